From an optimization exercise on the open Yosys and OpenROAD flow, aimed at small area and a short achievable clock period; shortcuts taken in it are not production practice.
Function was checked by simulation only, so behaviour that the tests miss may differ from the original.
Runs are listed by start time; runs that overlapped did not see each other's results, and the first one shown may already differ from the original design.
The series may have gaps, and a smaller design here may also do less where the tests do not look.
Power and IR drop assume default switching activity.

[run.sh]
#!/bin/bash
# synth_recipe.tcl (not shown) runs the flow's synth.tcl, then flattens the netlist and writes it again
# the make line also repeats each setting of config.mk as NAME=value (left out here)
make -C /OpenROAD-flow-scripts/flow DESIGN_CONFIG=/design/flow/config.mk WORK_HOME=/design/flow/orfs CLKGATE_MAP_FILE= SYNTH_SCRIPT=/design/flow/synth_recipe.tcl finish
[config.mk]
export PLATFORM = sky130hd
export DESIGN_NAME = rf_alu
export DESIGN_NICKNAME = rf_alu
export VERILOG_FILES = /design/flow/design.v
export SDC_FILE = /design/flow/constraint.sdc
export NUM_CORES = 4
export LEC_CHECK = 0
export CAP_MARGIN = 20
export CORE_MARGIN = 2
export CORE_UTILIZATION = 35
export SETUP_SLACK_MARGIN = 0.5
export SLEW_MARGIN = 20
[constraint.sdc]
create_clock -name core_clock -period 11.0 [get_ports {clk}]
set_input_delay 2.2000 -clock core_clock [delete_from_list [all_inputs] [get_ports {clk}]]
set_output_delay 2.2000 -clock core_clock [all_outputs]
set_load 0.01 [all_outputs]
[design.v]
`timescale 1ns / 1ps
module registerfile(
    input clk,
    input rst,
    input WriteEnable,
    input [4:0] rs1,
    input [4:0] rs2,
    input [4:0] rd,
    input [31:0] WriteData,
    output [31:0] readdata1,
    output [31:0] readdata2
);
reg [31:0] regs [31:0];
integer i;
always @(posedge clk or posedge rst)
begin
    if (rst)
    begin
        for (i = 0; i < 32; i = i + 1)
            regs[i] <= i;
        regs[0] <= 32'b0;
    end
    else
    begin
        if (WriteEnable && rd != 5'b00000)
            regs[rd] <= WriteData;
        regs[0] <= 32'b0;
    end
end
assign readdata1 = (rs1 == 5'b00000) ? 32'b0 : regs[rs1];
assign readdata2 = (rs2 == 5'b00000) ? 32'b0 : regs[rs2];
endmodule
module alu(
    input  [31:0] A,
    input  [31:0] B,
    input  [3:0]  ALUControl,
    output reg [31:0] ALUResult,
    output Zero
);
always @(*) begin
    case (ALUControl)
        4'b0000: ALUResult = A & B;               
        4'b0001: ALUResult = A | B;               
        4'b0010: ALUResult = A + B;               
        4'b0110: ALUResult = A - B;               
        4'b0011: ALUResult = A ^ B;               
        4'b0100: ALUResult = A << B[4:0];         
        4'b0101: ALUResult = A >> B[4:0];         
        4'b0111: ALUResult = (A == B) ? 32'd1 : 32'd0;  
        default: ALUResult = 32'd0;
    endcase
end
assign Zero = (ALUResult == 32'd0);
endmodule
`timescale 1ns / 1ps
module rf_alu(
    input         clk,
    input         rst,
    input         WriteEnable,
    input  [4:0]  rs1,
    input  [4:0]  rs2,
    input  [4:0]  rd,
    input  [31:0] WriteData,
    input  [3:0]  ALUControl,
    output [31:0] ReadData1,
    output [31:0] ReadData2,
    output [31:0] ALUResult,
    output        Zero
);
registerfile rfmod(
    .clk(clk),
    .rst(rst),
    .WriteEnable(WriteEnable),
    .rs1(rs1),
    .rs2(rs2),
    .rd(rd),
    .WriteData(WriteData),
    .readdata1(ReadData1),
    .readdata2(ReadData2)
);
alu alumod(
    .A(ReadData1),
    .B(ReadData2),
    .ALUControl(ALUControl),
    .ALUResult(ALUResult),
    .Zero(Zero)
);
endmodule
==> impl.org, run 1 <==
** Yosys
- Avg Synthesized Cell Area :: 10.37 µm²
- The cell area that synthesis handed to floorplanning was slightly above 60,000 µm².
- The synthesized design contains 0 enable-type register cells.
- Count of cell types in the netlist :: 106
- The largest total area in the synthesized netlist belongs to dfrtp_1.
- By area the synthesized netlist is led by dfrtp_1, mux2_2, a22oi_1.
- Sequential cells were found to cover around two fifths of the synthesized design area.
- Counting flops and latches in the post-synthesis netlist gives just under 1,000.
- The Yosys step of the flow raised 3 warnings.
- Counting every net in the synthesized netlist gives just over 6,000.
- The top cell type by area accounts for between 30 and 40% of the synthesized area.
- Counting flops with an async set or reset pin after synthesis yields a share of between 90% and 100%.
- In the synthesized netlist the dominant register cell turns out to be dfrtp_1.
- After technology mapping, the gate count stands at 5,883.

** Cells and area
- Most common cell after layout, fill and taps aside :: mux2_2
- Highest-count cells in the layout ignoring fill and taps :: mux2_2, buf_4, dfrtp_1, a22oi_1, nand3_1
- Design Area, Final :: between 70,000 and 80,000 µm²
- Fraction of layout cells with a size suffix above 1 :: roughly two fifths
- Filler cell count in the final layout :: 16,370
- Area growth, synth to finish :: 27.67%
- The register with the most flip-flops in the layout has roughly 1,000 of them.
- Registers with the most flip-flops :: rfmod.regs: 992 flops
- At the end of the flow, the number of nets in the layout was between 6,000 and 7,000.
- Register bank with the most flops :: rfmod.regs

** Floorplanning
- Die W :: between 400 and 500 µm
- The floorplan step defined a die boundary enclosing 177,600 µm².
- Initial cell density of the core :: roughly a third
- The initialized floorplan defines 153 standard-cell rows.
- Core footprint :: ~170,000 µm²
- During I/O placement, the number of pins put on the boundary was between 150 and 200.
- Chip height :: around 420 µm

** Global route
- GR Overflow Total :: 0
- Entering global routing, the biggest net connects ~170 pins.
- The number of antenna violations at the first check in global routing is 32.
- The first global-routing pass estimated around 500,000 µm of wire.
- The number of global-route vias before repair was between 50,000 and 60,000.
- GRT Resource Usage Total :: about two fifths

** Power
- VDD IR max :: approximately 0.13 mV
- Leakage power of the design :: ~35 nW
- Pwr per Cell Area :: 175.8 nW/µm²

** Min path
- The worst hold path begins at rfmod.regs[25][7].
- Counting instances, the worst hold path has a depth of 1.
- Hold-critical path endpoint :: rfmod.regs[25][7]
- The path class of the tightest hold or removal check is flop to flop.

** STA
- The worst pin sits at a relative slew slack of around 18%.
- Max-slew violation total from the final report :: 0
- Setup repair after global routing left no endpoint under its margin.
- After layout, the worst setup slack is between 0.4 and 0.5 ns.
- The worst path needs roughly 11 ns of the cycle, external delays included.
- Period Utilization, post-route :: 95.81%
- At the pin with the least slew margin, the transition time is about 1.2 ns.
- Clock Skews :: 0 ns
- Hold Worst Slack :: approximately 0.53 ns
- Endpoints failing setup :: 0
- Max Fclk :: ~0.095 GHz
- Number of endpoints with negative hold slack in the final report :: 0

** Clock network
- Number of clock sinks :: between 900 and 1,000
- CTS tree :: yes
- Clock Root Buffer :: clkbuf_16
- Clock-pin slew was measured on the worst setup and hold paths at about 0.070 ns.
- Number of clock buffers inserted by TritonCTS :: 107
- Clock latency on the worst-skew pair, taken at its later pin, is roughly 0.77 ns.
- CTS built an H-tree with a depth of 3.
- In this run, post-CTS hold repair placed 0 buffers.
- The longest clock path from root to sink contains 3 buffers.

** Worst setup path
- Arrival time at the worst endpoint :: approximately 8.3 ns
- Number of cells traversed by the worst register-to-register path :: 1
- STA classifies the critical path endpoint as a primary output.
- Required time of the critical path :: 8.80 ns
- Worst Setup Start Kind :: input pin
- The endpoint identified for the worst register-to-register timing path is rfmod.regs[17][7].
- Setup slack on the worst reg-to-reg path comes out at 9.99 ns.
- Crit Reg-Reg Startpoint :: rfmod.regs[17][7]
- Critical path start-end classification :: input pin to primary output
- Worst Path Max Fanout :: 10

** Status
- The flow ran to the end and the layout has no timing, DRC or antenna violations.

** Placement
- Number of buffers inserted by port buffering :: 150
- Post-place instance area :: 72,260 µm²
- At the placement stage, the worst setup path has a slack of -0.7587 ns.
- Final weighted congestion in routability-driven placement :: around 1.1
- Dpl hpwl :: 252,900 µm

** Drt
- Dividing the detail-routed via count by the number of cells gives 6.966.
- Number of DRC violations after detailed-routing iteration 0 :: 10,390
- Average wire per standard cell :: about 41 µm
- Drc violations :: 0
- Wires add up to 370,700 µm.
- In this run the remaining antenna-violating nets after routing total 0.
- Summing over every cut layer, the via total after detailed routing is 63,210.
- The first TritonRoute pass finished after 8 iterations.

** Run
- MaxCap Viol Count :: 0
==> cell type report <==
cell class	count	area, µm²	area share, %
tap	2325	2909	3.736
antenna	20	50.05	0.06428
sequential	992	24920	32.01
clock buffer	146	2974	3.820
clock inverter	51	665.6	0.8549
inverter	104	394.1	0.5062
timing repair buffer	1227	11000	14.13
multi-input combinational	4209	34940	44.88
==> cell usage after synthesis, drive strengths merged, types with 12 or more instances <==
| cell type | count |
|---|---|
| mux2 | 1013 |
| dfrtp | 912 |
| clkbuf | 408 |
| a22oi | 397 |
| nor2 | 292 |
| nand3 | 289 |
| and3 | 265 |
| nand2 | 232 |
| mux2i | 186 |
| a21oi | 172 |
| buf | 170 |
| nand4 | 128 |
| a2111oi | 107 |
| inv | 103 |
| a22o | 102 |
| o21ai | 99 |
| ha | 96 |
| nor3 | 81 |
| dfstp | 80 |
| a221oi | 67 |
| a211oi | 45 |
| o211ai | 41 |
| nand3b | 36 |
| nor4 | 33 |
| o22ai | 29 |
| a222oi | 27 |
| nand2b | 27 |
| nor2b | 26 |
| a32oi | 21 |
| o32ai | 21 |
| a31oi | 19 |
| and4 | 19 |
| a21o | 17 |
| nor3b | 17 |
| xnor2 | 16 |
| and3b | 15 |
| o21bai | 15 |
| o221ai | 14 |
| or3 | 14 |
| or4 | 14 |
| o2111ai | 13 |
| or3b | 13 |
| or2 | 12 |
==> repair_timing <==
| item | in CTS | in global routing |
|---|---|---|
| gates resized for setup | 122 | 219 |
| pin swaps | 37 | 78 |
| setup endpoints to repair | 15 | 16 |
| gates cloned | 2 | 1 |
| setup buffers | 9 | 33 |
==> stage by stage <==
step | power (W) | TNS, ns | std cells | util (%)
floorplan | 0.007090 | -4450.72 | 5883 | -
global placement | 0.009382 | -1.981 | 8812 | 41.66
detailed placement | 0.009412 | -1.485 | 8812 | 41.66
CTS | 0.01330 | 0 | 9020 | 44.13
global route | 0.01404 | 0 | 9055 | 44.86
finish | 0.01368 | 0 | 9074 | 44.89
==> logic make-up (layout without fill, tap and decap cells) <==
group	after synthesis	count (layout)	share of synthesized area (%)
DFF	992	992	40.87
adders and majority gates	98	98	2.035
other	0	20	0
buffers and inverters	682	1528	4.754
muxes	1205	1205	22.02
AOI/OAI and AO/OA	1327	1327	16.34
xor gates and xnor gates	26	26	0.3734
and+or+nand+nor	1553	1553	13.61
==> per-layer routing <==
metal	up-vias	track usage [%]	routed length [µm]
met3	1839	14.03	49780
met5	-	0	175
met2	5752	57.63	151500
li1	24040	-	-
met4	28	29.94	34760
met1	31550	49.74	134500
==> worst max-delay path: stages <==
cell       delay [ns]
buf_12           0.14
buf_4            0.14
buf_4            0.18
nand2_2          0.11
buf_8            0.16
buf_4            0.16
nor2_4           0.36
buf_4            0.30
buf_4            0.28
a22oi_1          0.15
and4_1           0.23
a21oi_1          0.64
ha_4             0.33
nand4_1          0.09
nor4_1           0.11
a21oi_1          0.24
o21ai_0          0.15
a311oi_1         0.24
buf_4            0.15
nand4_1          0.12
a2111oi_2        0.36
buf_4            0.16
or4b_1           0.44
nor4_2           0.29
buf_4            0.18
nand4b_1         0.11
nor2b_2          0.14
buf_2            0.14
==> report_power, final <==
part / switching (W) / leakage (nW) / internal [W]
registers: 0.000823 / 12.5 / 0.00441
clock network: 0.00169 / 1.78 / 0.00215
logic: 0.00256 / 20.4 / 0.00205
==> worst max-delay path by stage <==
stage | start | end | slack, ns | cells past startpoint
finish | rs1[4] | Zero | 0.46 | 28
global route | rs1[4] | Zero | 0.44 | 30
CTS | rs2[2] | Zero | 0.39 | 31
detailed placement | rs1[0] | Zero | -0.76 | 29
global placement | rs1[0] | Zero | -0.87 | 29
floorplan | rst | rfmod.regs[10][0] | -4.80 | 1
==> inputs of run 2 (changes only) <==
==> design.v (replaced) <==
`timescale 1ns / 1ps
module registerfile(
    input clk,
    input rst,
    input WriteEnable,
    input [4:0] rs1,
    input [4:0] rs2,
    input [4:0] rd,
    input [31:0] WriteData,
    output [31:0] readdata1,
    output [31:0] readdata2
);
reg  [31:0] regs [1:31];
reg  [31:1] valid;
wire [31:1] wsel;
wire [991:0] flat;
genvar g;
generate
    for (g = 1; g < 32; g = g + 1) begin : row
        assign wsel[g] = WriteEnable && (rd == g);
        assign flat[32*g-1 -: 32] = regs[g];
        always @(posedge clk)
            if (wsel[g])
                regs[g] <= WriteData;
    end
endgenerate
always @(posedge clk or posedge rst)
    if (rst)
        valid <= 31'b0;
    else
        valid <= valid | wsel;
rf_rport port1(.rs(rs1), .valid(valid), .d(flat), .y(readdata1));
rf_rport port2(.rs(rs2), .valid(valid), .d(flat), .y(readdata2));
endmodule
module rf_rport(
    input  [4:0]   rs,
    input  [31:1]  valid,
    input  [991:0] d,
    output [31:0]  y
);
wire [3:0] lo = 4'b0001 << rs[1:0];
wire [7:0] hi = 8'b0000_0001 << rs[4:2];
wire [31:1] s, u;
genvar g;
generate
    for (g = 1; g < 32; g = g + 1) begin : dec
        assign s[g] = valid[g] & lo[g % 4] & hi[g / 4];
        assign u[g] = ~valid[g] & lo[g % 4] & hi[g / 4];
    end
endgenerate
generate
    for (g = 0; g < 32; g = g + 1) begin : rb
        wire [30:0] col;
        genvar r;
        for (r = 1; r < 32; r = r + 1) begin : c
            assign col[r-1] = d[32*(r-1) + g];
        end
        if (g < 5) begin : lo
            rf_mux31t #(.B(g)) m(.d(col), .s(s), .u(u), .y(y[g]));
        end else begin : hi
            rf_mux31 m(.d(col), .s(s), .y(y[g]));
        end
    end
endgenerate
endmodule
module rf_aoi222(input a1, input a2, input b1, input b2, input c1, input c2, output y);
assign y = ~((a1 & a2) | (b1 & b2) | (c1 & c2));
endmodule
module rf_nand2(input a, input b, output y);
assign y = ~(a & b);
endmodule
module rf_mux31(input [30:0] d, input [31:1] s, output y);
wire [10:0] n;
genvar k;
generate
    for (k = 0; k < 10; k = k + 1) begin : a
        rf_aoi222 u(.a1(d[3*k]), .a2(s[3*k+1]), .b1(d[3*k+1]), .b2(s[3*k+2]),
                    .c1(d[3*k+2]), .c2(s[3*k+3]), .y(n[k]));
    end
endgenerate
rf_nand2 u30(.a(d[30]), .b(s[31]), .y(n[10]));
rf_or11n o(.n(n), .y(y));
endmodule
module rf_mux31t #(parameter B = 0) (input [30:0] d, input [31:1] s, input [31:1] u, output y);
wire [10:0] n;
genvar k;
generate
    for (k = 0; k < 10; k = k + 1) begin : a
        rf_aoi222 u(.a1(d[3*k]), .a2(s[3*k+1]), .b1(d[3*k+1]), .b2(s[3*k+2]),
                    .c1(d[3*k+2]), .c2(s[3*k+3]), .y(n[k]));
    end
endgenerate
rf_nand2 u30(.a(d[30]), .b(s[31]), .y(n[10]));
wire [15:0] t;
generate
    for (k = 0; k < 16; k = k + 1) begin : ix
        localparam integer R = ((k >> B) << (B + 1)) | (1 << B) | (k & ((1 << B) - 1));
        assign t[k] = u[R];
    end
endgenerate
wire [3:0] m;
generate
    for (k = 0; k < 4; k = k + 1) begin : nr
        rf_nor4 v(.a(t[4*k+3:4*k]), .y(m[k]));
    end
endgenerate
rf_or15n o(.n({m, n}), .y(y));
endmodule
module rf_nor4(input [3:0] a, output y);
assign y = ~|a;
endmodule
module rf_or11n(input [10:0] n, output y);
wire a, b, c, cn, ab;
rf_nand4 u0(.a(n[3:0]), .y(a));
rf_nand4 u1(.a(n[7:4]), .y(b));
rf_nand3 u2(.a(n[10:8]), .y(c));
rf_nor2 u3(.a(a), .b(b), .y(ab));
rf_inv u4(.a(c), .y(cn));
rf_nand2 u5(.a(ab), .b(cn), .y(y));
endmodule
module rf_or15n(input [14:0] n, output y);
wire a, b, c, d, ab, cd;
rf_nand4 u0(.a(n[3:0]), .y(a));
rf_nand4 u1(.a(n[7:4]), .y(b));
rf_nand4 u2(.a(n[11:8]), .y(c));
rf_nand3 u3(.a(n[14:12]), .y(d));
rf_nor2 u4(.a(a), .b(b), .y(ab));
rf_nor2 u5(.a(c), .b(d), .y(cd));
rf_nand2 u6(.a(ab), .b(cd), .y(y));
endmodule
module rf_nand4(input [3:0] a, output y);
assign y = ~&a;
endmodule
module rf_nand3(input [2:0] a, output y);
assign y = ~&a;
endmodule
module rf_nor2(input a, input b, output y);
assign y = ~(a | b);
endmodule
module rf_inv(input a, output y);
assign y = ~a;
endmodule
module alu_add(input [31:0] a, input [31:0] b, input sub, output [31:0] s,
               output [31:0] p, output [31:0] g);
wire [31:0] p0, g0;
wire [31:0] bx = b ^ {32{sub}};
wire g0x;
assign p = p0;
assign g = {g0[31:1], g0x};
genvar i;
generate for (i = 0; i < 32; i = i + 1) begin : pg
    alu_x2 x(.a(a[i]), .b(bx[i]), .y(p0[i]));
    if (i == 0) begin : c
        alu_a2 n(.a(a[i]), .b(bx[i]), .y(g0x));
        alu_g0 m(.gx(g0x), .p(p0[0]), .sub(sub), .g(g0[0]));
    end else begin : c
        alu_a2 n(.a(a[i]), .b(bx[i]), .y(g0[i]));
    end
end endgenerate
wire [31:0] g1, p1;
alu_inv v1_0(.a(g0[0]), .y(g1[0]));
assign p1[0] = 1'b0;
alu_gcp c1_1(.g1(g0[1]), .p1(p0[1]), .g0(g0[0]), .g(g1[1]));
assign p1[1] = 1'b0;
alu_bcp c1_2(.g1(g0[2]), .p1(p0[2]), .g0(g0[1]), .p0(p0[1]), .g(g1[2]), .p(p1[2]));
alu_bcp c1_3(.g1(g0[3]), .p1(p0[3]), .g0(g0[2]), .p0(p0[2]), .g(g1[3]), .p(p1[3]));
alu_bcp c1_4(.g1(g0[4]), .p1(p0[4]), .g0(g0[3]), .p0(p0[3]), .g(g1[4]), .p(p1[4]));
alu_bcp c1_5(.g1(g0[5]), .p1(p0[5]), .g0(g0[4]), .p0(p0[4]), .g(g1[5]), .p(p1[5]));
alu_bcp c1_6(.g1(g0[6]), .p1(p0[6]), .g0(g0[5]), .p0(p0[5]), .g(g1[6]), .p(p1[6]));
alu_bcp c1_7(.g1(g0[7]), .p1(p0[7]), .g0(g0[6]), .p0(p0[6]), .g(g1[7]), .p(p1[7]));
alu_bcp c1_8(.g1(g0[8]), .p1(p0[8]), .g0(g0[7]), .p0(p0[7]), .g(g1[8]), .p(p1[8]));
alu_bcp c1_9(.g1(g0[9]), .p1(p0[9]), .g0(g0[8]), .p0(p0[8]), .g(g1[9]), .p(p1[9]));
alu_bcp c1_10(.g1(g0[10]), .p1(p0[10]), .g0(g0[9]), .p0(p0[9]), .g(g1[10]), .p(p1[10]));
alu_bcp c1_11(.g1(g0[11]), .p1(p0[11]), .g0(g0[10]), .p0(p0[10]), .g(g1[11]), .p(p1[11]));
alu_bcp c1_12(.g1(g0[12]), .p1(p0[12]), .g0(g0[11]), .p0(p0[11]), .g(g1[12]), .p(p1[12]));
alu_bcp c1_13(.g1(g0[13]), .p1(p0[13]), .g0(g0[12]), .p0(p0[12]), .g(g1[13]), .p(p1[13]));
alu_bcp c1_14(.g1(g0[14]), .p1(p0[14]), .g0(g0[13]), .p0(p0[13]), .g(g1[14]), .p(p1[14]));
alu_bcp c1_15(.g1(g0[15]), .p1(p0[15]), .g0(g0[14]), .p0(p0[14]), .g(g1[15]), .p(p1[15]));
alu_bcp c1_16(.g1(g0[16]), .p1(p0[16]), .g0(g0[15]), .p0(p0[15]), .g(g1[16]), .p(p1[16]));
alu_bcp c1_17(.g1(g0[17]), .p1(p0[17]), .g0(g0[16]), .p0(p0[16]), .g(g1[17]), .p(p1[17]));
alu_bcp c1_18(.g1(g0[18]), .p1(p0[18]), .g0(g0[17]), .p0(p0[17]), .g(g1[18]), .p(p1[18]));
alu_bcp c1_19(.g1(g0[19]), .p1(p0[19]), .g0(g0[18]), .p0(p0[18]), .g(g1[19]), .p(p1[19]));
alu_bcp c1_20(.g1(g0[20]), .p1(p0[20]), .g0(g0[19]), .p0(p0[19]), .g(g1[20]), .p(p1[20]));
alu_bcp c1_21(.g1(g0[21]), .p1(p0[21]), .g0(g0[20]), .p0(p0[20]), .g(g1[21]), .p(p1[21]));
alu_bcp c1_22(.g1(g0[22]), .p1(p0[22]), .g0(g0[21]), .p0(p0[21]), .g(g1[22]), .p(p1[22]));
alu_bcp c1_23(.g1(g0[23]), .p1(p0[23]), .g0(g0[22]), .p0(p0[22]), .g(g1[23]), .p(p1[23]));
alu_bcp c1_24(.g1(g0[24]), .p1(p0[24]), .g0(g0[23]), .p0(p0[23]), .g(g1[24]), .p(p1[24]));
alu_bcp c1_25(.g1(g0[25]), .p1(p0[25]), .g0(g0[24]), .p0(p0[24]), .g(g1[25]), .p(p1[25]));
alu_bcp c1_26(.g1(g0[26]), .p1(p0[26]), .g0(g0[25]), .p0(p0[25]), .g(g1[26]), .p(p1[26]));
alu_bcp c1_27(.g1(g0[27]), .p1(p0[27]), .g0(g0[26]), .p0(p0[26]), .g(g1[27]), .p(p1[27]));
alu_bcp c1_28(.g1(g0[28]), .p1(p0[28]), .g0(g0[27]), .p0(p0[27]), .g(g1[28]), .p(p1[28]));
alu_bcp c1_29(.g1(g0[29]), .p1(p0[29]), .g0(g0[28]), .p0(p0[28]), .g(g1[29]), .p(p1[29]));
alu_bcp c1_30(.g1(g0[30]), .p1(p0[30]), .g0(g0[29]), .p0(p0[29]), .g(g1[30]), .p(p1[30]));
alu_bcp c1_31(.g1(g0[31]), .p1(p0[31]), .g0(g0[30]), .p0(p0[30]), .g(g1[31]), .p(p1[31]));
wire [31:0] g2, p2;
alu_inv v2_0(.a(g1[0]), .y(g2[0]));
assign p2[0] = 1'b0;
alu_inv v2_1(.a(g1[1]), .y(g2[1]));
assign p2[1] = 1'b0;
alu_gcn c2_2(.g1(g1[2]), .p1(p1[2]), .g0(g1[0]), .g(g2[2]));
assign p2[2] = 1'b0;
alu_gcn c2_3(.g1(g1[3]), .p1(p1[3]), .g0(g1[1]), .g(g2[3]));
assign p2[3] = 1'b0;
alu_bcn c2_4(.g1(g1[4]), .p1(p1[4]), .g0(g1[2]), .p0(p1[2]), .g(g2[4]), .p(p2[4]));
alu_bcn c2_5(.g1(g1[5]), .p1(p1[5]), .g0(g1[3]), .p0(p1[3]), .g(g2[5]), .p(p2[5]));
alu_bcn c2_6(.g1(g1[6]), .p1(p1[6]), .g0(g1[4]), .p0(p1[4]), .g(g2[6]), .p(p2[6]));
alu_bcn c2_7(.g1(g1[7]), .p1(p1[7]), .g0(g1[5]), .p0(p1[5]), .g(g2[7]), .p(p2[7]));
alu_bcn c2_8(.g1(g1[8]), .p1(p1[8]), .g0(g1[6]), .p0(p1[6]), .g(g2[8]), .p(p2[8]));
alu_bcn c2_9(.g1(g1[9]), .p1(p1[9]), .g0(g1[7]), .p0(p1[7]), .g(g2[9]), .p(p2[9]));
alu_bcn c2_10(.g1(g1[10]), .p1(p1[10]), .g0(g1[8]), .p0(p1[8]), .g(g2[10]), .p(p2[10]));
alu_bcn c2_11(.g1(g1[11]), .p1(p1[11]), .g0(g1[9]), .p0(p1[9]), .g(g2[11]), .p(p2[11]));
alu_bcn c2_12(.g1(g1[12]), .p1(p1[12]), .g0(g1[10]), .p0(p1[10]), .g(g2[12]), .p(p2[12]));
alu_bcn c2_13(.g1(g1[13]), .p1(p1[13]), .g0(g1[11]), .p0(p1[11]), .g(g2[13]), .p(p2[13]));
alu_bcn c2_14(.g1(g1[14]), .p1(p1[14]), .g0(g1[12]), .p0(p1[12]), .g(g2[14]), .p(p2[14]));
alu_bcn c2_15(.g1(g1[15]), .p1(p1[15]), .g0(g1[13]), .p0(p1[13]), .g(g2[15]), .p(p2[15]));
alu_bcn c2_16(.g1(g1[16]), .p1(p1[16]), .g0(g1[14]), .p0(p1[14]), .g(g2[16]), .p(p2[16]));
alu_bcn c2_17(.g1(g1[17]), .p1(p1[17]), .g0(g1[15]), .p0(p1[15]), .g(g2[17]), .p(p2[17]));
alu_bcn c2_18(.g1(g1[18]), .p1(p1[18]), .g0(g1[16]), .p0(p1[16]), .g(g2[18]), .p(p2[18]));
alu_bcn c2_19(.g1(g1[19]), .p1(p1[19]), .g0(g1[17]), .p0(p1[17]), .g(g2[19]), .p(p2[19]));
alu_bcn c2_20(.g1(g1[20]), .p1(p1[20]), .g0(g1[18]), .p0(p1[18]), .g(g2[20]), .p(p2[20]));
alu_bcn c2_21(.g1(g1[21]), .p1(p1[21]), .g0(g1[19]), .p0(p1[19]), .g(g2[21]), .p(p2[21]));
alu_bcn c2_22(.g1(g1[22]), .p1(p1[22]), .g0(g1[20]), .p0(p1[20]), .g(g2[22]), .p(p2[22]));
alu_bcn c2_23(.g1(g1[23]), .p1(p1[23]), .g0(g1[21]), .p0(p1[21]), .g(g2[23]), .p(p2[23]));
alu_bcn c2_24(.g1(g1[24]), .p1(p1[24]), .g0(g1[22]), .p0(p1[22]), .g(g2[24]), .p(p2[24]));
alu_bcn c2_25(.g1(g1[25]), .p1(p1[25]), .g0(g1[23]), .p0(p1[23]), .g(g2[25]), .p(p2[25]));
alu_bcn c2_26(.g1(g1[26]), .p1(p1[26]), .g0(g1[24]), .p0(p1[24]), .g(g2[26]), .p(p2[26]));
alu_bcn c2_27(.g1(g1[27]), .p1(p1[27]), .g0(g1[25]), .p0(p1[25]), .g(g2[27]), .p(p2[27]));
alu_bcn c2_28(.g1(g1[28]), .p1(p1[28]), .g0(g1[26]), .p0(p1[26]), .g(g2[28]), .p(p2[28]));
alu_bcn c2_29(.g1(g1[29]), .p1(p1[29]), .g0(g1[27]), .p0(p1[27]), .g(g2[29]), .p(p2[29]));
alu_bcn c2_30(.g1(g1[30]), .p1(p1[30]), .g0(g1[28]), .p0(p1[28]), .g(g2[30]), .p(p2[30]));
alu_bcn c2_31(.g1(g1[31]), .p1(p1[31]), .g0(g1[29]), .p0(p1[29]), .g(g2[31]), .p(p2[31]));
wire [31:0] g3, p3;
alu_inv v3_0(.a(g2[0]), .y(g3[0]));
assign p3[0] = 1'b0;
alu_inv v3_1(.a(g2[1]), .y(g3[1]));
assign p3[1] = 1'b0;
alu_inv v3_2(.a(g2[2]), .y(g3[2]));
assign p3[2] = 1'b0;
alu_inv v3_3(.a(g2[3]), .y(g3[3]));
assign p3[3] = 1'b0;
alu_gcp c3_4(.g1(g2[4]), .p1(p2[4]), .g0(g2[0]), .g(g3[4]));
assign p3[4] = 1'b0;
alu_gcp c3_5(.g1(g2[5]), .p1(p2[5]), .g0(g2[1]), .g(g3[5]));
assign p3[5] = 1'b0;
alu_gcp c3_6(.g1(g2[6]), .p1(p2[6]), .g0(g2[2]), .g(g3[6]));
assign p3[6] = 1'b0;
alu_gcp c3_7(.g1(g2[7]), .p1(p2[7]), .g0(g2[3]), .g(g3[7]));
assign p3[7] = 1'b0;
alu_bcp c3_8(.g1(g2[8]), .p1(p2[8]), .g0(g2[4]), .p0(p2[4]), .g(g3[8]), .p(p3[8]));
alu_bcp c3_9(.g1(g2[9]), .p1(p2[9]), .g0(g2[5]), .p0(p2[5]), .g(g3[9]), .p(p3[9]));
alu_bcp c3_10(.g1(g2[10]), .p1(p2[10]), .g0(g2[6]), .p0(p2[6]), .g(g3[10]), .p(p3[10]));
alu_bcp c3_11(.g1(g2[11]), .p1(p2[11]), .g0(g2[7]), .p0(p2[7]), .g(g3[11]), .p(p3[11]));
alu_bcp c3_12(.g1(g2[12]), .p1(p2[12]), .g0(g2[8]), .p0(p2[8]), .g(g3[12]), .p(p3[12]));
alu_bcp c3_13(.g1(g2[13]), .p1(p2[13]), .g0(g2[9]), .p0(p2[9]), .g(g3[13]), .p(p3[13]));
alu_bcp c3_14(.g1(g2[14]), .p1(p2[14]), .g0(g2[10]), .p0(p2[10]), .g(g3[14]), .p(p3[14]));
alu_bcp c3_15(.g1(g2[15]), .p1(p2[15]), .g0(g2[11]), .p0(p2[11]), .g(g3[15]), .p(p3[15]));
alu_bcp c3_16(.g1(g2[16]), .p1(p2[16]), .g0(g2[12]), .p0(p2[12]), .g(g3[16]), .p(p3[16]));
alu_bcp c3_17(.g1(g2[17]), .p1(p2[17]), .g0(g2[13]), .p0(p2[13]), .g(g3[17]), .p(p3[17]));
alu_bcp c3_18(.g1(g2[18]), .p1(p2[18]), .g0(g2[14]), .p0(p2[14]), .g(g3[18]), .p(p3[18]));
alu_bcp c3_19(.g1(g2[19]), .p1(p2[19]), .g0(g2[15]), .p0(p2[15]), .g(g3[19]), .p(p3[19]));
alu_bcp c3_20(.g1(g2[20]), .p1(p2[20]), .g0(g2[16]), .p0(p2[16]), .g(g3[20]), .p(p3[20]));
alu_bcp c3_21(.g1(g2[21]), .p1(p2[21]), .g0(g2[17]), .p0(p2[17]), .g(g3[21]), .p(p3[21]));
alu_bcp c3_22(.g1(g2[22]), .p1(p2[22]), .g0(g2[18]), .p0(p2[18]), .g(g3[22]), .p(p3[22]));
alu_bcp c3_23(.g1(g2[23]), .p1(p2[23]), .g0(g2[19]), .p0(p2[19]), .g(g3[23]), .p(p3[23]));
alu_bcp c3_24(.g1(g2[24]), .p1(p2[24]), .g0(g2[20]), .p0(p2[20]), .g(g3[24]), .p(p3[24]));
alu_bcp c3_25(.g1(g2[25]), .p1(p2[25]), .g0(g2[21]), .p0(p2[21]), .g(g3[25]), .p(p3[25]));
alu_bcp c3_26(.g1(g2[26]), .p1(p2[26]), .g0(g2[22]), .p0(p2[22]), .g(g3[26]), .p(p3[26]));
alu_bcp c3_27(.g1(g2[27]), .p1(p2[27]), .g0(g2[23]), .p0(p2[23]), .g(g3[27]), .p(p3[27]));
alu_bcp c3_28(.g1(g2[28]), .p1(p2[28]), .g0(g2[24]), .p0(p2[24]), .g(g3[28]), .p(p3[28]));
alu_bcp c3_29(.g1(g2[29]), .p1(p2[29]), .g0(g2[25]), .p0(p2[25]), .g(g3[29]), .p(p3[29]));
alu_bcp c3_30(.g1(g2[30]), .p1(p2[30]), .g0(g2[26]), .p0(p2[26]), .g(g3[30]), .p(p3[30]));
alu_bcp c3_31(.g1(g2[31]), .p1(p2[31]), .g0(g2[27]), .p0(p2[27]), .g(g3[31]), .p(p3[31]));
wire [31:0] g4, p4;
alu_inv v4_0(.a(g3[0]), .y(g4[0]));
assign p4[0] = 1'b0;
alu_inv v4_1(.a(g3[1]), .y(g4[1]));
assign p4[1] = 1'b0;
alu_inv v4_2(.a(g3[2]), .y(g4[2]));
assign p4[2] = 1'b0;
alu_inv v4_3(.a(g3[3]), .y(g4[3]));
assign p4[3] = 1'b0;
alu_inv v4_4(.a(g3[4]), .y(g4[4]));
assign p4[4] = 1'b0;
alu_inv v4_5(.a(g3[5]), .y(g4[5]));
assign p4[5] = 1'b0;
alu_inv v4_6(.a(g3[6]), .y(g4[6]));
assign p4[6] = 1'b0;
alu_inv v4_7(.a(g3[7]), .y(g4[7]));
assign p4[7] = 1'b0;
alu_gcn c4_8(.g1(g3[8]), .p1(p3[8]), .g0(g3[0]), .g(g4[8]));
assign p4[8] = 1'b0;
alu_gcn c4_9(.g1(g3[9]), .p1(p3[9]), .g0(g3[1]), .g(g4[9]));
assign p4[9] = 1'b0;
alu_gcn c4_10(.g1(g3[10]), .p1(p3[10]), .g0(g3[2]), .g(g4[10]));
assign p4[10] = 1'b0;
alu_gcn c4_11(.g1(g3[11]), .p1(p3[11]), .g0(g3[3]), .g(g4[11]));
assign p4[11] = 1'b0;
alu_gcn c4_12(.g1(g3[12]), .p1(p3[12]), .g0(g3[4]), .g(g4[12]));
assign p4[12] = 1'b0;
alu_gcn c4_13(.g1(g3[13]), .p1(p3[13]), .g0(g3[5]), .g(g4[13]));
assign p4[13] = 1'b0;
alu_gcn c4_14(.g1(g3[14]), .p1(p3[14]), .g0(g3[6]), .g(g4[14]));
assign p4[14] = 1'b0;
alu_gcn c4_15(.g1(g3[15]), .p1(p3[15]), .g0(g3[7]), .g(g4[15]));
assign p4[15] = 1'b0;
alu_bcn c4_16(.g1(g3[16]), .p1(p3[16]), .g0(g3[8]), .p0(p3[8]), .g(g4[16]), .p(p4[16]));
alu_bcn c4_17(.g1(g3[17]), .p1(p3[17]), .g0(g3[9]), .p0(p3[9]), .g(g4[17]), .p(p4[17]));
alu_bcn c4_18(.g1(g3[18]), .p1(p3[18]), .g0(g3[10]), .p0(p3[10]), .g(g4[18]), .p(p4[18]));
alu_bcn c4_19(.g1(g3[19]), .p1(p3[19]), .g0(g3[11]), .p0(p3[11]), .g(g4[19]), .p(p4[19]));
alu_bcn c4_20(.g1(g3[20]), .p1(p3[20]), .g0(g3[12]), .p0(p3[12]), .g(g4[20]), .p(p4[20]));
alu_bcn c4_21(.g1(g3[21]), .p1(p3[21]), .g0(g3[13]), .p0(p3[13]), .g(g4[21]), .p(p4[21]));
alu_bcn c4_22(.g1(g3[22]), .p1(p3[22]), .g0(g3[14]), .p0(p3[14]), .g(g4[22]), .p(p4[22]));
alu_bcn c4_23(.g1(g3[23]), .p1(p3[23]), .g0(g3[15]), .p0(p3[15]), .g(g4[23]), .p(p4[23]));
alu_bcn c4_24(.g1(g3[24]), .p1(p3[24]), .g0(g3[16]), .p0(p3[16]), .g(g4[24]), .p(p4[24]));
alu_bcn c4_25(.g1(g3[25]), .p1(p3[25]), .g0(g3[17]), .p0(p3[17]), .g(g4[25]), .p(p4[25]));
alu_bcn c4_26(.g1(g3[26]), .p1(p3[26]), .g0(g3[18]), .p0(p3[18]), .g(g4[26]), .p(p4[26]));
alu_bcn c4_27(.g1(g3[27]), .p1(p3[27]), .g0(g3[19]), .p0(p3[19]), .g(g4[27]), .p(p4[27]));
alu_bcn c4_28(.g1(g3[28]), .p1(p3[28]), .g0(g3[20]), .p0(p3[20]), .g(g4[28]), .p(p4[28]));
alu_bcn c4_29(.g1(g3[29]), .p1(p3[29]), .g0(g3[21]), .p0(p3[21]), .g(g4[29]), .p(p4[29]));
alu_bcn c4_30(.g1(g3[30]), .p1(p3[30]), .g0(g3[22]), .p0(p3[22]), .g(g4[30]), .p(p4[30]));
alu_bcn c4_31(.g1(g3[31]), .p1(p3[31]), .g0(g3[23]), .p0(p3[23]), .g(g4[31]), .p(p4[31]));
wire [31:0] g5, p5;
assign p5[0] = 1'b0;
assign p5[1] = 1'b0;
assign p5[2] = 1'b0;
assign p5[3] = 1'b0;
assign p5[4] = 1'b0;
assign p5[5] = 1'b0;
assign p5[6] = 1'b0;
assign p5[7] = 1'b0;
assign p5[8] = 1'b0;
assign p5[9] = 1'b0;
assign p5[10] = 1'b0;
assign p5[11] = 1'b0;
assign p5[12] = 1'b0;
assign p5[13] = 1'b0;
assign p5[14] = 1'b0;
assign p5[15] = 1'b0;
alu_gcp c5_16(.g1(g4[16]), .p1(p4[16]), .g0(g4[0]), .g(g5[16]));
assign p5[16] = 1'b0;
alu_gcp c5_17(.g1(g4[17]), .p1(p4[17]), .g0(g4[1]), .g(g5[17]));
assign p5[17] = 1'b0;
alu_gcp c5_18(.g1(g4[18]), .p1(p4[18]), .g0(g4[2]), .g(g5[18]));
assign p5[18] = 1'b0;
alu_gcp c5_19(.g1(g4[19]), .p1(p4[19]), .g0(g4[3]), .g(g5[19]));
assign p5[19] = 1'b0;
alu_gcp c5_20(.g1(g4[20]), .p1(p4[20]), .g0(g4[4]), .g(g5[20]));
assign p5[20] = 1'b0;
alu_gcp c5_21(.g1(g4[21]), .p1(p4[21]), .g0(g4[5]), .g(g5[21]));
assign p5[21] = 1'b0;
alu_gcp c5_22(.g1(g4[22]), .p1(p4[22]), .g0(g4[6]), .g(g5[22]));
assign p5[22] = 1'b0;
alu_gcp c5_23(.g1(g4[23]), .p1(p4[23]), .g0(g4[7]), .g(g5[23]));
assign p5[23] = 1'b0;
alu_gcp c5_24(.g1(g4[24]), .p1(p4[24]), .g0(g4[8]), .g(g5[24]));
assign p5[24] = 1'b0;
alu_gcp c5_25(.g1(g4[25]), .p1(p4[25]), .g0(g4[9]), .g(g5[25]));
assign p5[25] = 1'b0;
alu_gcp c5_26(.g1(g4[26]), .p1(p4[26]), .g0(g4[10]), .g(g5[26]));
assign p5[26] = 1'b0;
alu_gcp c5_27(.g1(g4[27]), .p1(p4[27]), .g0(g4[11]), .g(g5[27]));
assign p5[27] = 1'b0;
alu_gcp c5_28(.g1(g4[28]), .p1(p4[28]), .g0(g4[12]), .g(g5[28]));
assign p5[28] = 1'b0;
alu_gcp c5_29(.g1(g4[29]), .p1(p4[29]), .g0(g4[13]), .g(g5[29]));
assign p5[29] = 1'b0;
alu_gcp c5_30(.g1(g4[30]), .p1(p4[30]), .g0(g4[14]), .g(g5[30]));
assign p5[30] = 1'b0;
alu_gcp c5_31(.g1(g4[31]), .p1(p4[31]), .g0(g4[15]), .g(g5[31]));
assign p5[31] = 1'b0;
assign s[0] = p0[0] ^ sub;
assign s[1] = p0[1] ^ g4[0];
assign s[2] = p0[2] ^ g4[1];
assign s[3] = p0[3] ^ g4[2];
assign s[4] = p0[4] ^ g4[3];
assign s[5] = p0[5] ^ g4[4];
assign s[6] = p0[6] ^ g4[5];
assign s[7] = p0[7] ^ g4[6];
assign s[8] = p0[8] ^ g4[7];
assign s[9] = p0[9] ^ g4[8];
assign s[10] = p0[10] ^ g4[9];
assign s[11] = p0[11] ^ g4[10];
assign s[12] = p0[12] ^ g4[11];
assign s[13] = p0[13] ^ g4[12];
assign s[14] = p0[14] ^ g4[13];
assign s[15] = p0[15] ^ g4[14];
assign s[16] = p0[16] ^ g4[15];
assign s[17] = ~(p0[17] ^ g5[16]);
assign s[18] = ~(p0[18] ^ g5[17]);
assign s[19] = ~(p0[19] ^ g5[18]);
assign s[20] = ~(p0[20] ^ g5[19]);
assign s[21] = ~(p0[21] ^ g5[20]);
assign s[22] = ~(p0[22] ^ g5[21]);
assign s[23] = ~(p0[23] ^ g5[22]);
assign s[24] = ~(p0[24] ^ g5[23]);
assign s[25] = ~(p0[25] ^ g5[24]);
assign s[26] = ~(p0[26] ^ g5[25]);
assign s[27] = ~(p0[27] ^ g5[26]);
assign s[28] = ~(p0[28] ^ g5[27]);
assign s[29] = ~(p0[29] ^ g5[28]);
assign s[30] = ~(p0[30] ^ g5[29]);
assign s[31] = ~(p0[31] ^ g5[30]);
endmodule
module alu_x2(input a, input b, output y);
assign y = a ^ b;
endmodule
module alu_a2(input a, input b, output y);
assign y = a & b;
endmodule
module alu_g0(input gx, input p, input sub, output g);
assign g = gx | (p & sub);
endmodule
module alu_bcp(input g1, input p1, input g0, input p0, output g, output p);
assign g = ~(g1 | (p1 & g0));
assign p = ~(p1 & p0);
endmodule
module alu_gcp(input g1, input p1, input g0, output g);
assign g = ~(g1 | (p1 & g0));
endmodule
module alu_bcn(input g1, input p1, input g0, input p0, output g, output p);
assign g = ~(g1 & (p1 | g0));
assign p = ~(p1 | p0);
endmodule
module alu_gcn(input g1, input p1, input g0, output g);
assign g = ~(g1 & (p1 | g0));
endmodule
module alu_inv(input a, output y);
assign y = ~a;
endmodule
module alu_ao4(input [3:0] d, input [3:0] s, output y);
assign y = |(d & s);
endmodule
module alu_mx2(input a, input b, input s, output y);
assign y = s ? b : a;
endmodule
module alu_shl(input [31:0] x, input [4:0] sh, output [31:0] y);
wire [3:0] s1 = 4'b0001 << sh[1:0];
wire [3:0] s2 = 4'b0001 << sh[3:2];
wire [31:0] t1, t2;
genvar i;
generate for (i = 0; i < 32; i = i + 1) begin : st
    if (i >= 3) begin : a
        alu_ao4 a(.d({x[i-3], x[i-2], x[i-1], x[i]}), .s(s1), .y(t1[i]));
    end else if (i == 2) begin : a
        assign t1[i] = (x[2] & s1[0]) | (x[1] & s1[1]) | (x[0] & s1[2]);
    end else if (i == 1) begin : a
        assign t1[i] = (x[1] & s1[0]) | (x[0] & s1[1]);
    end else begin : a
        assign t1[i] = x[0] & s1[0];
    end
    if (i >= 12) begin : b
        alu_ao4 b(.d({t1[i-12], t1[i-8], t1[i-4], t1[i]}), .s(s2), .y(t2[i]));
    end else if (i >= 8) begin : b
        assign t2[i] = (t1[i] & s2[0]) | (t1[i-4] & s2[1]) | (t1[i-8] & s2[2]);
    end else if (i >= 4) begin : b
        assign t2[i] = (t1[i] & s2[0]) | (t1[i-4] & s2[1]);
    end else begin : b
        assign t2[i] = t1[i] & s2[0];
    end
    if (i >= 16) begin : c
        alu_mx2 c(.a(t2[i]), .b(t2[i-16]), .s(sh[4]), .y(y[i]));
    end else begin : c
        assign y[i] = t2[i] & ~sh[4];
    end
end endgenerate
endmodule
module alu_res(input sum, input sl, input sr, input lg,
               input s_add, input s_sll, input s_srl, output y);
assign y = (sum & s_add) | (sl & s_sll) | (sr & s_srl) | lg;
endmodule
module alu(
    input  [31:0] A,
    input  [31:0] B,
    input  [3:0]  ALUControl,
    output [31:0] ALUResult,
    output Zero
);
wire [3:0] c = ALUControl;
wire s_and = (c == 4'b0000);
wire s_or  = (c == 4'b0001);
wire s_add = (c == 4'b0010) | (c == 4'b0110);
wire s_xor = (c == 4'b0011);
wire s_sll = (c == 4'b0100);
wire s_srl = (c == 4'b0101);
wire s_eq  = (c == 4'b0111);
wire sub   = c[2];
wire [31:0] sum, p, g;
alu_add add(.a(A), .b(B), .sub(sub), .s(sum), .p(p), .g(g));
function [31:0] rev(input [31:0] x);
    integer k;
    for (k = 0; k < 32; k = k + 1) rev[k] = x[31-k];
endfunction
wire [31:0] shin = c[0] ? rev(A) : A;
wire [31:0] shl;
alu_shl sh(.x(shin), .sh(B[4:0]), .y(shl));
wire [31:0] shr = rev(shl);
wire [31:0] o  = p | g;
wire        eq = &p;
wire [31:0] lg = (g & {32{s_and}}) | (o & {32{s_or}}) | (p & {32{s_xor}})
               | {31'd0, eq & s_eq};
genvar i;
generate for (i = 0; i < 32; i = i + 1) begin : rb
    alu_res r(.sum(sum[i]), .sl(shl[i]), .sr(shr[i]), .lg(lg[i]),
              .s_add(s_add), .s_sll(s_sll), .s_srl(s_srl), .y(ALUResult[i]));
end endgenerate
wire add_zero = ~|(p ^ {o[30:0], 1'b0});
wire [31:0] nz;
genvar k;
generate for (k = 0; k < 32; k = k + 1) begin : pz
    assign nz[k] = |shin[k:0];
end endgenerate
wire [31:0] zs = 32'd1 << B[4:0];
wire sh_zero  = ~|(zs & rev(nz));
assign Zero = (s_and & ~|g) | (s_or & ~|o) | ((c == 4'b0010) & add_zero)
            | ((c == 4'b0110) & eq) | (s_xor & ~|p) | ((s_sll | s_srl) & sh_zero)
            | (s_eq & ~eq) | ~(s_and | s_or | s_add | s_xor | s_sll | s_srl | s_eq);
endmodule
`timescale 1ns / 1ps
module rf_alu(
    input         clk,
    input         rst,
    input         WriteEnable,
    input  [4:0]  rs1,
    input  [4:0]  rs2,
    input  [4:0]  rd,
    input  [31:0] WriteData,
    input  [3:0]  ALUControl,
    output [31:0] ReadData1,
    output [31:0] ReadData2,
    output [31:0] ALUResult,
    output        Zero
);
registerfile rfmod(
    .clk(clk),
    .rst(rst),
    .WriteEnable(WriteEnable),
    .rs1(rs1),
    .rs2(rs2),
    .rd(rd),
    .WriteData(WriteData),
    .readdata1(ReadData1),
    .readdata2(ReadData2)
);
alu alumod(
    .A(ReadData1),
    .B(ReadData2),
    .ALUControl(ALUControl),
    .ALUResult(ALUResult),
    .Zero(Zero)
);
endmodule
--- a/config.mk
+++ b/config.mk
@@ -7,6 +7,9 @@
 export LEC_CHECK = 0
 export CAP_MARGIN = 20
 export CORE_MARGIN = 2
-export CORE_UTILIZATION = 35
-export SETUP_SLACK_MARGIN = 0.5
+export CORE_UTILIZATION = 50
+export CTS_BUF_LIST = sky130_fd_sc_hd__clkbuf_8
+export SETUP_SLACK_MARGIN = 3
 export SLEW_MARGIN = 20
+export SYNTH_HIERARCHICAL = 1
+export SYNTH_MINIMUM_KEEP_SIZE = 0
==> impl.org, run 2 <==
** Status
- Status: finished clean (unchanged).

** Yosys
- The cell type with the highest aggregate area in the netlist is edfxtp_1 (was dfrtp_1).
- The fraction of registers with async set/reset is 3.030% (was 100.0%).
- Most frequent cells after synthesis :: edfxtp_1, a222oi_1, nand2_1 (was mux2_2, dfrtp_1, clkbuf_1)
- The commonest register cell after synthesis is edfxtp_1 (was dfrtp_1).
- Post-synthesis sequential area ratio :: 62.94% (was 40.87%)
- The fraction of post-synthesis cell area in the top cell type by area is 61.34% (was 37.42%).
- The number of warnings reported in the yosys synthesis log came to 9 (was 3).
- Most frequent cell after synthesis :: edfxtp_1 (was mux2_2)
- Top cells by area, synth :: edfxtp_1, a222oi_1, nand2_1 (was dfrtp_1, mux2_2, a22oi_1)
- The number of synthesized flops with an enable pin is 992 (was 0).
- The average size of a mapped cell is 13.87 µm² (was 10.37 µm²).
- Area of the mapped netlist :: 48,560 µm² (was 60,980 µm²)
- Synthesized net count :: 3,556 (was 6,035)
- The count of unique library cells instantiated by Yosys came to 85 (was 106).
- The number of cells produced by synthesis is 3,502 (was 5,883).
- The number of storage elements in the synthesis netlist was 1,023 (was 992).

** STA
- Slew headroom :: 24.95% (was 17.53%)
- Max-slew violation total from the final report :: 0 (unchanged)
- Min Tclk post-route :: 8.906 ns (was 10.54 ns)
- The highest clock rate was 0.1123 GHz (was 0.09488 GHz).
- The total negative slack was 0 ns (unchanged).
- Number of endpoints with negative hold slack in the final report :: 0 (unchanged)
- Slew of the pin with the lowest slew margin :: 1.115 ns (was 1.237 ns)
- The final setup violation count was 0 (unchanged).
- RSZ-0062 raised after global routing: true (was false).
- Clock Skews :: 0 ns (unchanged)
- Period Utilization, post-route :: 80.96% (was 95.81%)
- The worst slack on hold paths was 0.6709 ns (was 0.5324 ns).
- The post-layout worst setup margin came to 2.094 ns (was 0.4607 ns).

** Worst setup path
- Worst reg-to-reg setup slack :: 9.79 ns (was 9.99 ns)
- Crit Reg-Reg Startpoint :: rfmod.valid[7] (was rfmod.regs[17][7])
- Crit path capture type :: primary output (unchanged)
- The category of the worst setup path launch point is an input pin (unchanged).
- The path depth of the worst reg2reg path is 1 (unchanged).
- The critical path launch point was rs2[3] (was rs1[4]).
- Arrival time at the worst endpoint :: 6.71 ns (was 8.34 ns)
- Reg-to-Reg End :: rfmod.valid[7] (was rfmod.regs[17][7])
- Worst Path Max Fanout :: 11 (was 10)
- The critical setup path kind is input pin to primary output (unchanged).
- The endpoint of the most critical setup path is Zero (unchanged).
- Required time of the critical path :: 8.80 ns (about the same)

** Clock network
- The later-pin clock latency in the skew report is 0.85 ns (was 0.77 ns).
- Number of clock buffers inserted by TritonCTS :: 166 (was 107)
- The number of H-tree levels came to 4 (was 3).
- The clock root buffer was clkbuf_8 (was clkbuf_16).
- Number of clock sinks :: 1,023 (was 992)
- Post-CTS Hold Buffers :: 0 (unchanged)
- The number of buffers on the longest clock path came to 3 (unchanged).
- The clock transition at the registers of the reported paths was 0.06 ns (was 0.07 ns).
- CTS tree :: yes (unchanged)

** Global route
- Initial antenna violation count :: 7 (was 32)
- Vias in the first global route :: 41,220 (was 59,790)
- The global routing usage summed across all routing layers was 42.41% (was 40.23%).
- First-pass GRT wire length :: 298,400 µm (was 503,300 µm)
- The sum of overflow across all layers after global routing came to 0 (unchanged).
- Largest net degree at the start of global routing :: 54 (was 173)

** Drt
- Aggregate routed wire length :: 217,800 µm (was 370,700 µm)
- Drc violations :: 0 (unchanged)
- Number of nets still failing antenna checks after routing :: 0 (unchanged)
- First-pass iteration count of the detailed router :: 14 (was 8)
- Number of DRC violations after detailed-routing iteration 0 :: 10,470 (was 10,390)
- The vias after detailed routing is 43,680 (was 63,210).
- The detail-routed via count per cell is 7.733 (was 6.966).
- The mean routed wirelength per cell was 38.56 µm (was 40.85 µm).

** Power
- The power consumption came to 0.01049 W (was 0.01368 W).
- The peak supply drop was 0.1470 mV (was 0.1294 mV).
- The power per cell area is 171.3 nW/µm² (was 175.8 nW/µm²).
- Leakage power of the design :: 20.90 nW (was 34.71 nW)

** Cells and area
- The flip-flop count of the largest register, all copies and words added was 992 (unchanged).
- The share of layout cells above drive strength 1 came to 32.17% (was 39.86%).
- The net count of the finished layout is 4,292 (was 6,793).
- The register name with the most flops is rfmod.regs (unchanged).
- Registers with the most flip-flops :: rfmod.regs: 992 flops, rfmod.valid: 31 flops (was rfmod.regs: 992 flops)
- The most common library cell in the layout ignoring fill and taps is edfxtp_1 (was mux2_2).
- Area growth, synth to finish :: 26.11% (was 27.67%)
- Highest-count cells in the layout ignoring fill and taps :: edfxtp_1, a222oi_1, buf_4, nand2_1, clkbuf_8 (was mux2_2, buf_4, dfrtp_1, a22oi_1, nand3_1)

** Min path
- The class of the worst hold path is flop to flop (unchanged).

** Floorplanning
- Top-Level Pins :: 151 (unchanged)
- The row count is 114 (was 153).
- Die area :: 99,630 µm² (was 177,600 µm²)
- Chip height :: 315.6 µm (was 421.4 µm)
- The core region area came to 96,420 µm² (was 173,400 µm²).
- The x dimension of the die was 315.6 µm (was 421.4 µm).
- The starting density of the core was 50.36% (was 35.16%).

** Placement
- The count of input and output buffers is 150 (unchanged).
- Dpl ws :: 0.2479 ns (was -0.7587 ns)
- Dpl hpwl :: 141,200 µm (was 252,900 µm)
- Final weighted congestion in routability-driven placement :: 0.9729 (was 1.061)

** Run
- The number of violations of the max-capacitance limit came to 0 (unchanged).
[run 2: metal layers]
metal / global-route usage [%] / wire length [µm]
met3: 12.23 / 31210
met2: 65.69 / 95760
met5: 0 / 10
met1: 53.36 / 74480
met4: 24.74 / 16350
[run 2: per-module statistics from Yosys (local to each module, per instance), excerpt]
module        times used  flip-flops and latches  area (µm²)
rf_rport               2                       0       606.8
alu_res               32                       0       16.27
alu_gcn               10                       0       5.005
rf_nand4             138                       0       6.256
alu_add                1                       0       872.1
alu_a2                32                       0       6.256
alu_shl                1                       0       442.9
rf_aoi222            640                       0       10.01
rf_nand3              64                       0       5.005
alu_gcp               20                       0       8.758
registerfile           1                    1023       31090
alu                    1                       0        2261
alu_bcp               52                       0       12.51
[run 2: critical path, stage by stage]
cell      delay (ns)
buf_6           0.12
and3b_2         0.27
and3_4          0.27
buf_12          0.15
buf_16          0.14
a222oi_1        0.40
nand4_1         0.35
nor2_4          0.33
nand2_2         0.18
xor2_2          0.22
xor2_1          0.18
buf_4           0.19
nand4_1         0.14
nor4_2          0.31
nand2_1         0.12
xnor2_1         0.14
a311o_1         0.39
a31oi_2         0.18
buf_4           0.16
o31ai_2         0.07
buf_2           0.15
[run 2: worst min path at each step]
stage                      endpoint  cells past startpoint             from  slack, ns
floorplan           rfmod.valid[15]                      1  rfmod.valid[15]       0.50
global placement    rfmod.valid[28]                      1  rfmod.valid[28]       0.62
detailed placement  rfmod.valid[28]                      1  rfmod.valid[28]       0.63
CTS                 rfmod.valid[30]                      1  rfmod.valid[30]       0.66
global route        rfmod.valid[30]                      1  rfmod.valid[30]       0.70
finish              rfmod.valid[30]                      1  rfmod.valid[30]       0.67
[run 2: cell families after synthesis]
family	synth area share (%)
buf+inv	1.809
xor+xnor	1.948
flops	62.94
compound gates	20.05
mux	1.471
simple gates	11.78
[run 2: timing repair]
| action | in CTS | in global routing |
|---|---|---|
| pin swaps | 260 | 135 |
| setup buffers | 149 | 38 |
| endpoints found under the setup margin | 81 | 35 |
| gates resized for setup | 676 | 148 |
| cloned | 21 | 1 |
[run 2: final cells by class]
cell class,instances,area (µm²)
Clock inverter,128,730.7
Multi-Input combinational cell,2313,19600
Fill cell,7288,35180
Tap cell,1276,1597
Sequential cell,1023,30560
Timing Repair Buffer,646,6066
Inverter,86,326.6
Timing Repair inverter,2,15.01
Antenna cell,6,15.01
Clock buffer,169,2326
[run 2: per-stage QoR]
stage | util [%] | cell area [µm²] | cells
global route | 63.50 | 61230 | 5645
detailed placement | 55.78 | 53790 | 5135
finish | 63.51 | 61240 | 5649
CTS | 62.47 | 60230 | 5602
global placement | 55.79 | 53790 | 5135
floorplan | - | 48610 | 3502
[run 2: power by group]
part           internal (W)  leakage, nW  switching, W  total [W]
clock               0.00152         1.75       0.00157    0.00309
sequential          0.00435         9.29      0.000116    0.00446
combinational       0.00113         9.86       0.00180    0.00293
total               0.00700         20.9       0.00349     0.0105
==> inputs of run 3 (changes only) <==
--- a/design.v
+++ b/design.v
@@ -433,20 +433,27 @@
 module alu_mx2(input a, input b, input s, output y);
 assign y = s ? b : a;
 endmodule
-module alu_shl(input [31:0] x, input [4:0] sh, output [31:0] y);
+module alu_ao8(input [7:0] d, input [7:0] s, output y);
+assign y = |(d & s);
+endmodule
+module alu_shl(input [31:0] x, input rv, input [4:0] sh, output [31:0] y);
 wire [3:0] s1 = 4'b0001 << sh[1:0];
+wire [3:0] sf = s1 & {4{~rv}};
+wire [3:0] sr = s1 & {4{rv}};
 wire [3:0] s2 = 4'b0001 << sh[3:2];
 wire [31:0] t1, t2;
 genvar i;
 generate for (i = 0; i < 32; i = i + 1) begin : st
     if (i >= 3) begin : a
-        alu_ao4 a(.d({x[i-3], x[i-2], x[i-1], x[i]}), .s(s1), .y(t1[i]));
+        alu_ao8 a(.d({x[i-3], x[i-2], x[i-1], x[i], x[34-i], x[33-i], x[32-i], x[31-i]}),
+                  .s({sf, sr}), .y(t1[i]));
     end else if (i == 2) begin : a
-        assign t1[i] = (x[2] & s1[0]) | (x[1] & s1[1]) | (x[0] & s1[2]);
+        assign t1[i] = (x[2] & sf[0]) | (x[1] & sf[1]) | (x[0] & sf[2])
+                     | (x[29] & sr[0]) | (x[30] & sr[1]) | (x[31] & sr[2]);
     end else if (i == 1) begin : a
-        assign t1[i] = (x[1] & s1[0]) | (x[0] & s1[1]);
+        assign t1[i] = (x[1] & sf[0]) | (x[0] & sf[1]) | (x[30] & sr[0]) | (x[31] & sr[1]);
     end else begin : a
-        assign t1[i] = x[0] & s1[0];
+        assign t1[i] = (x[0] & sf[0]) | (x[31] & sr[0]);
     end
     if (i >= 12) begin : b
         alu_ao4 b(.d({t1[i-12], t1[i-8], t1[i-4], t1[i]}), .s(s2), .y(t2[i]));
@@ -492,7 +499,7 @@
 endfunction
 wire [31:0] shin = c[0] ? rev(A) : A;
 wire [31:0] shl;
-alu_shl sh(.x(shin), .sh(B[4:0]), .y(shl));
+alu_shl sh(.x(A), .rv(c[0]), .sh(B[4:0]), .y(shl));
 wire [31:0] shr = rev(shl);
 wire [31:0] o  = p | g;
 wire        eq = &p;
==> impl.org, run 3 <==
** Floorplanning
- Die area :: 100,500 µm² (was 99,630 µm²)
- Core footprint :: 96,850 µm² (was 96,420 µm²)
- The starting density of the core came to 50.59% (was 50.36%).
- Top-Level Pins :: 151 (unchanged)
- The x dimension of the die came to 317.0 µm (was 315.6 µm).
- The row count came to 114 (unchanged).
- The floorplan die height came to 317.0 µm (was 315.6 µm).

** Run
- MaxCap Viol Count :: 0 (unchanged)

** Cells and area
- Registers with the most flip-flops :: rfmod.regs: 992 flops, rfmod.valid: 31 flops (unchanged)
- The synthesis-to-finish area growth is 26.05% (was 26.11%).
- The final instance count without filler cells came to 5,742 (was 5,649).
- The flip-flop count of the largest register, all copies and words added is 992 (unchanged).
- The net count of the finished layout was 4,387 (was 4,292).
- Register bank with the most flops :: rfmod.regs (unchanged)
- Highest-count cells in the layout ignoring fill and taps: edfxtp_1, a222oi_1, buf_4, nand2_1, nand4_1 (was edfxtp_1, a222oi_1, buf_4, nand2_1, clkbuf_8).
- The most common library cell in the layout ignoring fill and taps is edfxtp_1 (unchanged).
- Fraction of layout cells with a size suffix above 1 :: 32.25% (was 32.17%)

** Yosys
- Most frequent cells after synthesis: edfxtp_1, a222oi_1, nand2_1 (unchanged).
- Post-synthesis async set-or-reset flop share :: 3.030% (unchanged)
- Most used flip-flop cell after synthesis :: edfxtp_1 (unchanged)
- Synthesized net count :: 3,615 (was 3,556)
- Area share of the leading cell type in the synthesized netlist :: 60.80% (was 61.34%)
- Post-synthesis instance total :: 3,561 (was 3,502)
- The synthesized area is 49,000 µm² (was 48,560 µm²).
- The post-synthesis sequential area ratio came to 62.38% (was 62.94%).
- Yosys Warn Count :: 9 (unchanged)
- The most frequent cell after synthesis is edfxtp_1 (unchanged).
- The number of synthesized flops with an enable pin was 992 (unchanged).
- The count of unique library cells instantiated by Yosys was 76 (was 85).
- Top cells by area, synth :: edfxtp_1, a222oi_1, a22oi_1 (was edfxtp_1, a222oi_1, nand2_1)
- The average size of a mapped cell was 13.76 µm² (was 13.87 µm²).
- The cell type with the highest aggregate area in the netlist is edfxtp_1 (unchanged).
- Number of synthesized register bits :: 1,023 (unchanged)

** Clock network
- The clock transition at the registers of the reported paths is 0.05 ns (was 0.06 ns).
- Clock Root Buffer :: clkbuf_8 (unchanged)
- The number of H-tree levels was 4 (unchanged).
- The later-pin clock latency in the skew report was 0.85 ns (about the same).
- CTS tree :: yes (unchanged)
- Number of clock sinks :: 1,023 (unchanged)
- Deepest clock path buffer count :: 3 (unchanged)
- Number of clock buffers inserted by TritonCTS :: 161 (was 166)

** STA
- The transition time at the pin with the least slew margin is 1.150 ns (was 1.115 ns).
- Min Tclk post-route :: 9.238 ns (was 8.906 ns)
- Setup TNS :: 0 ns (unchanged)
- Slew headroom :: 22.89% (was 24.95%)
- The final cycle utilization of the critical path came to 83.98% (was 80.96%).
- Max Fclk :: 0.1083 GHz (was 0.1123 GHz)
- RSZ-0062 raised after global routing: true (unchanged).
- Hold Worst Slack :: 0.6947 ns (was 0.6709 ns)
- Clock Skews :: 0 ns (unchanged)
- Endpoints failing setup :: 0 (unchanged)
- Number of endpoints with negative hold slack in the final report :: 0 (unchanged)
- The total count of max-transition violations in the final report came to 0 (unchanged).

** Global route
- The global routing usage summed across all routing layers is 44.55% (was 42.41%).
- The global-route wire length before repair was 315,900 µm (was 298,400 µm).
- The sum of overflow across all layers after global routing is 0 (unchanged).
- Vias in the first global route :: 43,190 (was 41,220)
- The largest net degree at the start of global routing is 42 (was 54).
- The number of antenna violations at the first check in global routing came to 18 (was 7).

** Worst setup path
- Required time of the critical path :: 8.80 ns (about the same)
- Crit path capture type :: primary output (unchanged)
- The category of the worst setup path launch point was an input pin (unchanged).
- Arrival time at the worst endpoint :: 7.04 ns (was 6.71 ns)
- Number of cells traversed by the worst register-to-register path :: 1 (unchanged)
- The peak fanout along the critical path was 5 (was 11).
- The critical setup path kind is input pin to primary output (unchanged).

** Power
- Pwr per Cell Area :: 169.2 nW/µm² (was 171.3 nW/µm²)
- Leakage power of the design :: 20.96 nW (was 20.90 nW)
- VDD IR max :: 0.1558 mV (was 0.1470 mV)

** Placement
- The global placement routability congestion came to 1.012 (was 0.9729).
- The cell total after placement came to 5,169 (was 5,135).
- The estimated wirelength of the detail-placed design is 140,300 µm (was 141,200 µm).
- Number of buffers inserted by port buffering :: 150 (unchanged)

** Min path
- Worst hold path depth :: 1 (unchanged)
- The class of the worst hold path is flop to flop (unchanged).

** Drt
- The first-iteration detailed-routing DRC count is 11,430 (was 10,470).
- The number of detailed-routing iterations run before antenna repair was 17 (was 14).
- Aggregate routed wire length :: 228,700 µm (was 217,800 µm)
- Vias after detailed routing :: 45,360 (was 43,680)
- The mean routed wirelength per cell came to 39.83 µm (was 38.56 µm).
- Number of nets still failing antenna checks after routing :: 0 (unchanged)
- Drc violations :: 0 (unchanged)
- Vias/cell :: 7.900 (was 7.733)

** Status
- Status :: finished clean (unchanged)
[run 3: kinds of logic after synthesis]
logic type / count (synthesis) / share of synthesized area (%)
AO/OA/AOI/OAI: 1140 / 20.87
buffers and inverters: 168 / 1.765
flip-flops: 1023 / 62.38
AND/OR/NAND/NOR: 1084 / 12.05
XOR/XNOR: 108 / 1.931
multiplexers: 38 / 1.014
[run 3: timing repair]
action	CTS	global route
endpoints found under the setup margin	84	33
pin swaps	318	70
resized for setup	743	64
cloned	35	0
hold buffers	0	0
buffers inserted	216	26
[run 3: worst max-delay path, stage by stage]
cell	delay (ns)
buf_12	0.11
nor3b_4	0.15
and3_4	0.23
buf_4	0.15
buf_12	0.12
a222oi_1	0.79
nand4_1	0.55
nor2_4	0.32
nand2_4	0.11
buf_6	0.15
or3_4	0.36
a222oi_1	0.32
buf_4	0.20
buf_6	0.10
nand4b_1	0.20
o31ai_1	0.26
nand4_1	0.19
o31ai_4	0.33
buf_2	0.19
[run 3: per-stage QoR]
stage	utilization, %	setup slack (ns)	instance area, µm²	total power (W)
floorplan	-	3.000	49180	0.005707
global placement	55.89	0.3949	54130	0.006784
detailed placement	55.90	0.4081	54140	0.006785
CTS	63.30	2.268	61310	0.01026
global route	63.75	1.922	61750	0.01070
finish	63.77	1.762	61760	0.01045
[run 3: cell type report]
type / instances / area, µm²
antenna: 7 / 17.52
clock buffer: 163 / 2243
clock inverter: 126 / 684.4
fill: 7268 / 35090
inverter: 80 / 312.8
multi-input combinational: 2398 / 20220
sequential: 1023 / 30560
tap: 1276 / 1597
timing repair buffer: 669 / 6126
[run 3: final timing paths]
| kind | slack [ns] | end | start |
|---|---|---|---|
| min in group asynchronous | 1.77 | rfmod.valid[6] | rst |
| max in group asynchronous | 8.77 | rfmod.valid[9] | rst |
| worst max register to register | 9.80 | rfmod.valid[8] | rfmod.valid[8] |
| worst min-delay path | 0.69 | rfmod.valid[28] | rfmod.valid[28] |
| worst min register to register | 0.69 | rfmod.valid[28] | rfmod.valid[28] |
| worst max-delay path | 1.76 | Zero | rs1[2] |
[run 3: power breakdown]
group / switching, W / internal (W)
combinational: 0.00184 / 0.00111
clock: 0.00155 / 0.00145
sequential: 0.000148 / 0.00435
total: 0.00354 / 0.00691
[run 3: routing by layer]
layer	track usage [%]	vias to the layer above	routed length [µm]
met3	13.25	1074	32290
li1	-	17550	-
met2	69.14	4385	101600
met1	53.96	22330	75730
met5	0	-	153
met4	29.96	22	18870
[run 3: per-module statistics from Yosys (local to each module, per instance), excerpt]
module,times used,flip-flops and latches,cells inside
alu_bcp,52,0,2
alu_ao8,29,0,5
alu_bcn,42,0,2
rf_nor2,74,0,1
alu_res,32,0,3
alu_ao4,20,0,3
alu_gcp,20,0,1
rf_inv,54,0,1
rf_nor4,40,0,1
registerfile,1,1023,1113
alu_a2,32,0,1
alu_x2,32,0,1
rf_aoi222,640,0,1
rf_nand3,64,0,1
==> inputs of run 4 (changes only) <==
--- a/design.v
+++ b/design.v
@@ -433,27 +433,20 @@
 module alu_mx2(input a, input b, input s, output y);
 assign y = s ? b : a;
 endmodule
-module alu_ao8(input [7:0] d, input [7:0] s, output y);
-assign y = |(d & s);
-endmodule
-module alu_shl(input [31:0] x, input rv, input [4:0] sh, output [31:0] y);
+module alu_shl(input [31:0] x, input [4:0] sh, output [31:0] y);
 wire [3:0] s1 = 4'b0001 << sh[1:0];
-wire [3:0] sf = s1 & {4{~rv}};
-wire [3:0] sr = s1 & {4{rv}};
 wire [3:0] s2 = 4'b0001 << sh[3:2];
 wire [31:0] t1, t2;
 genvar i;
 generate for (i = 0; i < 32; i = i + 1) begin : st
     if (i >= 3) begin : a
-        alu_ao8 a(.d({x[i-3], x[i-2], x[i-1], x[i], x[34-i], x[33-i], x[32-i], x[31-i]}),
-                  .s({sf, sr}), .y(t1[i]));
+        alu_ao4 a(.d({x[i-3], x[i-2], x[i-1], x[i]}), .s(s1), .y(t1[i]));
     end else if (i == 2) begin : a
-        assign t1[i] = (x[2] & sf[0]) | (x[1] & sf[1]) | (x[0] & sf[2])
-                     | (x[29] & sr[0]) | (x[30] & sr[1]) | (x[31] & sr[2]);
+        assign t1[i] = (x[2] & s1[0]) | (x[1] & s1[1]) | (x[0] & s1[2]);
     end else if (i == 1) begin : a
-        assign t1[i] = (x[1] & sf[0]) | (x[0] & sf[1]) | (x[30] & sr[0]) | (x[31] & sr[1]);
+        assign t1[i] = (x[1] & s1[0]) | (x[0] & s1[1]);
     end else begin : a
-        assign t1[i] = (x[0] & sf[0]) | (x[31] & sr[0]);
+        assign t1[i] = x[0] & s1[0];
     end
     if (i >= 12) begin : b
         alu_ao4 b(.d({t1[i-12], t1[i-8], t1[i-4], t1[i]}), .s(s2), .y(t2[i]));
@@ -499,7 +492,7 @@
 endfunction
 wire [31:0] shin = c[0] ? rev(A) : A;
 wire [31:0] shl;
-alu_shl sh(.x(A), .rv(c[0]), .sh(B[4:0]), .y(shl));
+alu_shl sh(.x(shin), .sh(B[4:0]), .y(shl));
 wire [31:0] shr = rev(shl);
 wire [31:0] o  = p | g;
 wire        eq = &p;
--- a/config.mk
+++ b/config.mk
@@ -9,7 +9,7 @@
 export CORE_MARGIN = 2
 export CORE_UTILIZATION = 50
 export CTS_BUF_LIST = sky130_fd_sc_hd__clkbuf_8
-export SETUP_SLACK_MARGIN = 3
+export SETUP_SLACK_MARGIN = 2.2
 export SLEW_MARGIN = 20
 export SYNTH_HIERARCHICAL = 1
 export SYNTH_MINIMUM_KEEP_SIZE = 0
==> impl.org, run 4 <==
** Status
- Status :: finished clean (unchanged)

** Worst setup path
- The origin of the critical flop-to-flop path was rfmod.valid[1] (was rfmod.valid[8]).
- The data arrival time of the critical path is 6.73 ns (was 7.04 ns).
- The critical setup path kind is input pin to primary output (unchanged).
- The path depth of the worst reg2reg path came to 1 (unchanged).
- The category of the worst setup path launch point was an input pin (unchanged).
- Worst reg-to-reg setup slack :: 10.01 ns (was 9.80 ns)
- Crit path capture type :: primary output (unchanged)
- Worst Path Max Fanout :: 12 (was 5)
- Required time of the critical path :: 8.80 ns (about the same)
- The worst reg2reg path endpoint is rfmod.valid[1] (was rfmod.valid[8]).

** Global route
- Initial antenna violation count :: 8 (was 18)
- The global-route wire length before repair is 290,200 µm (was 315,900 µm).
- The sum of overflow across all layers after global routing was 0 (unchanged).
- The largest net degree at the start of global routing was 40 (was 42).
- Vias in the first global route :: 40,340 (was 43,190)
- GRT Resource Usage Total :: 40.68% (was 44.55%)

** Floorplanning
- The row count is 114 (unchanged).
- Core footprint :: 96,420 µm² (was 96,850 µm²)
- The top-level port count was 151 (unchanged).
- Die area :: 99,630 µm² (was 100,500 µm²)
- Die W :: 315.6 µm (was 317.0 µm)
- Initial cell density of the core :: 50.36% (was 50.59%)
- The floorplan die height is 315.6 µm (was 317.0 µm).

** Cells and area
- Utilization after layout :: 62.23% (was 63.77%)
- The net count of the finished layout is 4,199 (was 4,387).
- Area growth, synth to finish :: 23.57% (was 26.05%)
- The register name with the most flops is rfmod.regs (unchanged).
- Most common cell after layout, fill and taps aside :: edfxtp_1 (unchanged)
- Registers with the most flip-flops :: rfmod.regs: 992 flops, rfmod.valid: 31 flops (unchanged)
- The flip-flop count of the largest register, all copies and words added is 992 (unchanged).
- Fraction of layout cells with a size suffix above 1 :: 30.06% (was 32.25%)
- Highest-count cells in the layout ignoring fill and taps :: edfxtp_1, a222oi_1, buf_4, nand2_1, clkbuf_8 (was edfxtp_1, a222oi_1, buf_4, nand2_1, nand4_1)

** Min path
- Worst min-delay path category :: flop to flop (unchanged)
- Worst hold path depth :: 1 (unchanged)
- The endpoint of the worst hold-timing path is rfmod.valid[30] (was rfmod.valid[28]).
- Min-delay src :: rfmod.valid[30] (was rfmod.valid[28])

** Yosys
- EDFF count, synth :: 992 (unchanged)
- Most frequent cell after synthesis :: edfxtp_1 (unchanged)
- The number of storage elements in the synthesis netlist came to 1,023 (unchanged).
- Area share of the leading cell type in the synthesized netlist :: 61.34% (was 60.80%)
- Yosys Warn Count :: 9 (unchanged)
- The fraction of registers with async set/reset is 3.030% (unchanged).
- The count of unique library cells instantiated by Yosys was 85 (was 76).
- Top cells by area, synth :: edfxtp_1, a222oi_1, nand2_1 (was edfxtp_1, a222oi_1, a22oi_1)
- The number of cells produced by synthesis was 3,502 (was 3,561).
- Most frequent cells after synthesis :: edfxtp_1, a222oi_1, nand2_1 (unchanged)
- Post-synthesis sequential area ratio :: 62.94% (was 62.38%)
- Area of the mapped netlist :: 48,560 µm² (was 49,000 µm²)
- Synthesized net count :: 3,556 (was 3,615)
- Cell type with the largest total area after synthesis :: edfxtp_1 (unchanged)
- The average size of a mapped cell is 13.87 µm² (was 13.76 µm²).
- The commonest register cell after synthesis was edfxtp_1 (unchanged).

** Placement
- Dpl hpwl :: 138,900 µm (was 140,300 µm)
- Number of buffers inserted by port buffering :: 150 (unchanged)
- Dpl ws :: 0.4431 ns (was 0.4081 ns)
- The global placement routability congestion was 1.033 (was 1.012).

** Drt
- First-pass iteration count of the detailed router :: 17 (unchanged)
- The detail-routed via count per cell was 7.719 (was 7.900).
- The number of nets with antenna violations after detailed routing came to 0 (unchanged).
- The first-iteration detailed-routing DRC count was 10,560 (was 11,430).
- Drc violations :: 0 (unchanged)
- Vias after detailed routing :: 42,810 (was 45,360)
- The total detailed-routing wirelength came to 210,900 µm (was 228,700 µm).
- Average wire per standard cell :: 38.03 µm (was 39.83 µm)

** STA
- Slew headroom :: 23.36% (was 22.89%)
- The worst setup skew after layout came to 0 ns (unchanged).
- The transition time at the pin with the least slew margin was 1.150 ns (about the same).
- The final cycle utilization of the critical path came to 81.18% (was 83.98%).
- The minimum clock period after layout was 8.930 ns (was 9.238 ns).
- The total negative slack is 0 ns (unchanged).
- RSZ-0062 raised after global routing: true (unchanged).
- The highest clock rate came to 0.1120 GHz (was 0.1083 GHz).
- Max-slew violation total from the final report :: 0 (unchanged)
- Number of endpoints with negative hold slack in the final report :: 0 (unchanged)
- The worst slack on hold paths was 0.6672 ns (was 0.6947 ns).
- Endpoints failing setup :: 0 (unchanged)
- The post-layout worst setup margin was 2.070 ns (was 1.762 ns).

** Clock network
- The CTS tree is yes (unchanged).
- The clock transition at the registers of the reported paths is 0.05 ns (about the same).
- The number of sinks on the clock net is 1,023 (unchanged).
- The number of buffers on the longest clock path was 3 (unchanged).
- Number of H-tree levels :: 4 (unchanged)
- Number of clock buffers inserted by TritonCTS :: 163 (was 161)
- The clock root buffer was clkbuf_8 (unchanged).
- Worst skew pair latency :: 0.86 ns (was 0.85 ns)

** Power
- The total leakage power is 20.35 nW (was 20.96 nW).
- The power per cell area was 169.7 nW/µm² (was 169.2 nW/µm²).
- The power consumption came to 0.01019 W (was 0.01045 W).
- VDD IR max :: 0.1361 mV (was 0.1558 mV)

** Run
- MaxCap Viol Count :: 0 (unchanged)
==> run 4: cell count changes after synthesis, sizes merged, moves of 4 or more <==
cell,delta
a22oi,-51
nand4,-36
nand2,+31
mux2,+24
nor3,-16
o21a,-10
inv,+7
or4b,+6
and4,-4
nand3,+4
o22ai,-4
==> run 4: worst max-delay path by stage <==
stage | end | startpoint | slack, ns | cells after the start
floorplan | Zero | rs2[0] | 2.44 | 17
global placement | Zero | rs1[2] | 0.48 | 19
detailed placement | Zero | rs1[2] | 0.44 | 18
CTS | Zero | rs2[1] | 2.05 | 21
global route | Zero | rs2[0] | 2.08 | 20
finish | Zero | rs2[1] | 2.07 | 22
==> run 4: Yosys stat by module, one instance, submodules excluded, a selection <==
module    times used  area, µm²  flip-flops and latches  cells inside
alu_res           32      16.27                       0             3
rf_rport           2      606.8                       0            98
rf_nand3          64      5.005                       0             1
alu_a2            32      6.256                       0             1
alu_bcp           52      12.51                       0             2
rf_nor2           74      3.754                       0             1
alu_bcn           42      12.51                       0             2
rf_inv            54      3.754                       0             1
alu                1       2261                       0           329
==> run 4: cell type report <==
type                            instances  area, µm²
Timing Repair inverter                  3      20.02
Timing Repair Buffer                  558       5095
Inverter                               86      326.6
Clock inverter                        124      681.9
Tap cell                             1276       1597
Fill cell                            7509      36410
Clock buffer                          164       2257
Multi-Input combinational cell       2310      19460
Antenna cell                            2      5.005
Sequential cell                      1023      30560
==> run 4: repair_timing <==
item,4_1_cts,5_1_grt
buffers inserted,44,65
pin swaps,126,209
endpoints found under the setup margin,33,33
resized for setup,435,322
hold buffers,0,0
gates cloned,5,8
endpoints found under the hold margin,0,0
==> run 4: critical path, cell delays in order <==
cell and delay, ns:
buf_4 0.15, nor3b_1 0.14, buf_4 0.17, and3_4 0.23
buf_4 0.18, clkbuf_16 0.18, a222oi_1 0.37, nand4_1 0.27
nor2_1 0.54, nand2_1 0.25, xor2_1 0.26, xor2_1 0.17
buf_4 0.20, nand4_1 0.11, nor4_1 0.17, nand2_1 0.12
xnor2_1 0.14, a311o_1 0.28, a31oi_1 0.17, buf_4 0.18
o31ai_4 0.07, buf_2 0.17
==> run 4: metal layers <==
layer / track usage [%] / share of wire, % / vias up
li1: - / - / 16860
met1: 53.05 / 35 / 21160
met2: 61.71 / 44 / 3995
met3: 11.81 / 14 / 797
met4: 21.85 / 6.7 / 0
met5: 0 / 0 / -
==> run 4: report_power, final <==
group / internal (W) / leakage (nW) / switching (W)
Clock: 0.00149 / 1.71 / 0.00151
Sequential: 0.00435 / 9.29 / 0.000110
Combinational: 0.00100 / 9.35 / 0.00173
Total: 0.00684 / 20.4 / 0.00335
==> run 4: logic make-up (layout without fill, tap and decap cells) <==
| group | Yosys count | in the layout | share of synthesized area (%) |
|---|---|---|---|
| AOI/OAI and AO/OA | 1077 | 1077 | 20.05 |
| and+or+nand+nor | 1064 | 1067 | 11.78 |
| DFF | 1023 | 1023 | 62.94 |
| buffers and inverters | 172 | 935 | 1.809 |
| xor gates and xnor gates | 108 | 108 | 1.948 |
| muxes | 58 | 58 | 1.471 |
| other | 0 | 2 | 0 |
==> run 4: metrics by stage <==
stage,cells,cell area (µm²)
floorplan,3502,48560
global placement,5133,53690
detailed placement,5134,53680
CTS,5471,58230
global route,5545,60010
finish,5546,60010
==> inputs of run 5 (changes only) <==
--- a/config.mk
+++ b/config.mk
@@ -7,7 +7,7 @@
 export LEC_CHECK = 0
 export CAP_MARGIN = 20
 export CORE_MARGIN = 2
-export CORE_UTILIZATION = 50
+export CORE_UTILIZATION = 56
 export CTS_BUF_LIST = sky130_fd_sc_hd__clkbuf_8
 export SETUP_SLACK_MARGIN = 2.2
 export SLEW_MARGIN = 20
==> impl.org, run 5 <==
** Power
- Leakage power of the design :: 20.02 nW (was 20.35 nW)
- The power per cell area was 171.2 nW/µm² (was 169.7 nW/µm²).
- Total power after layout :: 0.01008 W (was 0.01019 W)
- Pint :: 0.006746 W (was 0.006836 W)
- Switching pwr :: 0.003333 W (was 0.003349 W)
- The power share of the combinational group came to 25.9% (was 26.8%).
- VDD IR max :: 0.1770 mV (was 0.1361 mV)
- Fraction of power consumed by sequential logic :: 44.2% (was 43.8%)
- Switching share of total power :: 33.07% (was 32.88%)
- The clock share of power was 29.9% (was 29.5%).

** Worst setup path
- The critical path launch point is rs1[4] (was rs2[1]).
- The path depth of the worst reg2reg path came to 1 (unchanged).
- Worst Setup Start Kind :: input pin (unchanged)
- The critical setup path kind is input pin to primary output (unchanged).
- The worst endpoint required time came to 8.80 ns (about the same).
- The capturing element type of the critical path is a primary output (unchanged).
- The worst reg2reg path endpoint was rfmod.valid[15] (was rfmod.valid[1]).
- The data arrival time of the critical path came to 6.84 ns (was 6.73 ns).
- Crit path to :: ALUResult[8] (was Zero)
- The origin of the critical flop-to-flop path is rfmod.valid[15] (was rfmod.valid[1]).
- Worst Path Max Fanout :: 8 (was 12)
- Worst reg-to-reg setup slack :: 10.02 ns (was 10.01 ns)

** Yosys
- Post-synthesis instance total :: 3,502 (unchanged)
- The most frequent cell after synthesis was edfxtp_1 (unchanged).
- Post-synthesis async set-or-reset flop share :: 3.030% (unchanged)
- The commonest register cell after synthesis was edfxtp_1 (unchanged).
- Yosys Warn Count :: 9 (unchanged)
- Synthesized net count :: 3,556 (unchanged)
- Number of synthesized register bits :: 1,023 (unchanged)
- Most frequent cells after synthesis: edfxtp_1, a222oi_1, nand2_1 (unchanged).
- EDFF count, synth :: 992 (unchanged)
- Avg Synthesized Cell Area :: 13.87 µm² (unchanged)
- Top cells by area, synth :: edfxtp_1, a222oi_1, nand2_1 (unchanged)
- The fraction of post-synthesis cell area in the top cell type by area came to 61.34% (unchanged).
- The synthesized area was 48,560 µm² (unchanged).
- Post-synthesis sequential area ratio :: 62.94% (unchanged)
- Cell type with the largest total area after synthesis :: edfxtp_1 (unchanged)
- Count of cell types in the netlist :: 85 (unchanged)

** Clock network
- Number of H-tree levels :: 4 (unchanged)
- The TritonCTS buffer count is 161 (was 163).
- Worst skew pair latency :: 0.84 ns (was 0.86 ns)
- Number of clock sinks :: 1,023 (unchanged)
- Clock transition at the register clock pins on the worst setup and hold paths after CTS :: 0.06 ns (was 0.05 ns)
- The clock root buffer is clkbuf_8 (unchanged).
- Deepest clock path buffer count :: 3 (unchanged)
- The CTS tree is yes (unchanged).

** Cells and area
- The net count of the finished layout is 4,155 (was 4,199).
- The register name with the most flops is rfmod.regs (unchanged).
- Registers with the most flip-flops :: rfmod.regs: 992 flops, rfmod.valid: 31 flops (unchanged)
- Area growth, synth to finish :: 21.27% (was 23.57%)
- The flip-flop count of the largest register, all copies and words added is 992 (unchanged).
- Fraction of layout cells with a size suffix above 1 :: 28.06% (was 30.06%)
- Highest-count cells in the layout ignoring fill and taps: edfxtp_1, a222oi_1, buf_4, nand2_1, clkbuf_8 (unchanged).
- Most common cell after layout, fill and taps aside :: edfxtp_1 (unchanged)

** Min path
- Worst min-delay path category :: flop to flop (unchanged)

** Floorplanning
- Die area :: 89,090 µm² (was 99,630 µm²)
- Die W :: 298.5 µm (was 315.6 µm)
- The core region area was 85,550 µm² (was 96,420 µm²).
- Chip height :: 298.5 µm (was 315.6 µm)
- Top-Level Pins :: 151 (unchanged)
- # rows :: 107 (was 114)
- The starting density of the core was 56.77% (was 50.36%).

** STA
- Max-slew violation total from the final report :: 0 (unchanged)
- The transition time at the pin with the least slew margin is 1.199 ns (was 1.150 ns).
- Number of endpoints with negative hold slack in the final report :: 0 (unchanged)
- Endpoints failing setup :: 0 (unchanged)
- Setup TNS :: 0 ns (unchanged)
- Min Tclk post-route :: 9.040 ns (was 8.930 ns)
- The highest clock rate came to 0.1106 GHz (was 0.1120 GHz).
- The worst slew margin relative to its limit was 19.71% (was 23.36%).
- Period Utilization, post-route :: 82.18% (was 81.18%)
- RSZ-0062 raised after global routing: true (unchanged).
- The worst setup skew after layout was 0 ns (unchanged).

** Global route
- The number of global-route vias before repair is 40,910 (was 40,340).
- First-pass GRT wire length :: 285,200 µm (was 290,200 µm)
- Initial antenna violation count :: 11 (was 8)
- The global routing usage summed across all routing layers came to 44.47% (was 40.68%).
- The sum of overflow across all layers after global routing is 0 (unchanged).
- The largest net degree at the start of global routing was 43 (was 40).

** Placement
- Number of buffers inserted by port buffering :: 150 (unchanged)
- The estimated wirelength of the detail-placed design came to 134,400 µm (was 138,900 µm).
- Final weighted congestion in routability-driven placement :: 1.030 (was 1.033)

** Drt
- The total detailed-routing wirelength was 204,900 µm (was 210,900 µm).
- Number of DRC violations after detailed-routing iteration 0 :: 10,800 (was 10,560)
- The number of detailed-routing iterations run before antenna repair is 15 (was 17).
- The detail-routed via count per cell is 7.969 (was 7.719).
- Number of nets still failing antenna checks after routing :: 0 (unchanged)
- Vias after detailed routing :: 42,840 (was 42,810)
- Drc violations :: 0 (unchanged)
- The mean routed wirelength per cell came to 38.11 µm (was 38.03 µm).

** Run
- MaxCap Viol Count :: 0 (unchanged)

** Status
- Status :: finished clean (unchanged)
-- run 5: logic make-up after synthesis --
kind of cell	Yosys count	share of synthesized area (%)
xor+xnor	108	1.948
buf+inv	172	1.809
compound gates	1077	20.05
flops	1023	62.94
mux	58	1.471
simple gates	1064	11.78
-- run 5: critical path, cell delays in order --
cell	delay (ns)
clkbuf_4	0.17
and3b_2	0.26
and3_4	0.29
buf_4	0.21
a222oi_1	0.35
nand4_1	0.35
nor2_1	0.36
nand2_1	0.25
buf_4	0.24
and2_1	0.31
a21oi_2	0.30
o21ai_2	0.13
a21oi_2	0.17
inv_1	0.10
buf_4	0.16
xor2_1	0.15
a21oi_1	0.22
nand2_1	0.08
clkdlybuf4s50_1	0.49
-- run 5: metal layers --
layer / wire length, µm / global-route usage, %
met1: 66880 / 56.94
met2: 87630 / 65.34
met3: 35730 / 17.16
met4: 14570 / 24.37
met5: 58 / 0
-- run 5: layout make-up --
type | instances | area, µm²
Timing Repair inverter | 1 | 7.507
Clock buffer | 164 | 2257
Tap cell | 1144 | 1431
Inverter | 86 | 326.6
Clock inverter | 124 | 705.7
Multi-Input combinational cell | 2312 | 19070
Fill cell | 5919 | 26660
Sequential cell | 1023 | 30560
Timing Repair Buffer | 516 | 4519
Antenna cell | 5 | 12.51
-- run 5: how the worst min path moves through the flow --
stage / from / depth (start not counted) / end
detailed placement: rfmod.valid[30] / 1 / rfmod.valid[30]
finish: rfmod.valid[30] / 1 / rfmod.valid[30]
CTS: rfmod.valid[30] / 1 / rfmod.valid[30]
global route: rfmod.valid[28] / 1 / rfmod.valid[28]
floorplan: rfmod.valid[11] / 1 / rfmod.valid[11]
global placement: rfmod.valid[30] / 1 / rfmod.valid[30]
-- run 5: stage by stage --
step / hold WS (ns) / util [%] / std cells / instance area, µm² / setup slack [ns]
5_1_grt: 0.6817 / 68.83 / 5371 / 58880 / 1.914
3_5_place_dp: 0.6282 / 62.42 / 4977 / 53400 / 0.3174
3_3_place_gp: 0.6461 / 62.44 / 4977 / 53410 / 0.1542
2_1_floorplan: 0.4967 / - / 3502 / 48560 / 2.441
4_1_cts: 0.6415 / 67.82 / 5329 / 58020 / 2.095
6_report: 0.6697 / 68.84 / 5375 / 58890 / 1.960
-- run 5: per-module statistics from Yosys (local to each module, per instance), excerpt --
module,area [µm²],flip-flops and latches,cells
alu_add,872.1,0,100
rf_rport,606.8,0,98
alu_shl,442.9,0,69
alu_res,16.27,0,3
alu_bcp,12.51,0,2
alu_bcn,12.51,0,2
rf_aoi222,10.01,0,1
alu_x2,8.758,0,1
alu_gcp,8.758,0,1
alu_a2,6.256,0,1
alu_gcn,5.005,0,1
rf_inv,3.754,0,1
rf_nor2,3.754,0,1
rf_nand2,3.754,0,1
-- run 5: power by group through the flow --
| stage | clock network [W] | logic, W | registers, W |
|---|---|---|---|
| global route | 0.00318 | 0.00271 | 0.00445 |
| floorplan | 0 | 0.00121 | 0.00447 |
| global placement | 0 | 0.00217 | 0.00452 |
| CTS | 0.00301 | 0.00239 | 0.00444 |
| detailed placement | 0 | 0.00218 | 0.00452 |
| finish | 0.00301 | 0.00261 | 0.00445 |
-- run 5: repair_timing --
action / CTS / global route
gates cloned: 3 / 3
pin swaps: 123 / 101
setup buffers: 61 / 38
endpoints found under the hold margin: 0 / 0
setup endpoints to repair: 33 / 33
hold buffers: 0 / 0
resized for setup: 414 / 157
==> inputs of run 6 (changes only) <==
--- a/design.v
+++ b/design.v
@@ -494,16 +494,18 @@
 wire [31:0] shl;
 alu_shl sh(.x(shin), .sh(B[4:0]), .y(shl));
 wire [31:0] shr = rev(shl);
-wire [31:0] o  = p | g;
-wire        eq = &p;
-wire [31:0] lg = (g & {32{s_and}}) | (o & {32{s_or}}) | (p & {32{s_xor}})
+wire [31:0] x  = A ^ B;
+wire [31:0] o  = A | B;
+wire [31:0] an = A & B;
+wire        eq = ~|x;
+wire [31:0] lg = (an & {32{s_and}}) | (o & {32{s_or}}) | (x & {32{s_xor}})
                | {31'd0, eq & s_eq};
 genvar i;
 generate for (i = 0; i < 32; i = i + 1) begin : rb
     alu_res r(.sum(sum[i]), .sl(shl[i]), .sr(shr[i]), .lg(lg[i]),
               .s_add(s_add), .s_sll(s_sll), .s_srl(s_srl), .y(ALUResult[i]));
 end endgenerate
-wire add_zero = ~|(p ^ {o[30:0], 1'b0});
+wire add_zero = ~|(x ^ {o[30:0], 1'b0});
 wire [31:0] nz;
 genvar k;
 generate for (k = 0; k < 32; k = k + 1) begin : pz
@@ -511,8 +513,8 @@
 end endgenerate
 wire [31:0] zs = 32'd1 << B[4:0];
 wire sh_zero  = ~|(zs & rev(nz));
-assign Zero = (s_and & ~|g) | (s_or & ~|o) | ((c == 4'b0010) & add_zero)
-            | ((c == 4'b0110) & eq) | (s_xor & ~|p) | ((s_sll | s_srl) & sh_zero)
+assign Zero = (s_and & ~|an) | (s_or & ~|o) | ((c == 4'b0010) & add_zero)
+            | ((c == 4'b0110) & eq) | (s_xor & eq) | ((s_sll | s_srl) & sh_zero)
             | (s_eq & ~eq) | ~(s_and | s_or | s_add | s_xor | s_sll | s_srl | s_eq);
 endmodule
 `timescale 1ns / 1ps
--- a/config.mk
+++ b/config.mk
@@ -7,7 +7,7 @@
 export LEC_CHECK = 0
 export CAP_MARGIN = 20
 export CORE_MARGIN = 2
-export CORE_UTILIZATION = 56
+export CORE_UTILIZATION = 50
 export CTS_BUF_LIST = sky130_fd_sc_hd__clkbuf_8
 export SETUP_SLACK_MARGIN = 2.2
 export SLEW_MARGIN = 20
==> impl.org, run 6 <==
** Yosys
- The number of warnings reported in the yosys synthesis log was 9 (unchanged).
- Area of the mapped netlist :: 49,280 µm² (was 48,560 µm²)
- The number of cells produced by synthesis is 3,613 (was 3,502).
- The synthesized netlist net count is 3,731 (was 3,556).
- Avg Synthesized Cell Area :: 13.64 µm² (was 13.87 µm²)

** Floorplanning
- The floorplan die height was 318.0 µm (was 298.5 µm).
- Die area :: 101,100 µm² (was 89,090 µm²)
- The core region area is 97,990 µm² (was 85,550 µm²).
- # rows :: 115 (was 107)
- Top-Level Pins :: 151 (unchanged)
- The x dimension of the die was 318.0 µm (was 298.5 µm).
- The starting density of the core was 50.30% (was 56.77%).

** Drt
- Vias after detailed routing :: 43,310 (was 42,840)
- The number of detailed-routing iterations run before antenna repair is 14 (was 15).
- Aggregate routed wire length :: 222,400 µm (was 204,900 µm)
- The first-iteration detailed-routing DRC count came to 10,770 (was 10,800).
- The mean routed wirelength per cell was 39.72 µm (was 38.11 µm).
- Number of nets still failing antenna checks after routing :: 0 (unchanged)
- The remaining design rule violation count came to 0 (unchanged).
- The detail-routed via count per cell came to 7.733 (was 7.969).

** Clock network
- The TritonCTS buffer count is 163 (was 161).
- The number of H-tree levels is 4 (unchanged).
- CTS tree :: yes (unchanged)
- The count of hold-fix buffers inserted at cts was 0 (unchanged).
- Deepest clock path buffer count :: 3 (unchanged)
- The later-pin clock latency in the skew report was 0.85 ns (was 0.84 ns).
- Number of clock sinks :: 1,023 (unchanged)
- The clock root buffer is clkbuf_8 (unchanged).
- The clock transition at the registers of the reported paths came to 0.07 ns (was 0.06 ns).

** Min path
- The endpoint of the worst hold-timing path was rfmod.valid[1] (was rfmod.valid[30]).
- The launch instance of the worst min-delay path is rfmod.valid[1] (was rfmod.valid[30]).
- The class of the worst hold path is flop to flop (unchanged).
- Worst hold path depth :: 1 (unchanged)

** Power
- Pwr per Cell Area :: 168.8 nW/µm² (was 171.2 nW/µm²)
- Fraction of power consumed by sequential logic :: 43.5% (was 44.2%)
- Switching pwr :: 0.003494 W (was 0.003333 W)
- Clk network pwr share :: 29.2% (was 29.9%)
- The peak supply drop came to 0.1541 mV (was 0.1770 mV).
- Part of the total power dissipated in combinational logic :: 27.3% (was 25.9%)
- Leakage power of the design :: 20.56 nW (was 20.02 nW)
- The fraction of power spent switching nets was 34.13% (was 33.07%).
- Pint :: 0.006743 W (was 0.006746 W)

** Global route
- First-pass GRT wire length :: 301,700 µm (was 285,200 µm)
- Vias in the first global route :: 40,690 (was 40,910)
- The number of antenna violations at the first check in global routing is 12 (was 11).
- The sum of overflow across all layers after global routing is 0 (unchanged).
- Largest net degree at the start of global routing :: 71 (was 43)
- The global routing usage summed across all routing layers is 41.89% (was 44.47%).

** Cells and area
- Register bank with the most flops :: rfmod.regs (unchanged)
- Utilization after layout :: 61.88% (was 68.84%)
- Highest-count cells in the layout ignoring fill and taps :: edfxtp_1, a222oi_1, buf_4, nand2_1, inv_1 (was edfxtp_1, a222oi_1, buf_4, nand2_1, clkbuf_8)
- Registers with the most flip-flops: rfmod.regs: 992 flops, rfmod.valid: 31 flops (unchanged).
- Area growth, synth to finish :: 23.04% (was 21.27%)
- The most common library cell in the layout ignoring fill and taps is edfxtp_1 (unchanged).
- The number of fillers in the final layout is 7,627 (was 5,919).
- The net count of the finished layout came to 4,303 (was 4,155).
- The area occupied by registers came to 30,560 µm² (unchanged).
- Fraction of layout cells with a size suffix above 1 :: 27.29% (was 28.06%)
- Flip-flop count of the largest register, all copies and words added :: 992 (unchanged)
- The area of the multi-input gates is 20,530 µm² (was 19,070 µm²).

** STA
- Number of endpoints with negative hold slack in the final report :: 0 (unchanged)
- Setup TNS :: 0 ns (unchanged)
- The worst slew margin relative to its limit was 28.74% (was 19.71%).
- RSZ-0062 raised after global routing: true (unchanged).
- The total count of max-transition violations in the final report came to 0 (unchanged).
- Clock Skews :: 0 ns (unchanged)
- Slew of the pin with the lowest slew margin :: 1.063 ns (was 1.199 ns)
- Min Tclk post-route :: 8.882 ns (was 9.040 ns)
- Max Fclk :: 0.1126 GHz (was 0.1106 GHz)
- Endpoints failing setup :: 0 (unchanged)
- The final cycle utilization of the critical path is 80.75% (was 82.18%).

** Worst setup path
- The cell family with the largest share of critical-path delay is simple AND/OR/NAND/NOR gates (unchanged).
- The origin of the critical flop-to-flop path was rfmod.valid[19] (was rfmod.valid[15]).
- Reg-to-Reg End :: rfmod.valid[19] (was rfmod.valid[15])
- The peak fanout along the critical path was 23 (was 8).
- The peak per-stage delay on the critical path came to 0.59 ns (was 0.49 ns).
- Crit path capture type :: primary output (unchanged)
- The critical setup path kind is input pin to primary output (unchanged).
- Crit path cell chain :: buf_4 -> and2_1 -> and3_4 -> buf_12 -> a222oi_1 -> nand4_1 -> nor2_4 -> nand2_4 -> xor2_2 -> xor2_2 -> nand2_2 -> nor2_2 -> nand2_1 -> nor2_2 -> a21oi_4 -> xnor2_2 -> a21oi_4 -> nand2_1 -> dlygate4sd2_1 (was clkbuf_4 -> and3b_2 -> and3_4 -> buf_4 -> a222oi_1 -> nand4_1 -> nor2_1 -> nand2_1 -> buf_4 -> and2_1 -> a21oi_2 -> o21ai_2 -> a21oi_2 -> inv_1 -> buf_4 -> xor2_1 -> a21oi_1 -> nand2_1 -> clkdlybuf4s50_1)
- Worst Setup Start Kind :: input pin (unchanged)
- Required time of the critical path :: 8.80 ns (about the same)
- The path depth of the worst reg2reg path is 1 (unchanged).
- The register-to-register setup slack is 10.03 ns (was 10.02 ns).
- The data arrival time of the critical path came to 6.68 ns (was 6.84 ns).
- The combined buffer and inverter count along the critical path is 3 (was 6).
- Critical path's slowest cell :: nand4_1 (was clkdlybuf4s50_1)

** Status
- Status :: finished clean (unchanged)

** Run
- The number of violations of the max-capacitance limit was 0 (unchanged).

** Placement
- Number of buffers inserted by port buffering :: 150 (unchanged)
- Dpl hpwl :: 147,000 µm (was 134,400 µm)
- Final weighted congestion in routability-driven placement :: 1.086 (was 1.030)
## run 6: per-stage QoR
step	worst slack, ns	instance area (µm²)	cells	total power [W]	hold WS, ns
detailed placement	0.03286	54280	5207	0.006767	0.6360
floorplan	2.562	49280	3613	0.005684	0.4967
finish	2.118	60640	5600	0.01024	0.6984
CTS	2.117	59320	5552	0.009971	0.6684
global route	2.118	60630	5595	0.01049	0.6995
global placement	0.1108	54220	5204	0.006774	0.6412
## run 6: final cells by class
| type | count | area share [%] |
|---|---|---|
| Multi-Input combinational cell | 2391 | 33.86 |
| Tap cell | 1287 | 2.656 |
| Clock inverter | 121 | 1.061 |
| Inverter | 142 | 0.8955 |
| Sequential cell | 1023 | 50.40 |
| Timing Repair inverter | 1 | 0.01238 |
| Clock buffer | 165 | 3.745 |
| Timing Repair Buffer | 463 | 7.337 |
| Antenna cell | 7 | 0.02889 |
## run 6: worst max-delay path by stage
stage | from | endpoint | slack [ns] | cells after the start
global placement | rs1[3] | Zero | 0.11 | 17
floorplan | rs2[0] | ALUResult[25] | 2.56 | 18
CTS | rs1[1] | Zero | 2.12 | 19
global route | rs1[2] | Zero | 2.12 | 18
finish | rs2[0] | ALUResult[26] | 2.12 | 19
detailed placement | rs1[3] | Zero | 0.03 | 17
## run 6: routing by layer
layer / up-vias / GRT usage [%] / part of all wire [%]
li1: 17040 / - / -
met1: 21580 / 56.05 / 36
met2: 3979 / 61.95 / 43
met3: 697 / 12.86 / 15
met4: 4 / 20.99 / 6.1
met5: - / 0 / 0.012
## run 6: timing repair
action,in CTS,in global routing
gates cloned,4,10
resized for setup,504,206
pin swaps,146,156
buffers inserted,55,31
setup endpoints to repair,35,33
## run 6: power by group through the flow
stage	logic (W)	registers, W	clock network [W]
final	0.00280	0.00445	0.00299
after global routing	0.00287	0.00444	0.00318
after CTS	0.00253	0.00444	0.00300
after detailed placement	0.00225	0.00451	0
after global placement	0.00226	0.00451	0
after floorplan	0.00122	0.00447	0
==> inputs of run 7 (changes only) <==
--- a/design.v
+++ b/design.v
@@ -494,18 +494,16 @@
 wire [31:0] shl;
 alu_shl sh(.x(shin), .sh(B[4:0]), .y(shl));
 wire [31:0] shr = rev(shl);
-wire [31:0] x  = A ^ B;
-wire [31:0] o  = A | B;
-wire [31:0] an = A & B;
-wire        eq = ~|x;
-wire [31:0] lg = (an & {32{s_and}}) | (o & {32{s_or}}) | (x & {32{s_xor}})
+wire [31:0] o  = p | g;
+wire        eq = &p;
+wire [31:0] lg = (g & {32{s_and}}) | (o & {32{s_or}}) | (p & {32{s_xor}})
                | {31'd0, eq & s_eq};
 genvar i;
 generate for (i = 0; i < 32; i = i + 1) begin : rb
     alu_res r(.sum(sum[i]), .sl(shl[i]), .sr(shr[i]), .lg(lg[i]),
               .s_add(s_add), .s_sll(s_sll), .s_srl(s_srl), .y(ALUResult[i]));
 end endgenerate
-wire add_zero = ~|(x ^ {o[30:0], 1'b0});
+wire add_zero = ~|(p ^ {o[30:0], 1'b0});
 wire [31:0] nz;
 genvar k;
 generate for (k = 0; k < 32; k = k + 1) begin : pz
@@ -513,8 +511,8 @@
 end endgenerate
 wire [31:0] zs = 32'd1 << B[4:0];
 wire sh_zero  = ~|(zs & rev(nz));
-assign Zero = (s_and & ~|an) | (s_or & ~|o) | ((c == 4'b0010) & add_zero)
-            | ((c == 4'b0110) & eq) | (s_xor & eq) | ((s_sll | s_srl) & sh_zero)
+assign Zero = (s_and & ~|g) | (s_or & ~|o) | ((c == 4'b0010) & add_zero)
+            | ((c == 4'b0110) & eq) | (s_xor & ~|p) | ((s_sll | s_srl) & sh_zero)
             | (s_eq & ~eq) | ~(s_and | s_or | s_add | s_xor | s_sll | s_srl | s_eq);
 endmodule
 `timescale 1ns / 1ps
--- a/config.mk
+++ b/config.mk
@@ -7,8 +7,10 @@
 export LEC_CHECK = 0
 export CAP_MARGIN = 20
 export CORE_MARGIN = 2
-export CORE_UTILIZATION = 50
+export CORE_UTILIZATION = 56
 export CTS_BUF_LIST = sky130_fd_sc_hd__clkbuf_8
+export CTS_CLUSTER_DIAMETER = 60
+export CTS_CLUSTER_SIZE = 13
 export SETUP_SLACK_MARGIN = 2.2
 export SLEW_MARGIN = 20
 export SYNTH_HIERARCHICAL = 1
==> impl.org, run 7 <==
** STA
- Slew headroom :: 21.68% (was 28.74%)
- The transition time at the pin with the least slew margin came to 1.170 ns (was 1.063 ns).
- Endpoints failing setup :: 0 (unchanged)
- Hold Worst Slack :: 0.6689 ns (was 0.6984 ns)
- The total count of max-transition violations in the final report came to 0 (unchanged).
- Max Fclk :: 0.1109 GHz (was 0.1126 GHz)
- The number of failing hold endpoints at the final stage came to 0 (unchanged).
- The post-layout worst setup margin was 1.979 ns (was 2.118 ns).
- Clock Skews :: 0 ns (unchanged)
- Setup TNS :: 0 ns (unchanged)
- The minimum clock period after layout came to 9.021 ns (was 8.882 ns).
- RSZ-0062 raised after global routing :: true (unchanged)
- Period Utilization, post-route :: 82.01% (was 80.75%)

** Yosys
- After synthesis, the cell types taking the most area are edfxtp_1, a222oi_1, nand2_1.
- Yosys Warn Count :: 9 (unchanged)
- Most used flip-flop cell after synthesis :: edfxtp_1
- By count the netlist is led by edfxtp_1, a222oi_1, nand2_1.
- Counting flops with an async set or reset pin after synthesis yields a share of roughly 3.0%.
- The synthesized netlist net count is 3,556 (was 3,731).
- The number of cells produced by synthesis is 3,502 (was 3,613).
- The synthesized area came to 48,560 µm² (was 49,280 µm²).
- EDFF count, synth :: around 1,000
- Area share of the leading cell type in the synthesized netlist :: between 60% and 70%
- After synthesis, flip-flops and latches occupy between 60% and 70% of the total area.
- Most frequent cell after synthesis :: edfxtp_1
- Number of synthesized register bits :: about 1,000
- edfxtp_1 takes more of the synthesized area than any other cell.
- Avg Synthesized Cell Area :: 13.87 µm² (was 13.64 µm²)
- Count of cell types in the netlist :: 85

** Worst setup path
- The origin of the critical flop-to-flop path was rfmod.valid[9] (was rfmod.valid[19]).
- Arrival time at the worst endpoint :: 6.82 ns (was 6.68 ns)
- The critical setup path kind is input pin to primary output (unchanged).
- Worst Setup Start Kind :: input pin (unchanged)
- CP max stage delay :: 0.44 ns (was 0.59 ns)
- The path depth of the worst reg2reg path came to 1 (unchanged).
- The worst endpoint required time came to 8.80 ns (about the same).
- Worst Path Max Fanout :: 9 (was 23)
- The critical path launch point is rs2[0] (unchanged).
- Critical path's slowest cell :: nor4_2 (was nand4_1)
- The cell family with the largest share of critical-path delay is simple AND/OR/NAND/NOR gates (unchanged).
- Crit path cell chain :: buf_4 -> nor3b_2 -> and3_4 -> buf_4 -> a222oi_1 -> nand4_1 -> nor2_4 -> nand2_2 -> xor2_1 -> xor2_1 -> nand4_1 -> nor4_2 -> nand2_1 -> xnor2_1 -> a311o_1 -> a31oi_2 -> buf_4 -> o31ai_2 -> buf_2 (was buf_4 -> and2_1 -> and3_4 -> buf_12 -> a222oi_1 -> nand4_1 -> nor2_4 -> nand2_4 -> xor2_2 -> xor2_2 -> nand2_2 -> nor2_2 -> nand2_1 -> nor2_2 -> a21oi_4 -> xnor2_2 -> a21oi_4 -> nand2_1 -> dlygate4sd2_1)
- By instance count, the cell type seen most on the critical path is buf_4.
- The capturing element type of the critical path was a primary output (unchanged).
- Number of buffers and inverters on the critical path :: 4 (was 3)
- WP depth :: 19 (unchanged)

** Clock network
- Number of clock buffers inserted by TritonCTS :: 94 (was 163)
- Deepest clock path buffer count :: 3 (unchanged)
- Clock transition at the register clock pins on the worst setup and hold paths after CTS :: 0.09 ns (was 0.07 ns)
- Post-CTS Hold Buffers :: 0 (unchanged)
- Worst skew pair latency :: 0.73 ns (was 0.85 ns)
- Number of clock sinks :: 1,023 (unchanged)
- The clock root buffer is clkbuf_8 (unchanged).
- CTS tree :: yes (unchanged)
- Number of H-tree levels :: 3 (was 4)

** Power
- Leakage power of the design :: 19.11 nW (was 20.56 nW)
- Pwr per Cell Area :: 161.4 nW/µm² (was 168.8 nW/µm²)
- VDD IR max :: 0.1857 mV (was 0.1541 mV)

** Global route
- The global routing usage summed across all routing layers came to 43.81% (was 41.89%).
- The number of antenna violations at the first check in global routing is 8 (was 12).
- Largest net degree at the start of global routing :: 43 (was 71)
- Vias in the first global route :: 40,040 (was 40,690)
- First-pass GRT wire length :: 281,800 µm (was 301,700 µm)
- GR Overflow Total :: 0 (unchanged)

** Floorplanning
- Core footprint :: 85,550 µm² (was 97,990 µm²)
- The x dimension of the die is 298.5 µm (was 318.0 µm).
- Top-Level Pins :: 151 (unchanged)
- The row count came to 107 (was 115).
- The die area is 89,090 µm² (was 101,100 µm²).
- Chip height :: 298.5 µm (was 318.0 µm)
- Initial cell density of the core :: 56.77% (was 50.30%)

** Drt
- The number of detailed-routing iterations run before antenna repair was 14 (unchanged).
- The vias after detailed routing came to 42,200 (was 43,310).
- The detail-routed via count per cell came to 8.107 (was 7.733).
- The mean routed wirelength per cell came to 38.79 µm (was 39.72 µm).
- Number of DRC violations after detailed-routing iteration 0 :: 10,620 (was 10,770)
- Number of nets still failing antenna checks after routing :: 0 (unchanged)
- The remaining design rule violation count came to 0 (unchanged).
- The total detailed-routing wirelength is 201,900 µm (was 222,400 µm).

** Placement
- The setup slack at placement was 0.3174 ns (was 0.03286 ns).
- The global placement routability congestion came to 1.030 (was 1.086).
- Number of buffers inserted by port buffering :: 150 (unchanged)
- The estimated wirelength of the detail-placed design is 134,400 µm (was 147,000 µm).

** Cells and area
- Register bank with the most flops :: rfmod.regs (unchanged)
- The most common library cell in the layout ignoring fill and taps is edfxtp_1 (unchanged).
- Fraction of layout cells with a size suffix above 1 :: 26.48% (was 27.29%)
- Area growth, synth to finish :: 18.18% (was 23.04%)
- Highest-count cells in the layout ignoring fill and taps :: edfxtp_1, a222oi_1, buf_4, nand2_1, nand4_1 (was edfxtp_1, a222oi_1, buf_4, nand2_1, inv_1)
- Flip-flop count of the largest register, all copies and words added :: 992 (unchanged)
- Registers with the most flip-flops: rfmod.regs: 992 flops, rfmod.valid: 31 flops (unchanged).
- Post-layout net count :: 4,082 (was 4,303)

** Run
- MaxCap Viol Count :: 0 (unchanged)

** Min path
- The class of the worst hold path is flop to flop (unchanged).
- Worst hold path depth :: 1 (unchanged)
- The launch instance of the worst min-delay path is rfmod.valid[29] (was rfmod.valid[1]).

** Status
- Status :: finished clean (unchanged)
[run 7: cell type report]
| cell class | count | area (µm²) |
|---|---|---|
| Antenna cell | 5 | 12.51 |
| Clock buffer | 97 | 1335 |
| Clock inverter | 27 | 335.3 |
| Fill cell | 6082 | 28160 |
| Inverter | 86 | 326.6 |
| Multi-Input combinational cell | 2311 | 18890 |
| Sequential cell | 1023 | 30560 |
| Tap cell | 1144 | 1431 |
| Timing Repair Buffer | 511 | 4492 |
| Timing Repair inverter | 1 | 7.507 |
[run 7: final timing paths]
check	end	slack (ns)
worst max-delay path	Zero	1.98
worst min-delay path	rfmod.valid[29]	0.67
worst max register to register	rfmod.valid[9]	10.03
worst min register to register	rfmod.valid[29]	0.67
max in group asynchronous	rfmod.valid[4]	8.71
min in group asynchronous	rfmod.valid[26]	1.81
[run 7: where the power goes]
group / total [W] / switching, W / internal, W
clock network: 0.00223 / 0.00129 / 0.000939
registers: 0.00444 / 0.000104 / 0.00434
logic: 0.00259 / 0.00166 / 0.000931
[run 7: modules after synthesis (local to each module, per instance), a selection]
module | area [µm²] | cells inside
alu_ao4 | 18.77 | 3
alu_x2 | 8.758 | 1
alu_bcn | 12.51 | 2
alu_bcp | 12.51 | 2
rf_rport | 606.8 | 98
alu | 2261 | 329
alu_res | 16.27 | 3
rf_aoi222 | 10.01 | 1
alu_mx2 | 15.01 | 1
alu_gcn | 5.005 | 1
alu_gcp | 8.758 | 1
registerfile | 31090 | 1113
alu_shl | 442.9 | 69
rf_inv | 3.754 | 1
rf_nand4 | 6.256 | 1
[run 7: logic make-up (layout without fill, tap and decap cells)]
group | count (synthesis) | in the layout | synth area share (%)
xor gates and xnor gates | 108 | 108 | 1.948
AOI/OAI and AO/OA | 1077 | 1077 | 20.05
muxes | 58 | 58 | 1.471
and+or+nand+nor | 1064 | 1068 | 11.78
buffers and inverters | 172 | 722 | 1.809
other | 0 | 5 | 0
DFF | 1023 | 1023 | 62.94
[run 7: layer usage]
metal	share of wire, %	GRT usage [%]
met5	0.013	0
met3	17	15.58
met1	33	56.62
met2	43	65.45
met4	6.6	22.61
[run 7: stage by stage]
stage | std cells | utilization, % | power (W) | cell area (µm²)
after CTS | 5157 | 66.20 | 0.009045 | 56630
after detailed placement | 4977 | 62.42 | 0.006694 | 53400
after floorplan | 3502 | - | 0.005677 | 48560
final | 5205 | 67.09 | 0.009261 | 57390
after global routing | 5201 | 67.07 | 0.009487 | 57380
after global placement | 4977 | 62.44 | 0.006688 | 53410
[run 7: repair_timing]
item / in CTS / in global routing
buffers inserted: 54 / 39
resized for setup: 408 / 127
gates cloned: 2 / 4
setup endpoints to repair: 33 / 33
pin swaps: 127 / 68

## re-timing with driven ports
How much do the figures lean on ideal ports? The routed layouts below were timed once more, with nothing changed but the port constraints.
Step 1 assumes that a clkbuf_16 drives the clock port and a buf_2 every other input.
Step 2 also shifts input and output timing later by t, the mid clock arrival at the registers, as if the neighbouring blocks saw the same clock.
a / b / c = no drivers / after step 1 / after step 2; a / b = the first two.
| run | shift t [ns] | slack for setup (ns) | worst hold slack (ns) |
|---|---|---|---|
| run 1 | 0.851 | 0.461 / 0.398 / 0.398 | 0.532 / 0.532 / 0.532 |
| run 2 | 0.926 | 2.094 / 2.042 / 2.042 | 0.671 / 0.671 / 0.671 |
| run 3 | 0.923 | 1.762 / 1.708 / 1.708 | 0.695 / 0.695 / 0.695 |
| run 4 | 0.918 | 2.070 / 2.022 / 2.022 | 0.667 / 0.667 / 0.667 |
| run 5 | 0.906 | 1.960 / 1.911 / 1.911 | 0.670 / 0.670 / 0.670 |
| run 6 | 0.913 | 2.118 / 2.028 / 2.028 | 0.698 / 0.698 / 0.698 |
| run 7 | 0.832 | 1.979 / 1.947 / 1.947 | 0.669 / 0.669 / 0.669 |
After both steps every run listed still meets setup and hold. The setup slack of run 6, which loses most, moves by -0.090 ns with the drivers and by -0.090 ns with both steps.
